Source: an optimization exercise on an open RTL-to-GDS flow (aim: small area). Production flows keep margins and buffers that such runs may drop. At most, simulation tests tie the RTL to the original design; equivalence was not proved. The runs stand in the order in which they began. Some may have run side by side, so a run need not build on the results above it, and the first need not be the original design. The series may have gaps, and a smaller design here may also do less where the tests do not look. Function not checked in run 3: the RTL went through the layout flow alone. No activity file was given, so power comes from the tool's default toggle rates.

## flow/config.mk

```make
export PLATFORM = sky130hd
export DESIGN_NAME = sccpu
export DESIGN_NICKNAME = sccpu
export VERILOG_FILES = /design/flow/design.v
export SDC_FILE = /design/flow/constraint.sdc
export NUM_CORES = 4
export LEC_CHECK = 0
export CAP_MARGIN = 20
export CORE_MARGIN = 2
export CORE_UTILIZATION = 30
export PLACE_DENSITY = 0.45
export SETUP_SLACK_MARGIN = 0.6
export SLEW_MARGIN = 20
```

## flow/constraint.sdc

```tcl
create_clock -name core_clock -period 13.0 [get_ports {clk}]
set_input_delay 2.6000 -clock core_clock [delete_from_list [all_inputs] [get_ports {clk}]]
set_output_delay 2.6000 -clock core_clock [all_outputs]
set_load 0.01 [all_outputs]
```

## flow/design.v

```verilog
`timescale 1ns / 1ps
module PC (newpc1, clk, clrn, pc1);
    input [31:0] newpc1;
    input clk, clrn;
    output reg [31:0] pc1;
    always @(posedge clk or negedge clrn)
    begin
    if (!clrn)
        pc1 <= 32'h00000000;
    else
        pc1 <= newpc1;
    end
endmodule
`timescale 1ns / 1ps
module PCadder (PC, P4);
    input [31:0] PC;
    output reg [31:0] P4;
    always @(*)
    begin
        P4 <= PC + 4;
    end
endmodule
`timescale 1ns / 1ps
module ControlUnit (op, func, z, wreg, regrt, jal, m2reg, shift, aluimm, sext, aluc, wmem, pcsrc);
    input [5:0] op;
    input [5:0] func;
    input z;
    output reg wreg, regrt, jal, m2reg, shift, aluimm, sext, wmem;
    output reg [3:0] aluc;
    output reg [1:0] pcsrc;
    always @(*)
    begin
        wreg = 1'b0;
        regrt = 1'b0;
        jal = 1'b0;
        m2reg = 1'b0;
        shift = 1'b0;
        aluimm = 1'b0;
        sext = 1'b0;
        aluc = 4'b0000;
        wmem = 1'b0;
        pcsrc = 2'b00;
        case(op)
            6'b000000 : begin
            case(func)
                6'b100000 : begin 
                wreg = 1'b1;
                regrt = 1'b0;
                jal = 1'b0;
                m2reg = 1'b0;
                shift = 1'b0;
                aluimm = 1'b0;
                sext = 1'b0;
                aluc = 4'b0000;
                wmem = 1'b0;
                pcsrc = 2'b00;
                end
                6'b100010 : begin 
                wreg = 1'b1;
                regrt = 1'b0;
                jal = 1'b0;
                m2reg = 1'b0;
                shift = 1'b0;
                aluimm = 1'b0;
                sext = 1'b0;
                aluc = 4'b0100;
                wmem = 1'b0;
                pcsrc = 2'b00;
                end
                6'b100100 : begin 
                wreg = 1'b1;
                regrt = 1'b0;
                jal = 1'b0;
                m2reg = 1'b0;
                shift = 1'b0;
                aluimm = 1'b0;
                sext = 1'b0;
                aluc = 4'b0001;
                wmem = 1'b0;
                pcsrc = 2'b00;
                end
                6'b100101 : begin 
                wreg = 1'b1;
                regrt = 1'b0;
                jal = 1'b0;
                m2reg = 1'b0;
                shift = 1'b0;
                aluimm = 1'b0;
                sext = 1'b0;
                aluc = 4'b0101;
                wmem = 1'b0;
                pcsrc = 2'b00;
                end
                6'b100110 : begin 
                wreg = 1'b1;
                regrt = 1'b0;
                jal = 1'b0;
                m2reg = 1'b0;
                shift = 1'b0;
                aluimm = 1'b0;
                sext = 1'b0;
                aluc = 4'b0010;
                wmem = 1'b0;
                pcsrc = 2'b00;
                end
                6'b000000 : begin 
                wreg = 1'b1;
                regrt = 1'b0;
                jal = 1'b0;
                m2reg = 1'b0;
                shift = 1'b1;
                aluimm = 1'b0;
                sext = 1'b0;
                aluc = 4'b0011;
                wmem = 1'b0;
                pcsrc = 2'b00;
                end
                6'b000010 : begin 
                wreg = 1'b1;
                regrt = 1'b0;
                jal = 1'b0;
                m2reg = 1'b0;
                shift = 1'b1;
                aluimm = 1'b0;
                sext = 1'b0;
                aluc = 4'b0111;
                wmem = 1'b0;
                pcsrc = 2'b00;
                end
                6'b000011 : begin  
                wreg = 1'b1;
                regrt = 1'b0;
                jal = 1'b0;
                m2reg = 1'b0;
                shift = 1'b1;
                aluimm = 1'b0;
                sext = 1'b0;
                aluc = 4'b1111;
                wmem = 1'b0;
                pcsrc = 2'b00;
                end
                6'b001000: begin  
                wreg = 1'b0;
                regrt = 1'b0;
                jal = 1'b0;
                m2reg = 1'b0;
                shift = 1'b0;
                aluimm = 1'b0;
                sext = 1'b0;
                aluc = 4'b0000;
                wmem = 1'b0;
                pcsrc = 2'b10;
                end
            endcase
            end
            6'b001000: begin  
            wreg = 1'b1;
            regrt = 1'b1;
            jal = 1'b0;
            m2reg = 1'b0;
            shift = 1'b0;
            aluimm = 1'b1;
            sext = 1'b1;
            aluc = 4'b0000;
            wmem = 1'b0;
            pcsrc = 2'b00;
            end
            6'b001100: begin  
            wreg = 1'b1;
            regrt = 1'b1;
            jal = 1'b0;
            m2reg = 1'b0;
            shift = 1'b0;
            aluimm = 1'b1;
            sext = 1'b0;
            aluc = 4'b0001;
            wmem = 1'b0;
            pcsrc = 2'b00;
            end
            6'b001101: begin  
            wreg = 1'b1;
            regrt = 1'b1;
            jal = 1'b0;
            m2reg = 1'b0;
            shift = 1'b0;
            aluimm = 1'b1;
            sext = 1'b0;
            aluc = 4'b0101;
            wmem = 1'b0;
            pcsrc = 2'b00;
            end
            6'b001110: begin  
            wreg = 1'b1;
            regrt = 1'b1;
            jal = 1'b0;
            m2reg = 1'b0;
            shift = 1'b0;
            aluimm = 1'b1;
            sext = 1'b0;
            aluc = 4'b0010;
            wmem = 1'b0;
            pcsrc = 2'b00;
            end
            6'b100011: begin  
            wreg = 1'b1;
            regrt = 1'b1;
            jal = 1'b0;
            m2reg = 1'b1;
            shift = 1'b0;
            aluimm = 1'b1;
            sext = 1'b1;
            aluc = 4'b0000;
            wmem = 1'b0;
            pcsrc = 2'b00;
            end
            6'b101011: begin  
            wreg = 1'b0;
            regrt = 1'b0;
            jal = 1'b0;
            m2reg = 1'b0;
            shift = 1'b0;
            aluimm = 1'b1;
            sext = 1'b1;
            aluc = 4'b0000;
            wmem = 1'b1;
            pcsrc = 2'b00;
            end
            6'b000100: begin  
            wreg = 1'b0;
            regrt = 1'b0;
            jal = 1'b0;
            m2reg = 1'b0;
            shift = 1'b0;
            aluimm = 1'b0;
            sext = 1'b1;
            aluc = 4'b0010;
            wmem = 1'b0;
            pcsrc = 2'b00;
            if (z == 1)
                begin
                wreg = 1'b0;
                regrt = 1'b0;
                jal = 1'b0;
                m2reg = 1'b0;
                shift = 1'b0;
                aluimm = 1'b0;
                sext = 1'b1;
                aluc = 4'b0010;
                wmem = 1'b0;
                pcsrc = 2'b01;
                end
            end
            6'b000101: begin  
            if (z == 0) begin
            wreg = 1'b0;
            regrt = 1'b0;
            jal = 1'b0;
            m2reg = 1'b0;
            shift = 1'b0;
            aluimm = 1'b0;
            sext = 1'b1;
            aluc = 4'b0010;
            wmem = 1'b0;
            pcsrc = 2'b01;
            end
            if (z == 1) begin
                wreg = 1'b0;
                regrt = 1'b0;
                jal = 1'b0;
                m2reg = 1'b0;
                shift = 1'b0;
                aluimm = 1'b0;
                sext = 1'b1;
                aluc = 4'b0010;
                wmem = 1'b0;
                pcsrc = 2'b00;
                end
            end
            6'b001111: begin  
            wreg = 1'b1;
            regrt = 1'b1;
            jal = 1'b0;
            m2reg = 1'b0;
            shift = 1'b0;
            aluimm = 1'b1;
            sext = 1'b0;
            aluc = 4'b0110;
            wmem = 1'b0;
            pcsrc = 2'b00;
            end
            6'b000010: begin  
            wreg = 1'b0;
            regrt = 1'b0;
            jal = 1'b0;
            m2reg = 1'b0;
            shift = 1'b0;
            aluimm = 1'b0;
            sext = 1'b0;
            aluc = 4'b0000;
            wmem = 1'b0;
            pcsrc = 2'b11;
            end
            6'b000011: begin  
            wreg = 1'b1;
            regrt = 1'b0;
            jal = 1'b1;
            m2reg = 1'b0;
            shift = 1'b0;
            aluimm = 1'b0;
            sext = 1'b0;
            aluc = 4'b0000;
            wmem = 1'b0;
            pcsrc = 2'b11;
            end
        endcase
    end
endmodule
`timescale 1ns / 1ps
module dstMUX (Ain, Bin, Sel, MUXout);
    input [4:0] Ain, Bin;
    input Sel;
    output reg [4:0] MUXout;
    always @(*)
    begin
    MUXout <= Ain;
    if (Sel == 1'b1)
        begin
        MUXout <= Bin;
        end
    end
endmodule
`timescale 1ns / 1ps
module f (jal, dst, dsel, wn);
    input jal;
    input [4:0] dst;
    output reg dsel;
    output reg [4:0] wn;
    always @(*)
    begin
        if (jal) begin
            dsel = 1;
            wn = 5'b11111;
        end
        else
        begin
            dsel = 0;
            wn = dst;
        end
    end
endmodule
`timescale 1ns / 1ps
module MUX2to1 (ina, inb, sel, out);
    input [31:0] ina, inb;
    input sel;
    output reg [31:0] out;
    always @(*)
    begin 
    if (sel == 1)
        begin
        out <= inb;
        end
    else     
        out <= ina;
    end 
endmodule
`timescale 1ns / 1ps
module signextend (in16, sel, out32);
    input [15:0] in16;
    input sel;
    output reg [31:0] out32;
    always @(*)
    begin
    if (sel == 1'b1)
    out32 <= {{16{in16[15]}}, in16};
    else
    begin
    out32 <= {16'b0, in16};
    end
    end
endmodule
`timescale 1ns / 1ps
module regfile (rna, rnb ,d ,wn ,we ,clk ,clrn ,qa ,qb);  
    input [31:0] d;  
    input [4:0] rna;  
    input [4:0] rnb;  
    input [4:0] wn;  
    input we;  
    input clk, clrn;  
    output [31:0] qa, qb;  
    reg [31:0] register [0:31];  
    assign qa = (rna == 0)? 0 : register[rna];  
    assign qb = (rnb == 0)? 0 : register[rnb];  
    integer i;
    always @(posedge clk or negedge clrn)  
        if (!clrn)
            for (i = 1; i < 32; i = i + 1)
                register[i] <= 0;  
        else
            if ((wn != 0) && we)  
                register[wn] <= d;  
endmodule
`timescale 1ns / 1ps
module ALU(INA, INB, aluc, ALUresult, zero);
    input [31:0] INA, INB;
    input [3:0] aluc;
    output reg [31:0] ALUresult;
    output reg zero;
    always @(*)
    begin
    casez (aluc)
    4'b?001: ALUresult = INA&INB; 
    4'b?101: ALUresult = INA|INB; 
    4'b?000: ALUresult = INA+INB; 
    4'b?100: ALUresult = INA-INB; 
    4'b?010: ALUresult = INA^INB; 
    4'b0011: ALUresult = INB << INA; 
    4'b0111: ALUresult = INB >> INA; 
    4'b1111: ALUresult = $signed(INB)>>>INA; 
    4'b?110: ALUresult = INB << 16; 
    default: ALUresult = 0;
    endcase
    if (INA == INB)
    begin
        zero = 1;
    end
    else
    begin
        zero = 0;
    end
    end
endmodule
`timescale 1ns / 1ps
module adder (A, B, S);
    input [31:0] A, B;
    output wire [31:0] S;
    assign S = A+B;
endmodule
`timescale 1ns / 1ps
module PCMux (in0, in1, in2, in3, sel, out);
    input [31:0] in0, in1, in2, in3;
    input [1:0] sel;
    output reg [31:0] out;
    always @(*)
    begin
    out <= in0;
    if (sel == 2'b01)
        begin
        out <= in1;
        end
    else if (sel == 2'b10)
        begin
        out <= in2;
        end
    else if (sel == 2'b11)
        begin
        out <= in3;
        end
    end
endmodule
`timescale 1ns / 1ps
module sccpu (instr, mem, clrn, clk, pc, alu, data, wmem);
    input [31:0] instr, mem;
    input clrn, clk;
    output [31:0] pc, alu, data;
    output wmem;
    wire [31:0] new_pc;
    PC PC_inst1 (new_pc, clk, clrn, pc);
    wire [31:0] p4;
    PCadder PCadder_inst1 (pc, p4);
    wire z, wreg, regrt, jal, m2reg, shift, aluimm, sext;
    wire [3:0] aluc;
    wire [1:0] pcsrc;
    ControlUnit ControlUnit_inst1 (instr[31:26], instr[5:0], z, wreg, regrt, jal, m2reg, shift, aluimm, sext, aluc, wmem, pcsrc);
    wire [4:0] dstout;
    dstMUX dstMUX_inst1 (instr[15:11], instr[20:16], regrt, dstout);
    wire dsel;
    wire [4:0] wn;
    f f_inst1 (jal, dstout, dsel, wn);
    wire [31:0] dmux;
    wire [31:0] dreg;
    MUX2to1 MUX2to1_inst2 (dmux, p4, dsel, dreg);
    wire [31:0] imm;
    signextend signextend_inst1 (instr[15:0], sext, imm);
    wire [31:0] qa, qb;
    regfile regfile_inst1 (instr[25:21], instr[20:16], dreg, wn, wreg, clk, clrn, qa, qb);
    wire [31:0] alu_a;
    MUX2to1 MUX2to1_inst3 (qa, {{27{1'b0}}, instr[10:6]}, shift, alu_a);
    wire [31:0] alu_b;
    MUX2to1 MUX2to1_inst4 (qb, imm, aluimm, alu_b);
    ALU ALU_inst1 (alu_a, alu_b, aluc, alu, z);
    wire [31:0] p1;
    adder adder_inst1 (p4, {imm[29:0], 2'b00}, p1);
    PCMux PCMux_inst1 (p4, p1, qa, {p4[31:28], {instr[25:0], 2'b00}}, pcsrc, new_pc);
    MUX2to1 MUX2to1_inst5 (alu, mem, m2reg, dmux);
    assign data = qb;
endmodule
```

## flow/run.sh

```bash
#!/bin/bash
# synth_recipe.tcl (not shown) runs the flow's synth.tcl, then flattens the netlist and writes it again
# the make line also repeats each setting of config.mk as NAME=value (left out here)
make -C /OpenROAD-flow-scripts/flow DESIGN_CONFIG=/design/flow/config.mk WORK_HOME=/design/flow/orfs CLKGATE_MAP_FILE= SYNTH_SCRIPT=/design/flow/synth_recipe.tcl finish
```

==> flow_metrics.env, run 1 <==
export IMPL_nFillCells=23000
export IMPL_wl_met3_um=57600
export IMPL_tritoncts="yes"
export IMPL_synth_cell_types=116
export IMPL_gp_congestion=1.079
export IMPL_wl_per_cell_um=43.69
export IMPL_met1Wirelength_um=186800
export IMPL_setup_viol_count_final=0
export IMPL_htreeDepth=3
export IMPL_die_area_um2=225500
export IMPL_ant_nets=0
export IMPL_final_cell_mix="1,154 x nand2_1, 1,024 x dfrtp_1, 777 x o21ai_0"
export IMPL_multi_input_area_um2=37900
export IMPL_clkPwrFrac_pct=36.5
export IMPL_highest_layer="met5"
export IMPL_wl_met2_um=204900
export IMPL_cp_data_arrival_time_ns=9.96
export IMPL_die_w_um=474.9
export IMPL_grt_max_degree=165
export IMPL_regArea_um2=25620
export IMPL_p_sw_share_pct=36.92
export IMPL_numClockSinks=1024
export IMPL_clk_pin_slew_worst_paths_ns=0.06
export IMPL_cp_max_fo=14
export IMPL_rows=172
export IMPL_ys_flop_type="dfrtp_1"
export IMPL_fmax_mhz=79.62
export IMPL_leakage_nw=35.38
export IMPL_relSlewSlack_pct=14.79
export IMPL_min_path_type="reg2reg"
export IMPL_numCtsBuffers=120
export IMPL_drt_total_wl_um=495600
export IMPL_layout_commonest_cell="nand2_1"
export IMPL_period_needed_ns=12.56
export IMPL_syn_area_per_cell_um2=8.346
export IMPL_worst_pin_slew_ns=1.246
export IMPL_clock_path_buffers=3
export IMPL_combPwrFrac_pct=27.5
export IMPL_intPower_mw=6.468
export IMPL_endpoint_kind="output pin"
export IMPL_fin_skew_ns=0.04500
export IMPL_synth_edf_count=0
export IMPL_grt_usage_pct=42.81
export IMPL_max_cap_violations=0
export IMPL_async_flop_share_pct=100.0
export IMPL_grt_overflow=0
export IMPL_drt_iter0_drc=12260
export IMPL_power_density_nw_per_um2=128.4
export IMPL_max_stage_delay_ns=0.94
export IMPL_nNetsFinal=8428
export IMPL_total_power_mw=10.25
export IMPL_ir_drop_mv=0.1178
export IMPL_core_um2=220200
export IMPL_cp_slowest_cell="nor3_4"
export IMPL_finalMaxSlewViolations=0
export IMPL_synth_seq_cells=1024
export IMPL_yosys_warnings=15
export IMPL_synth_nets=8164
export IMPL_grt_pass1_wl_um=654900
export IMPL_fin_setup_tns_ns=0
export IMPL_dr_pass1_iters=8
export IMPL_start_kind="input pin"
export IMPL_hold_viol=0
export IMPL_dp_hpwl_um=356000
export IMPL_die_h_um=474.9
export IMPL_seq_area_frac_synth_pct=38.52
export IMPL_netlist_instances=7970
export IMPL_vias=75360
export IMPL_worst_setup_path_type="in2out"
export IMPL_cts_root_buffer="clkbuf_16"
export IMPL_fin_crit_sh_pct=96.61
export IMPL_place_port_buffers=162
export IMPL_switchingPower_mw=3.785
export IMPL_drive_gt1_share_pct=16.90
export IMPL_syn_to_final_growth_pct=20.04
export IMPL_start_util_pct=30.22
export IMPL_grt_pass1_vias=69520
export IMPL_p_seq_share_pct=36.0
export IMPL_cp_common_cell="buf_4"
export IMPL_synthesis_area_um2=66520
export IMPL_clkLatencyLatePin_ns=0.83
export IMPL_antenna_found_initial=66
export IMPL_drc=0
export IMPL_run_status="timing/DRC/antenna clean"
export IMPL_ios=163
export IMPL_grt_setup_unrepaired="yes"
export IMPL_critical_path_required_ns=10.40
export IMPL_viasPerCell=6.644
[state kept, by name (all words and copies together), names as in the netlist]
name / flops
PC_inst1.pc1: 32
regfile_inst1.register: 992
[synthesized netlist by cell type (19+ instances only)]
library cell	instances	area, um^2
nand2_1	1189	4463
nor2_1	372	1396
xnor2_1	47	411.6
o31ai_1	165	1239
o21ai_0	781	3909
nand2b_1	41	256.5
a211oi_1	54	405.4
nand3_1	415	2077
buf_1	26	97.59
nor4_1	67	419.2
a221oi_1	53	464.2
a22o_1	32	280.3
a21o_1	42	315.3
o211ai_1	57	427.9
o21a_1	23	172.7
a2111oi_0	140	1226
buf_4	47	352.8
or2_2	19	118.9
nor3_1	106	530.5
and4_1	29	254.0
mux2_2	125	1408
a21oi_1	288	1441
a22oi_1	327	2455
and2_1	30	187.7
clkbuf_1	469	1760
nor2b_1	29	181.4
ha_1	125	1564
dfrtp_1	1024	25620
o21ai_2	30	262.8
a31oi_1	54	337.8
dlygate4sd1_1	49	429.2
and3_1	494	3090
buf_2	152	760.7
o21ai_1	138	690.7
mux2i_1	145	1451
o22ai_1	38	237.7
buf_6	20	225.2
xor2_1	25	219.0
or3_1	32	200.2
inv_1	112	420.4
nand4_1	176	1101
[power by group through the flow]
| stage | Clock (mW) | Sequential [mW] | Combinational (mW) |
|---|---|---|---|
| 3_5_place_dp | 0 | 3.73 | 2.68 |
| 4_1_cts | 3.76 | 3.67 | 2.69 |
| 5_1_grt | 3.89 | 3.70 | 2.90 |
| 6_report | 3.74 | 3.70 | 2.82 |
| 2_1_floorplan | 0 | 3.60 | 1.25 |
| 3_3_place_gp | 0 | 3.73 | 2.68 |
[critical path: cells and delay by family]
family,cells,cell delay [ns]
xor gates and xnor gates,1,0.11
AOI/OAI and AO/OA,10,2.59
and+or+nand+nor,8,2.27
buffers and inverters,7,2.10
adders and majority gates,1,0.24
[kinds of logic after synthesis]
| family | after synthesis | synth area share, % |
|---|---|---|
| adders and majority gates | 128 | 2.441 |
| xor gates and xnor gates | 72 | 0.9480 |
| AOI/OAI and AO/OA | 2443 | 23.98 |
| buffers and inverters | 888 | 6.166 |
| muxes | 285 | 4.793 |
| and+or+nand+nor | 3130 | 23.16 |
| DFF | 1024 | 38.52 |
[layout make-up]
class	instances	share of cell area, %
clock inverter	67	1.155
antenna	49	0.1536
timing repair buffer	909	9.777
inverter	121	0.5703
clock buffer	156	4.155
multi-input combinational	6058	47.46
sequential	1024	32.09
tap	2958	4.635
[metrics by stage]
stage	utilization, %	hold WS, ns	worst slack, ns	cell area, um^2	cells
after global routing	36.23	0.5046	0.5961	79770	11310
after CTS	36.14	0.4847	0.6218	79570	11290
after global placement	34.18	0.4697	0.3740	75250	11060
final	36.27	0.4827	0.4410	79850	11340
after floorplan	-	0.4498	2.432	66520	7970
after detailed placement	34.19	0.4710	0.3946	75280	11070
[metal layers]
layer  vias up  global-route usage, %
li1      30060                      -
met1     37530                  52.05
met2      5943                  61.75
met3      1776                  14.64
met4        44                  32.96
met5         -                  1.298
[worst paths after layout]
kind                                                  endpoint  cells after the start                     startpoint  slack [ns]
worst max-delay path                                   alu[31]                     27                      instr[18]        0.44
worst min-delay path             regfile_inst1.register[6][25]                      2  regfile_inst1.register[6][25]        0.48
worst max register to register   regfile_inst1.register[3][21]                     28   regfile_inst1.register[5][9]        5.36
worst min register to register   regfile_inst1.register[6][25]                      2  regfile_inst1.register[6][25]        0.48
max in group asynchronous                     PC_inst1.pc1[20]                      3                           clrn        8.66
min in group asynchronous       regfile_inst1.register[26][28]                      1                           clrn        1.89
[repair_timing]
action | 4_1_cts | 5_1_grt
setup buffers | 2 | 2
endpoints found under the setup margin | 7 | 10
resized for setup | 8 | 27
pin swaps | 1 | 1
hold buffers | 0 | 0
==> inputs of run 2 (changes only) <==
==> flow/design.v (replaced) <==
module sccpu (instr, mem, clrn, clk, pc, alu, data, wmem);
    input  [31:0] instr, mem;
    input         clrn, clk;
    output [31:0] pc, alu, data;
    output        wmem;
    wire [5:0]  op = instr[31:26];
    wire [5:0]  fn = instr[5:0];
    wire [4:0]  rs = instr[25:21];
    wire [4:0]  rt = instr[20:16];
    wire [4:0]  rd = instr[15:11];
    wire [4:0]  sa = instr[10:6];
    wire [15:0] imm = instr[15:0];
    wire rtype = (op == 6'b000000);
    wire r_alu = rtype & ((fn[5:3] == 3'b100 & ~(fn[2] & fn[1] & fn[0]) & ~(~fn[2] & fn[0]))
                        | (fn[5:2] == 4'b0000 & ~(~fn[1] & fn[0])));
    wire i_jr   = rtype & (fn == 6'b001000);
    wire i_iop  = (op[5:3] == 3'b001) & ~(op[2:0] == 3'b001) & ~(op[2:1] == 2'b01);
    wire i_lw   = (op == 6'b100011);
    wire i_sw   = (op == 6'b101011);
    wire i_beq  = (op == 6'b000100);
    wire i_bne  = (op == 6'b000101);
    wire i_jmp  = (op[5:1] == 5'b00001);
    wire i_jal  = i_jmp & op[0];
    wire wreg = r_alu | i_iop | i_lw | i_jal;
    wire rt_alu  = ~op[5] & ~op[3];
    wire f2      = rt_alu ? fn[2] : op[2];
    wire f1      = rt_alu ? fn[1] : op[1];
    wire f0      = rt_alu ? fn[0] : op[0];
    wire s_shift = rt_alu & ~fn[5];
    wire s_sub   = rt_alu & fn[1];
    wire use_imm = op[5] | op[3];
    wire sx      = ~op[2] & imm[15];
    wire [4:0]  wn = i_jal ? 5'd31 : (rtype ? rd : rt);
    wire [31:0] wd;
    reg  [31:1] vld;
    wire [31:1] wsel;
    wire [31:0] qa, qb;
    wire [30:0] ca [0:31];
    wire [30:0] cb [0:31];
    genvar g, k;
    generate
        for (g = 1; g < 32; g = g + 1) begin : rf
            reg [31:0] q;
            assign wsel[g] = wreg & (wn == g);
            always @(posedge clk)
                if (wsel[g]) q <= wd;
            wire sela = vld[g] & (rs == g);
            wire selb = vld[g] & (rt == g);
            for (k = 0; k < 32; k = k + 1) begin : b
                assign ca[k][g-1] = q[k] & sela;
                assign cb[k][g-1] = q[k] & selb;
            end
        end
        for (k = 0; k < 32; k = k + 1) begin : rdp
            assign qa[k] = |ca[k];
            assign qb[k] = |cb[k];
        end
    endgenerate
    always @(posedge clk or negedge clrn)
        if (!clrn) vld <= 31'd0;
        else       vld <= vld | wsel;
    wire [31:0] b  = use_imm ? {{16{sx}}, imm} : qb;
    wire [31:0] sum = qa + (b ^ {32{s_sub}}) + {31'd0, s_sub};
    wire [31:0] lres = f1 ? (f0 ? {imm, 16'h0000} : (qa ^ b))
                          : (f0 ? (qa | b) : (qa & b));
    wire        sll = ~fn[1];
    wire [31:0] qbr, yr;
    wire [31:0] x;
    wire [31:0] y;
    generate
        for (g = 0; g < 32; g = g + 1) begin : rev
            assign qbr[g] = qb[31-g];
            assign yr[g]  = y[31-g];
        end
    endgenerate
    assign x = sll ? qbr : qb;
    wire fill = fn[0] & qb[31];
    assign y = $signed({fill, x}) >>> sa;
    wire [31:0] sres = sll ? yr : y;
    wire [31:0] res = s_shift ? sres : (f2 ? lres : sum);
    assign alu = res;
    reg  [31:0] pcr;
    wire [31:0] pc4 = {pcr[31:2] + 30'd1, pcr[1:0]};
    wire [31:0] bt  = {pc4[31:2] + {{14{imm[15]}}, imm}, pcr[1:0]};
    wire        z   = (qa == qb);
    wire        taken = (i_beq & z) | (i_bne & ~z);
    wire [31:0] npc = i_jr  ? qa :
                      i_jmp ? {pc4[31:28], instr[25:0], 2'b00} :
                      taken ? bt : pc4;
    always @(posedge clk or negedge clrn)
        if (!clrn) pcr <= 32'd0;
        else       pcr <= npc;
    assign pc = pcr;
    assign wd   = i_lw ? mem : (i_jal ? pc4 : res);
    assign data = qb;
    assign wmem = i_sw;
endmodule
==> flow/flow/run.sh (new file) <==
#!/bin/bash
# Own flow: the standard layout, with synthesis mapped by an area-oriented
# ABC script and clock-tree synthesis without dummy loads.
set -euo pipefail
W=$(pwd)
F=$W/flow
export AREA_ABC_SCRIPT=$F/area.abc
sed "s|^source \$::env(SCRIPTS_DIR)/synth.tcl|source $F/abc_swap.tcl|" synth_recipe.tcl > area_synth.tcl
grep -q abc_swap.tcl area_synth.tcl
bash standard.sh SYNTH_SCRIPT=$W/area_synth.tcl \
  "CTS_ARGS=-sink_clustering_enable -repair_clock_nets -dont_use_dummy_load" \
  finish > $W/flow_make.log 2>&1
==> flow/flow/abc_swap.tcl (new file) <==
# Runs ORFS's synth.tcl unchanged except that ABC maps with flow/area.abc,
# an area-oriented script, instead of the platform's delay-oriented one.
set f [open $::env(SCRIPTS_DIR)/synth.tcl]
set t [read $f]
close $f
set hook "source \$::env(SCRIPTS_DIR)/synth_preamble.tcl"
set t [string map [list $hook "$hook\nset abc_args \[lreplace \$abc_args 1 1 $::env(AREA_ABC_SCRIPT)\]"] $t]
eval $t
==> flow/flow/area.abc (new file) <==
strash
&get -n
&st
&synch2
&nf -R 1000
&put
topo
==> flow/standard.sh (new file) <==
#!/bin/bash
# synth_recipe.tcl (not shown) runs the flow's synth.tcl, then flattens the netlist and writes it again
# the make line also repeats each setting of config.mk as NAME=value (left out here)
make -C /OpenROAD-flow-scripts/flow DESIGN_CONFIG=/design/flow/config.mk WORK_HOME=/design/flow/orfs CLKGATE_MAP_FILE= SYNTH_SCRIPT=/design/flow/synth_recipe.tcl "${@:-finish}"
removed: flow/run.sh
==> run 2 against run 1 <==
Net effect: power decreased by 15%; register-to-register slack improved by 0.69 ns; setup slack improved by 0.41 ns; sequential share of layout area increased by 19 points; largest power group is now sequential cells; highest routed layer unchanged.
==> flow_metrics.env, run 2 <==
export IMPL_drt_total_wl_um=273600
export IMPL_netlist_instances=3984
export IMPL_max_stage_delay_ns=0.69
export IMPL_power_density_nw_per_um2=140.0
export IMPL_synthesis_area_um2=51950
export IMPL_cp_max_fo=21
export IMPL_grt_setup_unrepaired="yes"
export IMPL_worst_pin_slew_ns=1.258
export IMPL_relSlewSlack_pct=13.76
export IMPL_syn_area_per_cell_um2=13.04
export IMPL_grt_pass1_vias=42530
export IMPL_drc=0
export IMPL_cp_slowest_cell="clkdlybuf4s50_1"
export IMPL_critical_path_required_ns=10.40
export IMPL_ys_flop_type="edfxtp_1"
export IMPL_setup_viol_count_final=0
export IMPL_cp_data_arrival_time_ns=9.55
export IMPL_synth_top_area_cell="edfxtp_1"
export IMPL_timing_critical_path_buf_inv=3
export IMPL_fin_ws_ns=0.8477
export IMPL_yosys_cell_count_top_type="edfxtp_1"
export IMPL_core_um2=171700
export IMPL_fin_setup_tns_ns=0
export IMPL_postCtsHoldBufs=0
export IMPL_synth_nets=4176
export IMPL_grt_overflow=0
export IMPL_layout_commonest_cell="edfxtp_1"
export IMPL_synth_cell_types=52
export IMPL_dr_pass1_iters=9
export IMPL_r2r_start="vld[7]"
export IMPL_leakage_nw=20.72
export IMPL_htreeDepth=3
export IMPL_dpl_cell_count=6711
export IMPL_synth_seq_cells=1055
export IMPL_ios=163
export IMPL_run_status="timing/DRC/antenna clean"
export IMPL_fmax_mhz=82.29
export IMPL_synth_top_cells_by_count="992 x edfxtp_1, 558 x a22oi_1, 272 x nand2_1"
export IMPL_period_needed_ns=12.15
export IMPL_grt_max_degree=64
export IMPL_die_area_um2=176500
export IMPL_biggestRegsByFlops="rf.q: 992 flops, pcr: 32 flops, vld: 31 flops"
export IMPL_start_util_pct=30.25
export IMPL_grt_pass1_wl_um=364900
export IMPL_dp_slack_ns=0.4062
export IMPL_min_path_type="reg2reg"
export IMPL_die_w_um=420.1
export IMPL_tritoncts="yes"
export IMPL_critPathTopFamily="simple AND/OR/NAND/NOR gates"
export IMPL_largest_reg_flops=992
export IMPL_wl_per_cell_um=40.05
export IMPL_vias=44680
export IMPL_hold_ws_ns=0.5240
export IMPL_hold_viol=0
export IMPL_clock_path_buffers=3
export IMPL_die_h_um=420.1
export IMPL_yosysTopAreaCellShare_pct=57.35
export IMPL_clk_pin_slew_worst_paths_ns=0.06
export IMPL_total_power_mw=8.669
export IMPL_cts_root_buffer="clkbuf_16"
export IMPL_numClockSinks=1055
export IMPL_final_cell_mix="992 x edfxtp_1, 558 x a22oi_1, 269 x nand2_1"
export IMPL_seq_area_frac_synth_pct=60.38
export IMPL_rows=152
export IMPL_endpoint_kind="output pin"
export IMPL_worst_setup_path_type="in2out"
export IMPL_dp_hpwl_um=185300
export IMPL_hold_start="vld[30]"
export IMPL_start_kind="input pin"
export IMPL_synth_area_top_cells="edfxtp_1 57%, a22oi_1 8.1%, mux2i_1 3.2%, dfrtp_1 3.0%, ha_1 3.0%"
export IMPL_numCtsBuffers=114
export IMPL_path_cells="clkdlybuf4s50_1 -> nor2b_1 -> nor2b_1 -> and3_2 -> buf_4 -> a22oi_1 -> nand4_1 -> or4_1 -> nand2_1 -> nand2_1 -> xnor2_1 -> ha_1 -> a21o_1 -> a31oi_1 -> o21ai_0 -> a21oi_1 -> nor3_1 -> nor3_1 -> or4b_1 -> nand3b_1 -> xor2_1 -> a21oi_1 -> o21ai_0 -> clkdlybuf4s50_1"
export IMPL_yosys_warnings=1
export IMPL_gp_congestion=0.9750
export IMPL_synth_edf_count=992
export IMPL_drt_iter0_drc=7636
export IMPL_max_cap_violations=0
export IMPL_ant_nets=0
export IMPL_viasPerCell=6.540
export IMPL_nNetsFinal=4710
export IMPL_place_port_buffers=162
export IMPL_async_flop_share_pct=5.972
export IMPL_syn_to_final_growth_pct=19.17
export IMPL_grt_usage_pct=30.19
export IMPL_fin_crit_sh_pct=93.48
export IMPL_drive_gt1_share_pct=11.54
export IMPL_clkLatencyLatePin_ns=0.76
export IMPL_critPathLaunch="instr[18]"
export IMPL_antenna_found_initial=11
export IMPL_ir_drop_mv=0.1102
export IMPL_finalMaxSlewViolations=0
export IMPL_fin_skew_ns=0.08466
export IMPL_regMostFlops="rf.q"
export IMPL_final_cells=6831
[run 2: routing by layer]
layer / share of wire, % / routed length, um / GRT usage [%] / vias up
li1: - / - / - / 17870
met2: 44 / 119800 / 46.10 / 3418
met3: 11 / 30570 / 7.683 / 704
met4: 6.4 / 17480 / 16.94 / 8
met5: 0.020 / 55 / 0 / -
met1: 39 / 105600 / 38.90 / 22670
[run 2: where the power goes]
group / total, mW / switching, mW / internal, mW
clock: 2.81 / 1.29 / 1.52
combinational: 1.86 / 1.23 / 0.633
sequential: 4.00 / 0.0833 / 3.91
total: 8.67 / 2.60 / 6.07
[run 2: final timing paths]
| path | endpoint | slack [ns] | cells past startpoint |
|---|---|---|---|
| setup reg to reg | rf[16].q[21] | 6.05 | 20 |
| hold reg to reg | vld[30] | 0.52 | 1 |
| hold / removal | vld[30] | 0.52 | 1 |
| setup / recovery | alu[29] | 0.85 | 24 |
| max in group asynchronous | pcr[17] | 10.33 | 1 |
| min in group asynchronous | pcr[1] | 2.00 | 1 |
[run 2: kinds of logic (layout without fill, tap and decap cells)]
family	count (synthesis)	in the layout	synth area share (%)
other	0	5	0
DFF	1055	1055	60.38
AOI/OAI and AO/OA	1463	1463	20.77
xor gates and xnor gates	153	153	2.580
and+or+nand+nor	933	933	9.032
muxes	179	179	3.630
adders and majority gates	126	126	3.064
buffers and inverters	75	607	0.5419
[run 2: area by class of cell]
| type | instances | area [um^2] |
|---|---|---|
| flip-flops and latches | 1055 | 31370 |
| multi-input cells | 2854 | 20950 |
| diodes | 5 | 12.51 |
| clock buffers | 114 | 2853 |
| inverters | 75 | 281.5 |
| fillers | 16590 | 109800 |
| well taps | 2310 | 2890 |
| repair buffers | 418 | 3553 |
[run 2: per-stage QoR]
stage	instance area (um^2)	util, %
3_3_place_gp	58850	34.27
4_1_cts	61780	35.97
5_1_grt	61890	36.04
6_report	61910	36.05
3_5_place_dp	58910	34.31
2_1_floorplan	51950	-
[run 2: what timing repair did]
item                                    4_1_cts  5_1_grt
setup buffers                                 0        1
endpoints found under the setup margin        5        6
cloned                                        0        0
gates resized for setup                       3       14
pin swaps                                     0        1
==> inputs of run 3 (changes only) <==
--- a/flow/design.v
+++ b/flow/design.v
@@ -28,5 +28,5 @@
     wire f0      = rt_alu ? fn[0] : op[0];
     wire s_shift = rt_alu & ~fn[5];
-    wire s_sub   = rt_alu & fn[1];
+    wire s_sub   = rtype & fn[1] & ~fn[2];
     wire use_imm = op[5] | op[3];
     wire sx      = ~op[2] & imm[15];
@@ -43,6 +43,7 @@
             reg [31:0] q;
             assign wsel[g] = wreg & (wn == g);
+            wire [31:0] we = {32{wsel[g]}};
             always @(posedge clk)
-                if (wsel[g]) q <= wd;
+                q <= (q & ~we) | (wd & we);
             wire sela = vld[g] & (rs == g);
             wire selb = vld[g] & (rt == g);
@@ -61,7 +62,28 @@
         else       vld <= vld | wsel;
     wire [31:0] b  = use_imm ? {{16{sx}}, imm} : qb;
-    wire [31:0] sum = qa + (b ^ {32{s_sub}}) + {31'd0, s_sub};
-    wire [31:0] lres = f1 ? (f0 ? {imm, 16'h0000} : (qa ^ b))
-                          : (f0 ? (qa | b) : (qa & b));
+    wire [31:0] bx = b ^ {32{s_sub}};
+    wire [31:0] p  = qa ^ bx;
+    wire [31:0] gg = qa & bx;
+    reg  [31:0] G, P;
+    integer l, i;
+    always @(*) begin
+        G = {gg[31:1], gg[0] | (p[0] & s_sub)};
+        P = p;
+        for (l = 0; l < 5; l = l + 1)
+            for (i = 0; i < 32; i = i + 1)
+                if (((i + 1) % (2 << l)) == 0) begin
+                    G[i] = G[i] | (P[i] & G[i - (1 << l)]);
+                    P[i] = P[i] & P[i - (1 << l)];
+                end
+        for (l = 3; l >= 0; l = l - 1)
+            for (i = 0; i < 32; i = i + 1)
+                if (i + 1 >= (3 << l) && ((i + 1 - (1 << l)) % (2 << l)) == 0) begin
+                    G[i] = G[i] | (P[i] & G[i - (1 << l)]);
+                    P[i] = P[i] & P[i - (1 << l)];
+                end
+    end
+    wire [31:0] sum  = p ^ {G[30:0], s_sub};
+    wire [31:0] lres = f1 ? (f0 ? {imm, 16'h0000} : p)
+                          : (f0 ? (p | gg) : gg);
     wire        sll = ~fn[1];
     wire [31:0] qbr, yr;
@@ -81,7 +103,34 @@
     assign alu = res;
     reg  [31:0] pcr;
-    wire [31:0] pc4 = {pcr[31:2] + 30'd1, pcr[1:0]};
-    wire [31:0] bt  = {pc4[31:2] + {{14{imm[15]}}, imm}, pcr[1:0]};
-    wire        z   = (qa == qb);
+    wire [31:0] pc4, bt;
+    wire [30:0] c;
+    wire [16:0] d;
+    wire [14:0] e, f;
+    wire [13:0] hi = pcr[31:18];
+    wire [13:0] hm1, hp1;
+    assign c[0] = 1'b1;
+    assign d[0] = 1'b1;
+    assign e[0] = 1'b1;
+    assign f[0] = 1'b1;
+    generate
+        for (g = 0; g < 30; g = g + 1) begin : inc
+            assign pc4[g+2] = pcr[g+2] ^ c[g];
+            assign c[g+1]   = pcr[g+2] & c[g];
+        end
+        for (g = 0; g < 16; g = g + 1) begin : lo
+            assign bt[g+2] = pcr[g+2] ^ imm[g] ^ d[g];
+            assign d[g+1]  = (pcr[g+2] & imm[g]) | (pcr[g+2] & d[g]) | (imm[g] & d[g]);
+        end
+        for (g = 0; g < 14; g = g + 1) begin : hid
+            assign hm1[g]  = hi[g] ^ e[g];
+            assign e[g+1]  = ~hi[g] & e[g];
+            assign hp1[g]  = hi[g] ^ f[g];
+            assign f[g+1]  = hi[g] & f[g];
+        end
+    endgenerate
+    assign pc4[1:0]  = pcr[1:0];
+    assign bt[1:0]   = pcr[1:0];
+    assign bt[31:18] = (d[16] == imm[15]) ? hi : (d[16] ? hp1 : hm1);
+    wire        z   = ~|p;
     wire        taken = (i_beq & z) | (i_bne & ~z);
     wire [31:0] npc = i_jr  ? qa :
==> flow/flow/run.sh (replaced) <==
#!/bin/bash
# Own flow: the standard layout, with synthesis mapped by an area-oriented
# ABC script, smaller port buffers and a clock tree of smaller buffers
# without dummy loads.
set -euo pipefail
W=$(pwd)
F=$W/flow
export AREA_ABC_SCRIPT=$F/area.abc
sed "s|^source \$::env(SCRIPTS_DIR)/synth.tcl|source $F/abc_swap.tcl|" synth_recipe.tcl > area_synth.tcl
grep -q abc_swap.tcl area_synth.tcl
bash standard.sh SYNTH_SCRIPT=$W/area_synth.tcl \
  "CTS_ARGS=-sink_clustering_enable -repair_clock_nets -dont_use_dummy_load -buf_list {sky130_fd_sc_hd__clkbuf_4 sky130_fd_sc_hd__clkbuf_8} -sink_clustering_size 24 -sink_clustering_max_diameter 45" \
  "BUFFER_PORTS_ARGS=-buffer_cell sky130_fd_sc_hd__buf_2" \
  ADDER_MAP_FILE= \
  finish > $W/flow_make.log 2>&1
==> flow/flow/area.abc (replaced) <==
strash
&get -n
&st
&synch2
&dch -f
&nf -R 1000 -a
&put
topo
==> flow/config.mk (replaced) <==
export PLATFORM = sky130hd
export DESIGN_NAME = sccpu
export DESIGN_NICKNAME = sccpu
export VERILOG_FILES = /design/flow/design.v
export SDC_FILE = /design/flow/constraint.sdc
export NUM_CORES = 4
export LEC_CHECK = 0
export CAP_MARGIN = 0
export CORE_MARGIN = 2
export CORE_UTILIZATION = 45
export PLACE_DENSITY = 0.6
export SETUP_SLACK_MARGIN = 0.2
export SLEW_MARGIN = 0
==> run 3 against run 2 <==
Net effect: still clean; sequential power about the same; combinational power is 36% lower; critical path type unchanged; highest routed layer unchanged; global-route usage up 19 points; largest cell class unchanged.
==> flow_metrics.env, run 3 <==
export IMPL_max_cap_violations=0
export IMPL_grt_max_degree=71
export IMPL_yosys_cell_count_top_type="edfxtp_1"
export IMPL_syn_to_final_growth_pct=13.83
export IMPL_gp_congestion=1.037
export IMPL_place_port_buffers=162
export IMPL_start_util_pct=45.28
export IMPL_ios=163
export IMPL_numClockSinks=1055
export IMPL_viasPerCell=8.162
export IMPL_dr_pass1_iters=17
export IMPL_die_area_um2=111900
export IMPL_finalMaxSlewViolations=0
export IMPL_seq_area_frac_synth_pct=63.81
export IMPL_vias=46910
export IMPL_fin_skew_ns=0.1326
export IMPL_async_flop_share_pct=5.972
export IMPL_postCtsHoldBufs=0
export IMPL_synth_top_area_cell="edfxtp_1"
export IMPL_synth_top_cells_by_count="992 x edfxtp_1, 350 x nand2_1, 322 x a22oi_1"
export IMPL_syn_area_per_cell_um2=13.02
export IMPL_min_path_type="reg2reg"
export IMPL_cp_slowest_cell="nor4_4"
export IMPL_yosys_warnings=1
export IMPL_hold_viol=0
export IMPL_synth_edf_count=992
export IMPL_endpoint_kind="output pin"
export IMPL_power_density_nw_per_um2=127.5
export IMPL_synth_nets=3841
export IMPL_grt_setup_unrepaired="no"
export IMPL_fmax_mhz=79.91
export IMPL_cp_max_fo=11
export IMPL_relSlewSlack_pct=5.930
export IMPL_critical_path_required_ns=10.40
export IMPL_dpl_cell_count=5612
export IMPL_grt_overflow=0
export IMPL_period_needed_ns=12.51
export IMPL_die_h_um=334.5
export IMPL_grt_usage_pct=48.95
export IMPL_run_status="timing/DRC/antenna clean"
export IMPL_rows=121
export IMPL_yosysTopAreaCellShare_pct=60.60
export IMPL_synthesis_area_um2=49160
export IMPL_drt_iter0_drc=13110
export IMPL_die_w_um=334.5
export IMPL_drc=0
export IMPL_nNetsFinal=4383
export IMPL_grt_pass1_vias=42760
export IMPL_ant_nets=0
export IMPL_htreeDepth=3
export IMPL_final_cells=5747
export IMPL_drive_gt1_share_pct=15.32
export IMPL_ir_drop_mv=0.08211
export IMPL_worst_pin_slew_ns=1.396
export IMPL_cp_data_arrival_time_ns=9.91
export IMPL_clock_path_buffers=3
export IMPL_setup_viol_count_final=0
export IMPL_tritoncts="yes"
export IMPL_worst_setup_path_type="in2out"
export IMPL_ys_flop_type="edfxtp_1"
export IMPL_synth_area_top_cells="edfxtp_1 61%, a222oi_1 6.3%, a22oi_1 4.9%, dfrtp_1 3.2%, nand2_1 2.7%"
export IMPL_layout_commonest_cell="edfxtp_1"
export IMPL_drt_total_wl_um=280800
export IMPL_wl_per_cell_um=48.87
export IMPL_leakage_nw=18.84
export IMPL_synth_cell_types=55
export IMPL_antenna_found_initial=15
export IMPL_synth_seq_cells=1055
export IMPL_max_stage_delay_ns=0.60
export IMPL_core_um2=108600
export IMPL_numCtsBuffers=117
export IMPL_clk_pin_slew_worst_paths_ns=0.06
export IMPL_start_kind="input pin"
export IMPL_total_power_mw=7.132
export IMPL_netlist_instances=3775
export IMPL_clkLatencyLatePin_ns=0.88
export IMPL_dp_hpwl_um=177900
export IMPL_cts_root_buffer="clkbuf_8"
export IMPL_fin_setup_tns_ns=0
export IMPL_grt_pass1_wl_um=370000
export IMPL_final_cell_mix="992 x edfxtp_1, 348 x nand2_1, 322 x a22oi_1"
export IMPL_fin_crit_sh_pct=96.26
## run 3: cell types whose count changed in the layout (fill, tap and decap cells not counted), sizes merged, moves of 78 or more
| cell | before | now |
|---|---|---|
| clkdlybuf4s50 | 154 | 0 |
| a22o | 171 | 64 |
| a222oi | 64 | 311 |
| nand2 | 272 | 350 |
| nor2 | 145 | 250 |
| a221oi | 171 | 75 |
| a22oi | 558 | 322 |
| buf | 261 | 423 |
| ha | 124 | 0 |
## run 3: worst paths after layout
path	slack [ns]	to	start	depth (start not counted)
worst max-delay path	0.49	alu[31]	instr[18]	29
worst min-delay path	0.52	vld[25]	vld[25]	1
worst max register to register	4.51	flop	vld[20]	28
worst min register to register	0.52	vld[25]	vld[25]	1
max in group asynchronous	10.37	pcr[17]	clrn	2
min in group asynchronous	1.97	pcr[31]	clrn	2
## run 3: cell families after synthesis
family	share of synthesized area (%)
compound gates	20.77
simple gates	10.71
flops	63.81
mux	2.326
xor+xnor	1.853
buf+inv	0.2978
fa+ha+maj	0.2444
## run 3: what timing repair did
action / 4_1_cts / 5_1_grt
gates resized for setup: 0 / 3
buffers inserted: 0 / 0
setup endpoints to repair: 0 / 1
## run 3: critical path: cells and delay by family
kind,cells,cell delay [ns]
buffers and inverters,5,1.08
adder cells (fa/ha/maj),1,0.41
XOR/XNOR,2,0.35
AND/OR/NAND/NOR,10,2.76
AO/OA/AOI/OAI,11,2.72
## run 3: cell type report
cell class / count / area [um^2]
fillers: 9406 / 52600
flip-flops and latches: 1055 / 31370
multi-input cells: 2681 / 18100
repair buffers: 423 / 2920
well taps: 1414 / 1769
clock buffers: 117 / 1610
inverters: 39 / 146.4
diodes: 18 / 45.04
## run 3: per-layer routing
layer	track usage [%]	part of all wire, %
met5	3.300	0.21
met4	37.58	10
met3	24.08	18
met1	57.00	32
met2	68.63	40
## run 3: stage by stage
step | hold WS (ns) | cell area (um^2) | setup slack [ns] | util [%]
floorplan | 0.4493 | 49160 | 0.7319 | -
global placement | 0.5052 | 54280 | 0.6250 | 50.01
detailed placement | 0.5012 | 54280 | 0.5095 | 50.01
CTS | 0.5183 | 55890 | 0.4826 | 51.49
global route | 0.5479 | 55910 | 0.3677 | 51.51
finish | 0.5235 | 55950 | 0.4866 | 51.55
## run 3: report_power, final
group / total, mW / leakage (nW) / switching [mW] / internal, mW
registers: 4.00 / 9.91 / 0.127 / 3.88
logic: 1.19 / 8.09 / 0.843 / 0.347
clock network: 1.94 / 0.841 / 1.15 / 0.789
total: 7.13 / 18.8 / 2.12 / 5.01
==> inputs of run 4 (changes only) <==
--- a/flow/design.v
+++ b/flow/design.v
@@ -106,11 +106,9 @@
     wire [30:0] c;
     wire [16:0] d;
-    wire [14:0] e, f;
-    wire [13:0] hi = pcr[31:18];
-    wire [13:0] hm1, hp1;
+    wire [14:0] f;
+    wire [13:0] t = pcr[31:18] ^ {14{imm[15]}};
     assign c[0] = 1'b1;
     assign d[0] = 1'b1;
-    assign e[0] = 1'b1;
-    assign f[0] = 1'b1;
+    assign f[0] = d[16] ^ imm[15];
     generate
         for (g = 0; g < 30; g = g + 1) begin : inc
@@ -123,13 +121,10 @@
         end
         for (g = 0; g < 14; g = g + 1) begin : hid
-            assign hm1[g]  = hi[g] ^ e[g];
-            assign e[g+1]  = ~hi[g] & e[g];
-            assign hp1[g]  = hi[g] ^ f[g];
-            assign f[g+1]  = hi[g] & f[g];
+            assign bt[g+18] = t[g] ^ f[g] ^ imm[15];
+            assign f[g+1]   = t[g] & f[g];
         end
     endgenerate
     assign pc4[1:0]  = pcr[1:0];
     assign bt[1:0]   = pcr[1:0];
-    assign bt[31:18] = (d[16] == imm[15]) ? hi : (d[16] ? hp1 : hm1);
     wire        z   = ~|p;
     wire        taken = (i_beq & z) | (i_bne & ~z);
--- a/flow/flow/run.sh
+++ b/flow/flow/run.sh
@@ -10,6 +10,6 @@
 grep -q abc_swap.tcl area_synth.tcl
 bash standard.sh SYNTH_SCRIPT=$W/area_synth.tcl \
-  "CTS_ARGS=-sink_clustering_enable -repair_clock_nets -dont_use_dummy_load -buf_list {sky130_fd_sc_hd__clkbuf_4 sky130_fd_sc_hd__clkbuf_8} -sink_clustering_size 24 -sink_clustering_max_diameter 45" \
-  "BUFFER_PORTS_ARGS=-buffer_cell sky130_fd_sc_hd__buf_2" \
-  ADDER_MAP_FILE= \
+  "CTS_ARGS=-sink_clustering_enable -repair_clock_nets -dont_use_dummy_load -buf_list {sky130_fd_sc_hd__clkbuf_8 sky130_fd_sc_hd__clkbuf_16} -sink_clustering_size 30 -sink_clustering_max_diameter 70" \
+  "BUFFER_PORTS_ARGS=-buffer_cell sky130_fd_sc_hd__buf_1" \
+  ADDER_MAP_FILE= MATCH_CELL_FOOTPRINT=0 \
   finish > $W/flow_make.log 2>&1
==> flow/flow/area.abc (replaced) <==
strash
&get -n
&st
&syn2
&dch -f
&nf -R 1000 -a -p
&put
topo
--- a/flow/config.mk
+++ b/flow/config.mk
@@ -8,6 +8,6 @@
 export CAP_MARGIN = 0
 export CORE_MARGIN = 2
-export CORE_UTILIZATION = 45
-export PLACE_DENSITY = 0.6
+export CORE_UTILIZATION = 55
+export PLACE_DENSITY = 0.68
 export SETUP_SLACK_MARGIN = 0.2
 export SLEW_MARGIN = 0
==> run 4 against run 3 <==
Net effect: the layout now fails its checks (max-capacitance violations); via count fell by 1.3%; critical path depth grew 4; synthesized cell count down 0.21%; final cell count down 6.1%; combinational power up 12%; sequential share of layout area rose by 1.0 points; critical endpoint unchanged; global-route usage grew 6.8 points.
==> flow_metrics.env, run 4 <==
export IMPL_viasPerCell=8.586
export IMPL_cp_slowest_cell="nand4_1"
export IMPL_ys_flop_type="edfxtp_1"
export IMPL_yosys_warnings=1
export IMPL_intPower_mw=5.030
export IMPL_synth_seq_cells=1055
export IMPL_drt_iter0_drc=14170
export IMPL_synthesis_area_um2=49100
export IMPL_vias=46320
export IMPL_rows=109
export IMPL_final_cell_mix="992 x edfxtp_1, 346 x nand2_1, 340 x a222oi_1"
export IMPL_drt_total_wl_um=260300
export IMPL_postCtsHoldBufs=0
export IMPL_synth_edf_count=992
export IMPL_syn_to_final_growth_pct=11.87
export IMPL_yosysTopAreaCellShare_pct=60.66
export IMPL_critPathLaunch="instr[22]"
export IMPL_critical_path_required_ns=10.40
export IMPL_antenna_found_initial=21
export IMPL_synth_area_top_cells="edfxtp_1 61%, a222oi_1 6.9%, a22oi_1 5.0%, dfrtp_1 3.2%, nand2_1 2.6%"
export IMPL_switchingPower_mw=2.143
export IMPL_seq_area_frac_synth_pct=63.87
export IMPL_p_sw_share_pct=29.87
export IMPL_dp_slack_ns=0.2173
export IMPL_combPwrFrac_pct=18.5
export IMPL_fin_setup_tns_ns=0
export IMPL_so_violations="max-capacitance violations"
export IMPL_placed_area_um2=53420
export IMPL_min_path_type="reg2reg"
export IMPL_fin_skew_ns=0.07194
export IMPL_grt_setup_unrepaired="no"
export IMPL_clock_path_buffers=3
export IMPL_ios=163
export IMPL_place_port_buffers=162
export IMPL_period_needed_ns=12.61
export IMPL_final_area_um2=54940
export IMPL_r2r_start="vld[20]"
export IMPL_holdPathStages=1
export IMPL_synth_cell_types=54
export IMPL_numClockSinks=1055
export IMPL_grt_pass1_wl_um=345400
export IMPL_worst_pin_slew_ns=1.576
export IMPL_post_route_util_pct=62.16
export IMPL_die_h_um=302.8
export IMPL_start_util_pct=55.56
export IMPL_relSlewSlack_pct=-6.194
export IMPL_fin_crit_sh_pct=97.03
export IMPL_die_area_um2=91690
export IMPL_numCtsBuffers=55
export IMPL_ant_nets=0
export IMPL_netlist_instances=3767
export IMPL_cp_common_cell="a31oi_1"
export IMPL_grt_max_degree=64
export IMPL_nNetsFinal=4276
export IMPL_dr_pass1_iters=17
export IMPL_hold_viol=0
export IMPL_hold_start="vld[13]"
export IMPL_power_density_nw_per_um2=130.6
export IMPL_hold_ws_ns=0.5160
export IMPL_reg2reg_depth=31
export IMPL_p_seq_share_pct=56.4
export IMPL_clkPwrFrac_pct=25.1
export IMPL_start_kind="input pin"
export IMPL_fmax_mhz=79.28
export IMPL_htreeDepth=2
export IMPL_setup_viol_count_final=0
export IMPL_gp_congestion=1.037
export IMPL_layout_commonest_cell="edfxtp_1"
export IMPL_finalMaxSlewViolations=9
export IMPL_cp_data_arrival_time_ns=10.01
export IMPL_clkLatencyLatePin_ns=0.71
export IMPL_max_stage_delay_ns=0.54
export IMPL_drc=0
export IMPL_min_to="vld[13]"
export IMPL_dp_hpwl_um=162800
export IMPL_max_cap_violations=4
export IMPL_worst_setup_path_type="in2out"
export IMPL_syn_area_per_cell_um2=13.04
export IMPL_synth_top_cells_by_count="992 x edfxtp_1, 346 x nand2_1, 340 x a222oi_1"
export IMPL_yosys_cell_count_top_type="edfxtp_1"
export IMPL_synth_top_area_cell="edfxtp_1"
export IMPL_die_w_um=302.8
export IMPL_leakage_nw=17.99
export IMPL_grt_pass1_vias=42250
export IMPL_r2r_slack_ns=4.49
export IMPL_grt_overflow=0
export IMPL_grt_usage_pct=55.76
export IMPL_endpoint_kind="output pin"
export IMPL_clk_pin_slew_worst_paths_ns=0.10
export IMPL_tritoncts="yes"
export IMPL_synth_nets=3833
export IMPL_drive_gt1_share_pct=9.933
export IMPL_async_flop_share_pct=5.972
export IMPL_fin_ws_ns=0.3857
export IMPL_ir_drop_mv=0.1302
export IMPL_wl_per_cell_um=48.25
export IMPL_run_status="complete, but fails checks"
export IMPL_cp_max_fo=8
export IMPL_core_um2=88370
export IMPL_cts_root_buffer="clkbuf_16"
run 4: timing repair:
action	CTS	global route
resized for setup	0	22
setup buffers	0	3
endpoints found under the setup margin	0	8
run 4: final cells by class:
class	count	area (um^2)
Antenna cell	22	55.05
Clock buffer	55	1376
Fill cell	6860	33440
Inverter	20	75.07
Multi-Input combinational cell	2692	18220
Sequential cell	1055	31370
Tap cell	1165	1458
Timing Repair Buffer	386	2386
run 4: worst max-delay path by stage:
stage / to / slack [ns] / cells after the start
after detailed placement: alu[31] / 0.22 / 34
after global placement: alu[31] / 0.32 / 34
final: alu[31] / 0.39 / 33
after floorplan: alu[31] / 0.59 / 27
after CTS: alu[31] / 0.21 / 34
after global routing: alu[31] / 0.21 / 34
run 4: power groups by stage:
stage	logic [mW]	registers (mW)	clock network, mW
floorplan	0.641	4.10	0
global placement	1.20	4.11	0
detailed placement	1.21	4.11	0
CTS	1.22	4.03	1.78
global route	1.37	4.05	1.88
finish	1.33	4.04	1.80
run 4: cell families (layout without fill, tap and decap cells):
kind of cell	Yosys count	after routing	synth area share, %
compound gates	1276	1276	19.57
simple gates	1171	1171	11.61
flops	1055	1055	63.87
mux	132	132	2.742
xor+xnor	100	100	1.784
buf+inv	20	461	0.1529
fa+ha+maj	13	13	0.2650
other cells	0	22	0
run 4: through the flow:
stage	total power, mW	instances
floorplan	4.737	3767
global placement	5.318	5314
detailed placement	5.325	5314
CTS	7.028	5369
global route	7.297	5375
finish	7.173	5395
run 4: metal layers:
| layer | global-route usage [%] | share of wire (%) | routed length (um) | vias to the layer above |
|---|---|---|---|---|
| met5 | 2.174 | 0.28 | 716 | - |
| met4 | 43.91 | 11 | 29110 | 26 |
| met3 | 31.86 | 20 | 51390 | 1945 |
| met2 | 75.48 | 39 | 100700 | 5744 |
| met1 | 64.37 | 30 | 78350 | 21630 |
| li1 | - | - | - | 16980 |
run 4: worst max-delay path, delay by kind of cell:
kind,cells,cell delay (ns)
AND/OR/NAND/NOR,14,3.75
AO/OA/AOI/OAI,14,2.49
buffers and inverters,4,1.02
XOR/XNOR,1,0.13
==> inputs of run 5 (changes only) <==
--- a/flow/flow/run.sh
+++ b/flow/flow/run.sh
@@ -12,4 +12,4 @@
   "CTS_ARGS=-sink_clustering_enable -repair_clock_nets -dont_use_dummy_load -buf_list {sky130_fd_sc_hd__clkbuf_8 sky130_fd_sc_hd__clkbuf_16} -sink_clustering_size 30 -sink_clustering_max_diameter 70" \
   "BUFFER_PORTS_ARGS=-buffer_cell sky130_fd_sc_hd__buf_1" \
-  ADDER_MAP_FILE= MATCH_CELL_FOOTPRINT=0 \
+  ADDER_MAP_FILE= MATCH_CELL_FOOTPRINT=0 RECOVER_POWER=100 \
   finish > $W/flow_make.log 2>&1
==> run 5 against run 4 <==
Net effect: first-iteration DRC count grew 0.62%; fails the layout checks on max-capacitance violations, max-slew violations; die area is the same; largest power group unchanged; register-to-register slack lost 1.7 ns.
==> flow_metrics.env, run 5 <==
export IMPL_async_flop_share_pct=5.972
export IMPL_clkLatencyLatePin_ns=0.72
export IMPL_seq_area_frac_synth_pct=63.87
export IMPL_total_power_mw=7.176
export IMPL_critical_path_required_ns=10.40
export IMPL_htreeDepth=2
export IMPL_die_area_um2=91690
export IMPL_holdPathStages=1
export IMPL_drc=0
export IMPL_final_area_um2=54620
export IMPL_die_w_um=302.8
export IMPL_yosysTopAreaCellShare_pct=60.66
export IMPL_grt_usage_pct=55.76
export IMPL_viasPerCell=8.566
export IMPL_yosys_cell_count_top_type="edfxtp_1"
export IMPL_fin_ws_ns=0.3110
export IMPL_cp_slowest_cell="nand4_1"
export IMPL_synth_area_top_cells="edfxtp_1 61%, a222oi_1 6.9%, a22oi_1 5.0%, dfrtp_1 3.2%, nand2_1 2.6%"
export IMPL_synth_seq_cells=1055
export IMPL_numCtsBuffers=55
export IMPL_place_port_buffers=162
export IMPL_antenna_found_initial=21
export IMPL_dp_slack_ns=0.2173
export IMPL_synth_top_cells_by_count="992 x edfxtp_1, 346 x nand2_1, 340 x a222oi_1"
export IMPL_synth_top_area_cell="edfxtp_1"
export IMPL_dr_pass1_iters=17
export IMPL_worst_pin_slew_ns=5.006
export IMPL_relSlewSlack_pct=-233.7
export IMPL_drt_total_wl_um=259800
export IMPL_die_h_um=302.8
export IMPL_ios=163
export IMPL_clock_path_buffers=3
export IMPL_rows=109
export IMPL_leakage_nw=17.75
export IMPL_period_needed_ns=12.69
export IMPL_grt_pass1_wl_um=345400
export IMPL_max_cap_violations=55
export IMPL_grt_setup_unrepaired="no"
export IMPL_ant_nets=0
export IMPL_numClockSinks=1055
export IMPL_ir_drop_mv=0.1303
export IMPL_hold_viol=0
export IMPL_final_cells=5389
export IMPL_final_cell_mix="992 x edfxtp_1, 346 x nand2_1, 340 x a222oi_1"
export IMPL_cp_max_fo=8
export IMPL_synthesis_area_um2=49100
export IMPL_cp_common_cell="a31oi_1"
export IMPL_wl_per_cell_um=48.21
export IMPL_max_stage_delay_ns=0.54
export IMPL_nFillCells=6944
export IMPL_gp_congestion=1.037
export IMPL_yosys_warnings=1
export IMPL_setup_viol_count_final=0
export IMPL_cp_data_arrival_time_ns=10.09
export IMPL_netlist_instances=3767
export IMPL_vias=46160
export IMPL_core_um2=88370
export IMPL_ys_flop_type="edfxtp_1"
export IMPL_endpoint_kind="output pin"
export IMPL_finalMaxSlewViolations=1767
export IMPL_fmax_mhz=78.81
export IMPL_fin_crit_sh_pct=97.61
export IMPL_drive_gt1_share_pct=8.294
export IMPL_fin_skew_ns=0.07321
export IMPL_layout_commonest_cell="edfxtp_1"
export IMPL_min_path_type="reg2reg"
export IMPL_clk_pin_slew_worst_paths_ns=0.10
export IMPL_synth_nets=3833
export IMPL_worst_setup_path_type="in2out"
export IMPL_so_violations="max-capacitance violations, max-slew violations"
export IMPL_syn_area_per_cell_um2=13.04
export IMPL_synth_cell_types=54
export IMPL_drt_iter0_drc=14250
export IMPL_nNetsFinal=4276
export IMPL_power_density_nw_per_um2=131.4
export IMPL_grt_overflow=0
export IMPL_start_kind="input pin"
export IMPL_dp_hpwl_um=162800
export IMPL_reg2reg_depth=32
export IMPL_synth_edf_count=992
export IMPL_dpl_cell_count=5314
export IMPL_run_status="complete, but fails checks"
export IMPL_start_util_pct=55.56
export IMPL_placed_area_um2=53420
export IMPL_fin_setup_tns_ns=0
export IMPL_cts_root_buffer="clkbuf_16"
export IMPL_tritoncts="yes"
export IMPL_grt_pass1_vias=42250
export IMPL_syn_to_final_growth_pct=11.24
export IMPL_grt_max_degree=64
==> run 5: cell count changes in the layout (fill, tap and decap cells not counted), sizes merged <==
cell / before / now
buf: 376 / 314
clkbuf: 65 / 127
diode: 22 / 16
==> run 5: final timing paths <==
check,start,endpoint,slack (ns)
setup / recovery,instr[22],alu[31],0.31
hold / removal,vld[13],vld[13],0.52
setup reg to reg,vld[10],flop,2.83
hold reg to reg,vld[13],vld[13],0.52
max in group asynchronous,clrn,pcr[10],6.76
min in group asynchronous,clrn,pcr[19],3.65
==> run 5: per-layer routing <==
| layer | global-route usage, % | vias up | wire (um) |
|---|---|---|---|
| met2 | 75.48 | 5695 | 100900 |
| li1 | - | 16970 | - |
| met4 | 43.91 | 25 | 28590 |
| met1 | 64.37 | 21610 | 78530 |
| met5 | 2.174 | - | 507 |
| met3 | 31.86 | 1853 | 51230 |
==> run 5: cells by family (layout without fill, tap and decap cells) <==
group | after synthesis | in the layout | share of synthesized area, %
fa+ha+maj | 13 | 13 | 0.2650
compound gates | 1276 | 1276 | 19.57
mux | 132 | 132 | 2.742
other cells | 0 | 16 | 0
buf+inv | 20 | 461 | 0.1529
flops | 1055 | 1055 | 63.87
simple gates | 1171 | 1171 | 11.61
xor+xnor | 100 | 100 | 1.784
==> run 5: timing repair <==
action,in CTS,in global routing
hold buffers,0,0
resized for setup,0,22
setup endpoints to repair,0,8
buffers inserted,0,3
==> run 5: cell type report <==
cell class | count | area, um^2 | area share, %
diodes | 16 | 40.04 | 0.07330
repair buffers | 386 | 2182 | 3.995
clock buffers | 55 | 1376 | 2.520
well taps | 1165 | 1458 | 2.668
inverters | 20 | 75.07 | 0.1374
flip-flops and latches | 1055 | 31370 | 57.42
multi-input cells | 2692 | 18130 | 33.19
==> run 5: stage by stage <==
step | utilization [%] | hold WS [ns]
6_report | 61.81 | 0.5169
5_1_grt | 61.77 | 0.5396
4_1_cts | 62.00 | 0.5089
3_5_place_dp | 60.44 | 0.4858
3_3_place_gp | 60.44 | 0.4833
2_1_floorplan | - | 0.4493
==> run 5: worst max-delay path: cells and delay by family <==
kind                      cells  cell delay (ns)
and+or+nand+nor              14             3.72
AOI/OAI and AO/OA            14             2.55
buffers and inverters         4             1.07
xor gates and xnor gates      1             0.14
==> run 5: power by group <==
group / internal (mW) / total, mW / leakage (nW) / switching (mW)
combinational: 0.340 / 1.31 / 7.28 / 0.967
sequential: 3.94 / 4.06 / 9.78 / 0.116
clock: 0.749 / 1.81 / 0.678 / 1.06
total: 5.03 / 7.18 / 17.7 / 2.15
==> inputs of run 6 (changes only) <==
--- a/flow/design.v
+++ b/flow/design.v
@@ -43,7 +43,6 @@
             reg [31:0] q;
             assign wsel[g] = wreg & (wn == g);
-            wire [31:0] we = {32{wsel[g]}};
             always @(posedge clk)
-                q <= (q & ~we) | (wd & we);
+                if (wsel[g]) q <= wd;
             wire sela = vld[g] & (rs == g);
             wire selb = vld[g] & (rt == g);
--- a/flow/flow/run.sh
+++ b/flow/flow/run.sh
@@ -12,4 +12,4 @@
   "CTS_ARGS=-sink_clustering_enable -repair_clock_nets -dont_use_dummy_load -buf_list {sky130_fd_sc_hd__clkbuf_8 sky130_fd_sc_hd__clkbuf_16} -sink_clustering_size 30 -sink_clustering_max_diameter 70" \
   "BUFFER_PORTS_ARGS=-buffer_cell sky130_fd_sc_hd__buf_1" \
-  ADDER_MAP_FILE= MATCH_CELL_FOOTPRINT=0 RECOVER_POWER=100 \
+  ADDER_MAP_FILE= MATCH_CELL_FOOTPRINT=0 \
   finish > $W/flow_make.log 2>&1
--- a/flow/config.mk
+++ b/flow/config.mk
@@ -6,8 +6,8 @@
 export NUM_CORES = 4
 export LEC_CHECK = 0
-export CAP_MARGIN = 0
+export CAP_MARGIN = 10
 export CORE_MARGIN = 2
-export CORE_UTILIZATION = 55
-export PLACE_DENSITY = 0.68
+export CORE_UTILIZATION = 45
+export PLACE_DENSITY = 0.6
 export SETUP_SLACK_MARGIN = 0.2
-export SLEW_MARGIN = 0
+export SLEW_MARGIN = 5
==> run 6 against run 5 <==
Net effect: the run now finishes clean; critical endpoint unchanged; first-iteration DRC count decreased by 6.7%; power increased by 3.9%; sequential share of layout area shrank 2.2 points; largest cell class unchanged.
==> flow_metrics.env, run 6 <==
export IMPL_synth_top_area_cell="edfxtp_1"
export IMPL_drt_iter0_drc=13290
export IMPL_max_stage_delay_ns=0.52
export IMPL_core_um2=108600
export IMPL_grt_pass1_wl_um=371900
export IMPL_drc=0
export IMPL_dp_slack_ns=0.2737
export IMPL_start_util_pct=45.23
export IMPL_synth_area_top_cells="edfxtp_1 61%, a222oi_1 7.1%, a22oi_1 4.5%, dfrtp_1 3.2%, nand2_1 2.7%"
export IMPL_syn_to_final_growth_pct=15.67
export IMPL_biggestRegsByFlops="rf.q: 992 flops, pcr: 32 flops, vld: 31 flops"
export IMPL_synthesis_area_um2=49100
export IMPL_fin_setup_tns_ns=0
export IMPL_hold_ws_ns=0.5178
export IMPL_dp_hpwl_um=183700
export IMPL_vias=46090
export IMPL_leakage_nw=18.90
export IMPL_endpoint_kind="output pin"
export IMPL_die_h_um=334.3
export IMPL_regMostFlops="rf.q"
export IMPL_power_density_nw_per_um2=131.3
export IMPL_drive_gt1_share_pct=12.93
export IMPL_nNetsFinal=4391
export IMPL_synth_nets=3817
export IMPL_wl_per_cell_um=49.27
export IMPL_cp_slowest_cell="buf_1"
export IMPL_gp_congestion=1.033
export IMPL_final_cell_mix="992 x edfxtp_1, 355 x nand2_1, 350 x a222oi_1"
export IMPL_grt_max_degree=61
export IMPL_die_area_um2=111800
export IMPL_synth_edf_count=992
export IMPL_grt_overflow=0
export IMPL_worst_setup_path_type="in2out"
export IMPL_synth_seq_cells=1055
export IMPL_r2r_slack_ns=5.07
export IMPL_ys_flop_type="edfxtp_1"
export IMPL_hold_viol=0
export IMPL_ant_nets=0
export IMPL_nFillCells=9400
export IMPL_grt_usage_pct=49.47
export IMPL_syn_area_per_cell_um2=13.09
export IMPL_rows=121
export IMPL_critical_path_required_ns=10.40
export IMPL_regArea_um2=31370
export IMPL_period_needed_ns=12.59
export IMPL_largest_reg_flops=992
export IMPL_cp_common_cell="nand2_1"
export IMPL_drt_total_wl_um=283300
export IMPL_clkLatencyLatePin_ns=0.71
export IMPL_ir_drop_mv=0.09848
export IMPL_r2r_end="rf[15].q[30]"
export IMPL_seq_area_frac_synth_pct=63.88
export IMPL_grt_pass1_vias=42190
export IMPL_cts_root_buffer="clkbuf_16"
export IMPL_max_cap_violations=0
export IMPL_run_status="timing/DRC/antenna clean"
export IMPL_placed_area_um2=54980
export IMPL_numClockSinks=1055
export IMPL_cp_max_fo=9
export IMPL_start_kind="input pin"
export IMPL_clk_pin_slew_worst_paths_ns=0.10
export IMPL_place_port_buffers=162
export IMPL_min_path_type="reg2reg"
export IMPL_worst_pin_slew_ns=1.289
export IMPL_setup_viol_count_final=0
export IMPL_synth_top_cells_by_count="992 x edfxtp_1, 356 x nand2_1, 350 x a222oi_1"
export IMPL_r2r_start="vld[8]"
export IMPL_yosys_cell_count_top_type="edfxtp_1"
export IMPL_final_area_um2=56790
export IMPL_ios=163
export IMPL_cp_data_arrival_time_ns=9.99
export IMPL_dr_pass1_iters=15
export IMPL_yosys_warnings=1
export IMPL_layout_commonest_cell="edfxtp_1"
export IMPL_critPathLaunch="instr[22]"
export IMPL_yosysTopAreaCellShare_pct=60.67
export IMPL_fin_skew_ns=0.09823
export IMPL_total_power_mw=7.458
export IMPL_netlist_instances=3751
export IMPL_holdPathStages=1
export IMPL_synth_cell_types=56
export IMPL_min_to="vld[16]"
export IMPL_tritoncts="yes"
export IMPL_antenna_found_initial=17
export IMPL_grt_setup_unrepaired="no"
export IMPL_finalMaxSlewViolations=0
export IMPL_fmax_mhz=79.45
export IMPL_fin_crit_sh_pct=96.82
export IMPL_htreeDepth=3
export IMPL_hold_start="vld[16]"
export IMPL_numCtsBuffers=68
export IMPL_die_w_um=334.3
export IMPL_clock_path_buffers=3
export IMPL_fin_ws_ns=0.4132
export IMPL_async_flop_share_pct=5.972
export IMPL_multi_input_area_um2=18420
export IMPL_viasPerCell=8.015
export IMPL_reg2reg_depth=39
export IMPL_relSlewSlack_pct=14.09
[run 6: cell types whose count changed in the layout (fill, tap and decap cells not counted), moves of 19 or more]
cell | previous run | this run
buf_4 | 162 | 322
clkbuf_1 | 63 | 0
a22oi_1 | 325 | 293
o21ai_0 | 208 | 177
nor2_1 | 248 | 269
o31ai_4 | 6 | 27
mux2i_1 | 120 | 101
[run 6: what timing repair did]
item | in CTS | in global routing
buffers inserted | 0 | 3
endpoints found under the setup margin | 0 | 5
hold buffers | 0 | 0
gates resized for setup | 0 | 10
[run 6: report_power, final]
group / internal [mW] / switching [mW]
clock network: 0.929 / 1.13
logic: 0.406 / 0.970
registers: 3.91 / 0.120
[run 6: cells by family (layout without fill, tap and decap cells)]
family / Yosys count / after routing / synth area share [%]
AO/OA/AOI/OAI: 1248 / 1248 / 19.50
AND/OR/NAND/NOR: 1191 / 1191 / 11.74
flip-flops: 1055 / 1055 / 63.88
multiplexers: 116 / 116 / 2.492
XOR/XNOR: 108 / 108 / 1.927
buffers and inverters: 17 / 589 / 0.1300
adder cells (fa/ha/maj): 16 / 16 / 0.3262
other: 0 / 14 / 0
[run 6: metal layers]
metal	track usage (%)	vias to the layer above	part of all wire [%]
met5	0.04342	-	0.10
met4	34.88	16	9.1
met3	22.07	1363	17
met2	69.12	5300	40
met1	60.86	22240	33
li1	-	17180	-
[run 6: stage by stage]
step | instances | util, %
4_1_cts | 5732 | 52.22
6_report | 5751 | 52.32
3_5_place_dp | 5664 | 50.65
3_3_place_gp | 5664 | 50.65
5_1_grt | 5739 | 52.29
2_1_floorplan | 3751 | -
[run 6: layout make-up]
type / instances / share of cell area, %
multi-input combinational: 2679 / 32.44
inverter: 17 / 0.1124
tap: 1414 / 3.115
sequential: 1055 / 55.23
antenna: 14 / 0.06169
clock buffer: 68 / 2.996
timing repair buffer: 504 / 6.048
[run 6: how the worst max path moves through the flow]
stage	end	slack (ns)	cells past startpoint
finish	alu[31]	0.41	39
global route	alu[31]	0.23	38
CTS	alu[31]	0.25	41
detailed placement	alu[31]	0.27	41
global placement	alu[31]	0.23	39
floorplan	alu[31]	0.89	27
[run 6: worst max-delay path: cells and delay by family]
| kind | cells | cell delay (ns) |
|---|---|---|
| muxes | 1 | 0.29 |
| buffers and inverters | 6 | 1.51 |
| and+or+nand+nor | 16 | 2.42 |
| xor gates and xnor gates | 1 | 0.19 |
| AOI/OAI and AO/OA | 15 | 2.91 |
==> inputs of run 7 (changes only) <==
--- a/flow/flow/run.sh
+++ b/flow/flow/run.sh
@@ -10,6 +10,6 @@
 grep -q abc_swap.tcl area_synth.tcl
 bash standard.sh SYNTH_SCRIPT=$W/area_synth.tcl \
-  "CTS_ARGS=-sink_clustering_enable -repair_clock_nets -dont_use_dummy_load -buf_list {sky130_fd_sc_hd__clkbuf_8 sky130_fd_sc_hd__clkbuf_16} -sink_clustering_size 30 -sink_clustering_max_diameter 70" \
+  "CTS_ARGS=-sink_clustering_enable -repair_clock_nets -dont_use_dummy_load -buf_list {sky130_fd_sc_hd__clkbuf_4 sky130_fd_sc_hd__clkbuf_8} -sink_clustering_size 24 -sink_clustering_max_diameter 45" \
   "BUFFER_PORTS_ARGS=-buffer_cell sky130_fd_sc_hd__buf_1" \
-  ADDER_MAP_FILE= MATCH_CELL_FOOTPRINT=0 \
+  ADDER_MAP_FILE= \
   finish > $W/flow_make.log 2>&1
--- a/flow/config.mk
+++ b/flow/config.mk
@@ -6,8 +6,8 @@
 export NUM_CORES = 4
 export LEC_CHECK = 0
-export CAP_MARGIN = 10
+export CAP_MARGIN = 2
 export CORE_MARGIN = 2
 export CORE_UTILIZATION = 45
 export PLACE_DENSITY = 0.6
 export SETUP_SLACK_MARGIN = 0.2
-export SLEW_MARGIN = 5
+export SLEW_MARGIN = 0
==> run 7 against run 6 <==
Net effect: routed wire length hardly changed; still clean on timing, DRC and antenna; register-to-register slack worse by 0.06 ns; fmax is 0.32% lower; final area is 0.31% lower; largest cell class unchanged; setup slack worse by 0.040 ns; worst hold slack worse by 0.0077 ns; critical path type unchanged; die area stayed put; core utilization is 0.16 points lower; largest power group unchanged; sequential share of layout area is 0.17 points higher; clock power is 8% lower.
==> flow_metrics.env, run 7 <==
export IMPL_run_status="timing/DRC/antenna clean"
export IMPL_power_density_nw_per_um2=128.7
export IMPL_multi_input_area_um2=18430
export IMPL_synthAdderAreaFrac_pct=0.3262
export IMPL_dr_pass1_iters=12
export IMPL_biggestRegsByFlops="rf.q: 992 flops, pcr: 32 flops, vld: 31 flops"
export IMPL_rows=121
export IMPL_start_kind="input pin"
export IMPL_grt_max_degree=61
export IMPL_clk_pin_slew_worst_paths_ns=0.04
export IMPL_final_cells=5793
export IMPL_leakage_nw=18.87
export IMPL_fin_ws_ns=0.3730
export IMPL_period_needed_ns=12.63
export IMPL_drt_total_wl_um=283100
export IMPL_fmax_mhz=79.20
export IMPL_cts_root_buffer="clkbuf_8"
export IMPL_start_util_pct=45.23
export IMPL_vias=46100
export IMPL_wl_per_cell_um=48.86
export IMPL_total_power_mw=7.288
export IMPL_numCtsBuffers=112
export IMPL_drc=0
export IMPL_worst_pin_slew_ns=1.301
export IMPL_antenna_found_initial=16
export IMPL_endpoint_kind="output pin"
export IMPL_synthMuxAreaShare_pct=2.492
export IMPL_relSlewSlack_pct=13.30
export IMPL_htreeDepth=3
export IMPL_ys_flop_type="edfxtp_1"
export IMPL_r2r_slack_ns=5.01
export IMPL_async_flop_share_pct=5.972
export IMPL_synth_area_top_cells="edfxtp_1 61%, a222oi_1 7.1%, a22oi_1 4.5%, dfrtp_1 3.2%, nand2_1 2.7%"
export IMPL_cp_slowest_cell="buf_1"
export IMPL_viasPerCell=7.958
export IMPL_min_path_type="reg2reg"
export IMPL_ios=163
export IMPL_grt_pass1_wl_um=372300
export IMPL_clkLatencyLatePin_ns=0.88
export IMPL_hold_viol=0
export IMPL_grt_usage_pct=49.52
export IMPL_synth_top_cells_by_count="992 x edfxtp_1, 356 x nand2_1, 350 x a222oi_1"
export IMPL_die_w_um=334.3
export IMPL_hold_ws_ns=0.5100
export IMPL_syn_to_final_growth_pct=15.31
export IMPL_die_h_um=334.3
export IMPL_numClockSinks=1055
export IMPL_ant_nets=0
export IMPL_worst_setup_path_type="in2out"
export IMPL_core_um2=108600
export IMPL_regMostFlops="rf.q"
export IMPL_die_area_um2=111800
export IMPL_nNetsFinal=4433
export IMPL_grt_pass1_vias=42370
export IMPL_largest_reg_flops=992
export IMPL_yosysTopAreaCellShare_pct=60.67
export IMPL_setup_viol_count_final=0
export IMPL_seq_area_frac_synth_pct=63.88
export IMPL_synthesis_area_um2=49100
export IMPL_gp_congestion=1.033
export IMPL_drt_iter0_drc=12990
export IMPL_grt_overflow=0
export IMPL_synth_xor_area_share_pct=1.927
export IMPL_drive_gt1_share_pct=13.84
export IMPL_final_cell_mix="992 x edfxtp_1, 355 x nand2_1, 350 x a222oi_1"
export IMPL_nFillCells=9444
export IMPL_layout_commonest_cell="edfxtp_1"
export IMPL_synth_compound_area_share_pct=19.50
export IMPL_cp_common_cell="nand2_1"
export IMPL_synth_top_family_by_area="compound AO/OA/AOI/OAI gates"
export IMPL_place_port_buffers=162
export IMPL_synth_nets=3817
export IMPL_synth_edf_count=992
export IMPL_tritoncts="yes"
export IMPL_synth_seq_cells=1055
export IMPL_fin_skew_ns=0.1290
export IMPL_clock_path_buffers=3
export IMPL_grt_setup_unrepaired="no"
export IMPL_cp_max_fo=9
export IMPL_netlist_instances=3751
export IMPL_dp_hpwl_um=183700
export IMPL_max_cap_violations=0
export IMPL_regArea_um2=31370
export IMPL_finalMaxSlewViolations=0
export IMPL_dpl_cell_count=5664
export IMPL_max_stage_delay_ns=0.53
export IMPL_fin_crit_sh_pct=97.13
export IMPL_cp_data_arrival_time_ns=10.03
export IMPL_dp_slack_ns=0.2737
export IMPL_syn_area_per_cell_um2=13.09
export IMPL_yosys_warnings=1
export IMPL_synth_cell_types=56
export IMPL_postCtsHoldBufs=0
export IMPL_synth_top_area_cell="edfxtp_1"
export IMPL_yosys_cell_count_top_type="edfxtp_1"
export IMPL_ir_drop_mv=0.1041
export IMPL_fin_setup_tns_ns=0
export IMPL_critical_path_required_ns=10.40
export IMPL_synthSimpleGateAreaFrac_pct=11.74
-- run 7: cell counts after synthesis --
Identical to the previous run, type by type.
-- run 7: timing repair --
item	4_1_cts	5_1_grt
gates resized for setup	0	13
endpoints found under the setup margin	0	6
setup buffers	0	2
-- run 7: logic make-up after synthesis --
group                      after synthesis
xor gates and xnor gates               108
DFF                                   1055
buffers and inverters                   17
muxes                                  116
adders and majority gates               16
AOI/OAI and AO/OA                     1248
and+or+nand+nor                       1191
-- run 7: layer usage --
layer / wire length [um] / up-vias / part of all wire (%) / GRT usage, %
met2: 114900 / 5151 / 41 / 69.63
met1: 95170 / 22350 / 34 / 60.51
li1: - / 17250 / - / -
met5: 133 / - / 0.047 / 0
met3: 48240 / 1342 / 17 / 22.62
met4: 24620 / 18 / 8.7 / 34.04
-- run 7: worst max-delay path: cells and delay by family --
kind / cells / cell delay (ns)
AO/OA/AOI/OAI: 15 / 2.96
buffers and inverters: 6 / 1.52
multiplexers: 1 / 0.29
AND/OR/NAND/NOR: 16 / 2.40
XOR/XNOR: 1 / 0.18
-- run 7: report_power, final --
| part | leakage [nW] | switching, mW | internal, mW |
|---|---|---|---|
| sequential | 9.78 | 0.119 | 3.91 |
| combinational | 8.28 | 0.970 | 0.404 |
| clock | 0.805 | 1.13 | 0.756 |
| total | 18.9 | 2.22 | 5.07 |
-- run 7: cell type report --
class	instances	area share [%]
inverter	17	0.1127
timing repair buffer	502	6.031
sequential	1055	55.40
antenna	14	0.06188
multi-input combinational	2679	32.55
tap	1414	3.125
clock buffer	112	2.723
-- run 7: worst paths after layout --
| kind | startpoint | endpoint | cells past startpoint |
|---|---|---|---|
| setup reg to reg | vld[8] | rf[12].q[30] | 39 |
| max in group asynchronous | clrn | vld[16] | 2 |
| hold / removal | vld[16] | vld[16] | 1 |
| setup / recovery | instr[21] | alu[31] | 39 |
| min in group asynchronous | clrn | pcr[30] | 1 |
| hold reg to reg | vld[16] | vld[16] | 1 |
-- run 7: metrics by stage --
stage | util [%] | instance area [um^2]
2_1_floorplan | - | 49100
3_3_place_gp | 50.65 | 54980
3_5_place_dp | 50.65 | 54980
4_1_cts | 52.07 | 56520
5_1_grt | 52.13 | 56590
6_report | 52.16 | 56620
==> inputs of run 8 (changes only) <==
==> flow/flow/area.abc (replaced) <==
strash
&get -n
&st
&synch2
&dch -f
&nf -R 1000 -a
&put
topo
==> run 8 against run 7 <==
Net effect: still clean on timing, DRC and antenna; die area barely moved; fmax up 1.1%; non-clock buffer count down 57; worst hold slack improved by 0.0023 ns; clock-buffer cell count grew 7; sequential cell count unchanged; synthesized area is essentially flat; first-iteration DRC count decreased by 11%.
==> flow_metrics.env, run 8 <==
export IMPL_drc=0
export IMPL_hold_viol=0
export IMPL_postCtsHoldBufs=0
export IMPL_start_util_pct=45.20
export IMPL_die_h_um=334.2
export IMPL_drt_total_wl_um=267800
export IMPL_core_um2=108600
export IMPL_met3_usage_pct=22.63
export IMPL_setup_viol_count_final=0
export IMPL_regArea_um2=31370
export IMPL_synth_top_area_cell="edfxtp_1"
export IMPL_regMostFlops="rf.q"
export IMPL_synth_edf_count=992
export IMPL_clk_pin_slew_worst_paths_ns=0.04
export IMPL_seq_area_frac_synth_pct=63.92
export IMPL_ys_flop_type="edfxtp_1"
export IMPL_nNetsFinal=4398
export IMPL_grt_usage_pct=46.77
export IMPL_ios=163
export IMPL_reg2reg_depth=28
export IMPL_vias=45930
export IMPL_holdPathStages=1
export IMPL_start_kind="input pin"
export IMPL_run_status="timing/DRC/antenna clean"
export IMPL_fin_crit_sh_pct=96.04
export IMPL_clkLatencyLatePin_ns=0.86
export IMPL_grt_use_met1_pct=55.48
export IMPL_relSlewSlack_pct=9.573
export IMPL_viasPerCell=7.974
export IMPL_cts_root_buffer="clkbuf_8"
export IMPL_biggestRegsByFlops="rf.q: 992 flops, pcr: 32 flops, vld: 31 flops"
export IMPL_nFillCells=9420
export IMPL_finalMaxSlewViolations=0
export IMPL_antenna_found_initial=20
export IMPL_fin_setup_tns_ns=0
export IMPL_drt_iter0_drc=11550
export IMPL_dpl_cell_count=5624
export IMPL_leakage_nw=18.47
export IMPL_synth_top_cells_by_count="992 x edfxtp_1, 332 x a222oi_1, 326 x nand2_1"
export IMPL_fin_skew_ns=0.1121
export IMPL_gp_congestion=1.034
export IMPL_grt_overflow=0
export IMPL_endpoint_kind="output pin"
export IMPL_numCtsBuffers=119
export IMPL_critical_path_required_ns=10.40
export IMPL_syn_area_per_cell_um2=13.03
export IMPL_yosys_cell_count_top_type="edfxtp_1"
export IMPL_multi_input_area_um2=18090
export IMPL_cp_max_fo=5
export IMPL_async_flop_share_pct=5.972
export IMPL_max_cap_violations=0
export IMPL_synth_cell_types=52
export IMPL_worst_pin_slew_ns=1.347
export IMPL_period_needed_ns=12.49
export IMPL_rows=121
export IMPL_place_port_buffers=162
export IMPL_htreeDepth=3
export IMPL_ant_nets=0
export IMPL_fmax_mhz=80.10
export IMPL_tritoncts="yes"
export IMPL_cts_setup_buffers=0
export IMPL_cp_slowest_cell="or4_1"
export IMPL_final_cells=5760
export IMPL_synth_seq_cells=1055
export IMPL_busiest_layer="met2"
export IMPL_synthesis_area_um2=49070
export IMPL_layout_commonest_cell="edfxtp_1"
export IMPL_hold_ws_ns=0.5124
export IMPL_synth_area_top_cells="edfxtp_1 61%, a222oi_1 6.8%, a22oi_1 4.4%, dfrtp_1 3.2%, nand2_1 2.5%"
export IMPL_cp_data_arrival_time_ns=9.89
export IMPL_syn_to_final_growth_pct=13.81
export IMPL_wl_per_cell_um=46.49
export IMPL_total_power_mw=6.994
export IMPL_grt_max_degree=64
export IMPL_synth_nets=3832
export IMPL_power_density_nw_per_um2=125.3
export IMPL_grt_pass1_vias=42110
export IMPL_netlist_instances=3766
export IMPL_grt_setup_unrepaired="no"
export IMPL_clock_path_buffers=3
export IMPL_drive_gt1_share_pct=12.59
export IMPL_cp_common_cell="a21oi_1"
export IMPL_grt_pass1_wl_um=355900
export IMPL_min_path_type="reg2reg"
export IMPL_numClockSinks=1055
export IMPL_worst_setup_path_type="in2out"
export IMPL_die_w_um=334.2
export IMPL_ir_drop_mv=0.09344
export IMPL_max_stage_delay_ns=0.62
export IMPL_dp_hpwl_um=171200
export IMPL_dr_pass1_iters=15
export IMPL_largest_reg_flops=992
export IMPL_yosys_warnings=1
export IMPL_use_met2_pct=66.27
export IMPL_final_cell_mix="992 x edfxtp_1, 332 x a222oi_1, 325 x nand2_1"
export IMPL_yosysTopAreaCellShare_pct=60.71
export IMPL_die_area_um2=111700
## run 8: changes by cell type in the layout (fill, tap and decap cells not counted), sizes merged, moves of 12 or more
cell,before,now
nand2b,23,8
nand3,93,106
clkinv,16,35
a22o,56,70
a21oi,143,209
a221oi,61,80
nor2,305,279
buf,491,437
and3,78,90
a222oi,350,332
nor2b,44,27
nand2,356,326
o31ai,34,8
## run 8: path summary, 6_finish.rpt
check	from	to	slack [ns]
hold reg to reg	vld[21]	vld[21]	0.51
setup reg to reg	vld[17]	rf[9].q[27]	4.62
min in group asynchronous	clrn	vld[24]	1.97
setup / recovery	instr[16]	alu[31]	0.51
hold / removal	vld[21]	vld[21]	0.51
max in group asynchronous	clrn	pcr[13]	10.36
## run 8: logic make-up after synthesis
| family | share of synthesized area [%] |
|---|---|
| and+or+nand+nor | 11.08 |
| muxes | 2.295 |
| xor gates and xnor gates | 1.910 |
| AOI/OAI and AO/OA | 20.30 |
| buffers and inverters | 0.2678 |
| adders and majority gates | 0.2244 |
| DFF | 63.92 |
## run 8: through the flow
| stage | utilization [%] | cell area, um^2 | worst slack (ns) |
|---|---|---|---|
| floorplan | - | 49070 | 0.5005 |
| global placement | 49.86 | 54120 | 0.3527 |
| detailed placement | 49.86 | 54120 | 0.3055 |
| CTS | 51.37 | 55760 | 0.2634 |
| global route | 51.42 | 55820 | 0.2049 |
| finish | 51.44 | 55840 | 0.5149 |
## run 8: layout make-up
cell class,instances,area share (%)
Antenna cell,16,0.07170
Clock buffer,119,2.933
Inverter,35,0.2353
Multi-Input combinational cell,2676,32.39
Sequential cell,1055,56.17
Tap cell,1414,3.168
Timing Repair Buffer,445,5.037
## run 8: power by group
group / internal (mW) / switching (mW)
clock network: 0.801 / 1.13
registers: 3.87 / 0.0925
logic: 0.308 / 0.794
total: 4.98 / 2.01
## run 8: worst max-delay path, delay by kind of cell
kind,cells,cell delay [ns]
buffers and inverters,3,0.60
AND/OR/NAND/NOR,14,3.28
AO/OA/AOI/OAI,16,3.22
XOR/XNOR,1,0.15
## run 8: per-layer routing
metal / part of all wire [%] / wire, um
met2: 40 / 108200
met3: 17 / 46740
met5: 0.20 / 544
met1: 33 / 87340
met4: 9.3 / 24940
## run 8: what timing repair did
action                                  CTS  global route
gates resized for setup                   0             9
endpoints found under the hold margin     0             0
endpoints found under the setup margin    0             3

[afterwards: timing with drivers on the ports]
The flow's constraints put no driver on any port. The routed layouts listed below were extracted and timed again, unchanged, in two steps.
Step 1 (the two cells are an assumption about what drives the block):
set clk [get_ports {clk}]
set_driving_cell -lib_cell sky130_fd_sc_hd__clkbuf_16 $clk
set_driving_cell -lib_cell sky130_fd_sc_hd__buf_2 [delete_from_list [all_inputs] $clk]
Step 2 times the ports against the registers' clock, not the clock port: input delays grow and output delays shrink by t, the midpoint of the rising clock arrivals with the driver on.
a / b / c = ideal ports / drivers / drivers and shift; a / b = the first two.
| run | t, ns | setup WS [ns] | hold WS [ns] | worst setup path at the end |
|---|---|---|---|---|
| run 1 | 0.891 | 0.441 / 0.309 / 0.309 | 0.483 / 0.483 / 0.483 | input to output |
| run 2 | 0.804 | 0.848 / 0.817 / 0.817 | 0.524 / 0.524 / 0.524 | input to output |
| run 3 | 0.884 | 0.487 / 0.469 / 0.469 | 0.523 / 0.523 / 0.523 | input to output |
| run 4 | 0.758 | 0.386 / 0.363 / 0.363 | 0.516 / 0.516 / 0.516 | input to output |
| run 5 | 0.762 | 0.311 / 0.287 / -0.126 | 0.517 / 0.517 / 0.517 | input to register |
| run 6 | 0.730 | 0.413 / 0.379 / 0.379 | 0.518 / 0.518 / 0.518 | input to output |
| run 7 | 0.882 | 0.373 / 0.340 / 0.340 | 0.510 / 0.510 / 0.510 | input to output |
| run 8 | 0.883 | 0.515 / 0.491 / 0.491 | 0.512 / 0.512 / 0.512 | input to output |
The setup slack of run 5, which loses most, moves by -0.024 ns with the drivers and by -0.437 ns with both steps.
